This design comes from an exercise in tuning for small area and a short achievable clock period on the open sky130 flow, not from production work. Only simulation tests tie the RTL to the original design; equivalence was not proved. The runs stand in the order in which they began. Some may have run side by side, so a run need not build on the results above it, and the first need not be the original design. The series may have gaps, and a smaller design here may also do less where the tests do not look. Power figures rest on the tool's default switching activity, not on a simulated workload.

--- run.sh ---
#!/bin/bash
# synth_recipe.tcl (not shown) runs the flow's synth.tcl, then flattens the netlist and writes it again
# the make line also repeats each setting of config.mk as NAME=value (left out here)
make -C /OpenROAD-flow-scripts/flow DESIGN_CONFIG=/design/flow/config.mk WORK_HOME=/design/flow/orfs CLKGATE_MAP_FILE= SYNTH_SCRIPT=/design/flow/synth_recipe.tcl finish
--- config.mk ---
export PLATFORM = sky130hd
export DESIGN_NAME = alpha_mean
export DESIGN_NICKNAME = alpha_mean
export VERILOG_FILES = /design/flow/design.v
export SDC_FILE = /design/flow/constraint.sdc
export NUM_CORES = 4
export LEC_CHECK = 0
export CAP_MARGIN = 20
export CORE_MARGIN = 2
export CORE_UTILIZATION = 45
export PLACE_DENSITY = 0.6
export SLEW_MARGIN = 20
--- constraint.sdc ---
create_clock -name core_clock -period 12.0 [get_ports {clk}]
set_input_delay 2.4000 -clock core_clock [delete_from_list [all_inputs] [get_ports {clk}]]
set_output_delay 2.4000 -clock core_clock [all_outputs]
set_load 0.01 [all_outputs]
--- design.v ---
module parallel_sort #
(
    parameter    DN = 25,     
    parameter    DW = 8,      
    parameter    DW_sequence = $clog2(DN)
)
(
    input                               clk             ,
    input                               rst_n           ,
    input                               sort_sig        ,  
    input       [DW*DN-1:0]             data_unsort     ,  
    output reg  [DW_sequence*DN-1:0]    sequence_sorted ,  
    output reg                          sort_finish        
);
integer i,j;
reg        [DN-1:0]             temp[DN-1:0]        ;  
reg                             temp_vld            ;
reg        [DW_sequence*DN-1:0] rank                ;  
always @(posedge clk or negedge rst_n)
begin
    if(!rst_n) begin
        for(i=0;i<DN;i=i+1)
            temp[i] <= 0;
    end
    else if(sort_sig) begin
        for(i=0;i<DN;i=i+1) begin
            for(j=0;j<DN;j=j+1) begin
                if(i>j) begin
                    if(data_unsort[i*DW+:DW]>=data_unsort[j*DW+:DW])
                        temp[i][j] <= 1;
                    else
                        temp[i][j] <= 0;
                end
                else begin
                    if(data_unsort[i*DW+:DW]>data_unsort[j*DW+:DW])
                        temp[i][j] <= 1;
                    else
                        temp[i][j] <= 0;
                end
            end
        end
    end
end
always @(posedge clk or negedge rst_n)
begin
    if(!rst_n)
        temp_vld <= 1'b0;
    else
        temp_vld <= sort_sig;
end
always @(*)
begin
    for(i=0;i<DN;i=i+1) begin
        rank[i*DW_sequence+:DW_sequence] = 0;
        for(j=0;j<DN;j=j+1)
            rank[i*DW_sequence+:DW_sequence] = rank[i*DW_sequence+:DW_sequence] + temp[i][j];
    end
end
always @(posedge clk or negedge rst_n)
begin
    if(!rst_n)
        sequence_sorted <= 0;
    else if(temp_vld)
        sequence_sorted <= rank;
end
always @(posedge clk or negedge rst_n)
begin
    if(!rst_n)
        sort_finish <= 1'b0;
    else
        sort_finish <= temp_vld;
end
endmodule
module alpha_mean
(
    input   wire            clk                 ,
    input   wire            rst_n               ,
    input   wire            win_vld             ,  
    input   wire  [199:0]   win                 ,  
    output  reg             mean_vld            ,  
    output  reg     [ 7:0]  mean_data              
);
parameter DW = 8                    ;  
parameter DN = 25                   ;  
parameter DW_sequence = $clog2(DN)  ;  
integer k;
wire    [DW_sequence*DN-1:0] sequence_sorted   ;
wire                         sort_finish       ;
reg     [DW*DN-1:0]          win_d1, win_d2    ;
reg     [DW*DN-1:0]          win_d3            ;
reg                          vld_d3            ;
reg     [11:0]               acc               ;
parallel_sort #
(
    .DN                 (DN             ),
    .DW                 (DW             )
)
parallel_sort_inst
(
    .clk                (clk            ),
    .rst_n              (rst_n          ),
    .sort_sig           (win_vld        ),
    .data_unsort        (win            ),
    .sequence_sorted    (sequence_sorted),
    .sort_finish        (sort_finish    )
);
always @(posedge clk or negedge rst_n) begin
    if(!rst_n) begin
        win_d1 <= 0;
        win_d2 <= 0;
    end
    else begin
        win_d1 <= win;
        win_d2 <= win_d1;
    end
end
always @(posedge clk or negedge rst_n) begin
    if(!rst_n) begin
        win_d3 <= 0;
        vld_d3 <= 1'b0;
    end
    else begin
        vld_d3 <= sort_finish;
        for(k=0;k<DN;k=k+1) begin
            if((sequence_sorted[k*DW_sequence+:DW_sequence] < 5'd8) ||
               (sequence_sorted[k*DW_sequence+:DW_sequence] > 5'd16))
                win_d3[k*DW+:DW] <= 8'd0;
            else
                win_d3[k*DW+:DW] <= win_d2[k*DW+:DW];
        end
    end
end
always @(*) begin
    acc = 0;
    for(k=0;k<DN;k=k+1)
        acc = acc + win_d3[k*DW+:DW];
end
always @(posedge clk or negedge rst_n) begin
    if(!rst_n) begin
        mean_data <= 8'd0;
        mean_vld  <= 1'b0;
    end
    else begin
        mean_data <= acc / 9;
        mean_vld  <= vld_d3;
    end
end
endmodule
==> results of run 1 <==
critical path, delay by kind of cell, from the launching register on:
kind	cells	cell delay [ns]
compound gates	20	4.39
flops	1	0.39
buf+inv	10	0.87
simple gates	5	1.25
fa+ha+maj	10	4.50
stage by stage:
stage | hold slack (ns) | instances
2_1_floorplan | 0.3312 | 11229
3_3_place_gp | 0.3321 | 14977
3_5_place_dp | 0.3347 | 14977
4_1_cts | 0.2992 | 15268
5_1_grt | 0.3177 | 15300
6_report | 0.2963 | 15316
timing repair:
action	4_1_cts	5_1_grt
buffers inserted	0	8
hold buffers	0	0
gates resized for setup	4	41
setup endpoints to repair	1	1
pin swaps	0	10
hold endpoints to repair	0	0
logic make-up after synthesis:
| kind of cell | Yosys count | share of synthesized area |
|---|---|---|
| flip-flops | 1337 | 0.2916 |
| XOR/XNOR | 68 | 0.005452 |
| other | 2 | 0.00006545 |
| buffers and inverters | 1687 | 0.05549 |
| AND/OR/NAND/NOR | 2333 | 0.1158 |
| multiplexers | 104 | 0.009890 |
| AO/OA/AOI/OAI | 2462 | 0.1292 |
| adder cells (fa/ha/maj) | 3235 | 0.3925 |
state kept, by name, indices dropped and copies added, names as in the netlist:
name,count
mean_data,8
parallel_sort_inst.temp,600
win_d1,200
parallel_sort_inst.sort_finish,1
parallel_sort_inst.temp_vld,1
vld_d3,1
mean_vld,1
parallel_sort_inst.sequence_sorted,125
win_d2,200
win_d3,200
path summary, 6_finish.rpt:
path / start / endpoint / slack (ns) / cells after the start
worst max-delay path: win_d3[30] / mean_data[0] / 0.46 / 45
worst min-delay path: vld_d3 / mean_vld / 0.30 / 0
worst max register to register: win_d3[30] / mean_data[0] / 0.46 / 45
worst min register to register: vld_d3 / mean_vld / 0.30 / 0
max in group asynchronous: rst_n / parallel_sort_inst.temp[24][17] / 7.95 / 3
min in group asynchronous: rst_n / win_d1[24] / 1.50 / 1
cells in the final DEF, fill, tap and decap left out, types with 11 or more instances in the layout:
cell type        count
mux2i_1             12
or4b_2              25
and2_1             207
nor2b_1            571
buf_4              311
nand4_1            592
o22a_1             141
xnor2_1             56
mux2_2              75
nor2_1             530
bufinv_16           15
nor3_1              11
clkbuf_16          162
clkinv_1            11
nand3_1             25
clkdlybuf4s50_1    165
o21ai_0            894
buf_2               44
inv_2               16
o21a_1              13
a211oi_1            15
o211a_1             18
clkbuf_8            32
a21oi_1            862
mux2i_2             12
clkbuf_1            17
o211ai_1            12
o2111ai_1          278
fa_1               608
inv_1             1522
dfrtp_1           1336
nand2b_1           297
clkinv_2            36
diode_2             39
a21o_1             125
nand2_1             33
ha_1              2621
layer usage:
layer  global-route usage  vias to the layer above
met5                    0                        -
met4               0.2917                       22
met3               0.1110                     1926
met2               0.5615                     6237
met1               0.5009                    48386
li1                     -                    41049
cell type report:
type	count	area, µm²	share of cell area
antenna	39	97.59	0.0007571
clock buffer	211	4558	0.03536
clock inverter	80	1111	0.008620
inverter	1551	5829	0.04523
multi-input combinational	8205	75280	0.5840
sequential	1337	33460	0.2596
tap	3366	4212	0.03267
timing repair buffer	527	4348	0.03373
==> impl_results.md, run 1 <==
- Die area: 259100 µm²
- Fmax: 86.69 MHz
- Syn. warnings: 3
- Wire length per cell: 33.35 µm
- Proportion of netlist area held by the largest area contributor: 0.2916
- Final setup violation count: 0
- Vias in the first global route: 97.81k
- Number of port buffers: 211
- Nets@finish: 15.22k
- Largest fanout on the critical path: 6
- Proportion of layout cells with a drive suffix above 1: 0.07052
- Setup CP Type: reg -> reg
- Die Ht: 509.0 µm
- Die width: 509.0 µm
- Clock Pin Slew Worst Setup and Hold Paths: 0.06 ns
- Initial antenna violation count: 72
- H-Tree Level Count: 4
- Post-Route M1 WL: 194700 µm
- Clk latency of the worst-skew pair: 0.88 ns
- Final min period: 11.54 ns
- Commonest cells post-synth: ha_1 (2624), inv_1 (1547), dfrtp_1 (1337)
- Count of cell types in the netlist: 92
- Count leader, synth: ha_1
- Setup TNS: 0 ns
- Final hold vios: 0
- Synth area leader: dfrtp_1
- CTS tree: built
- Post-layout util: 0.5076
- DP Worst Slack: -0.09987 ns
- Total gr overflow: 0
- Largest net degree at the start of global routing: 162
- Post-synth EDFFs: 0
- Core Region: 253900 µm²
- Worst Path Required: 12.75 ns
- Max-slew headroom: 0.1580
- Status: complete, no violations
- Most frequent CP cell: fa_1
- Top Metal Used: met5
- Max Slew Vio Count: 0
- First-pass GRT wire length: 715300 µm
- Final HPWL DP: 353800 µm
- MaxCap Viol Count: 0
- Setup slack after layout: 0.4644 ns
- Initial Utilization: 0.4519
- Area growth from synthesis to layout: 12.33%
- Crit path capture type: flop
- Worst EP arrival: 12.29 ns
- Final Skew: 0.07514 ns
- Drt first pass iters: 6
- Post-Syn Area: 114800 µm²
- Sequential area share after synthesis: 0.2916
- Finished Cell Area: 128900 µm²
- Vias per Instance: 6.374
- Standard-cell row count: 185
- Post-Syn Area per Cell: 10.22 µm²
- Worst min path class: reg -> reg
- Gate Count Post-Synth: 11.23k
- Filler cell count: 22.70k
- Primary FF master, synth: dfrtp_1
- CTS buffer count: 162
- Met2 wire len: 207300 µm
- DR iter-0 viols: 11.68k
- Post-synth ARST share: 1.000
- Worst Max-Slew Pin Slew: 1.239 ns
- DRC: 0
- GP Congestion: 0.9440
- DRT antenna net count: 0
- Crit-path max cell delay: 0.55 ns
- Crit share post-route: 0.9613
- Clk buf depth: 3
- Top cells by area, synth: dfrtp_1 (29%), ha_1 (29%), fa_1 (11%), inv_1 (5.1%), o21ai_0 (3.9%)
- Slowest CP cell: fa_1
- WL met3: 61280 µm
- WL final: 510900 µm
- Seq cells post-synth: 1337
- Clock sinks: 1337
- Critical Path Start Type: flop
- IO Pins: 212
- Via count: 97.62k
- GRT Total Usage: 0.3916
- Placed Area: 122800 µm²
- Root Buffer: clkbuf_16
Power of run 1 is not shown: default switching activity piles up to over one toggle a cycle in this logic, so the estimate is an artifact.
--- run 2: outline of the changes from run 1 ---
design.v: 148 -> 5809 lines; modules unchanged: 0
  alpha_mean: edited, 75 -> 5809 lines, shown in part
  removed: parallel_sort
==> module alpha_mean, changes in run 2, first 54 of 5873 lines <==
@@ -4,71 +4,5805 @@
     input   wire            rst_n               ,
-    input   wire            win_vld             ,  
-    input   wire  [199:0]   win                 ,  
-    output  reg             mean_vld            ,  
-    output  reg     [ 7:0]  mean_data              
+    input   wire            win_vld             ,
+    input   wire  [199:0]   win                 ,
+    output  reg             mean_vld            ,
+    output  reg     [ 7:0]  mean_data
 );
-parameter DW = 8                    ;  
-parameter DN = 25                   ;  
-parameter DW_sequence = $clog2(DN)  ;  
-integer k;
-wire    [DW_sequence*DN-1:0] sequence_sorted   ;
-wire                         sort_finish       ;
-reg     [DW*DN-1:0]          win_d1, win_d2    ;
-reg     [DW*DN-1:0]          win_d3            ;
-reg                          vld_d3            ;
-reg     [11:0]               acc               ;
-parallel_sort #
-(
-    .DN                 (DN             ),
-    .DW                 (DW             )
-)
-parallel_sort_inst
-(
-    .clk                (clk            ),
-    .rst_n              (rst_n          ),
-    .sort_sig           (win_vld        ),
-    .data_unsort        (win            ),
-    .sequence_sorted    (sequence_sorted),
-    .sort_finish        (sort_finish    )
-);
-always @(posedge clk or negedge rst_n) begin
-    if(!rst_n) begin
-        win_d1 <= 0;
-        win_d2 <= 0;
-    end
-    else begin
-        win_d1 <= win;
-        win_d2 <= win_d1;
-    end
-end
-always @(posedge clk or negedge rst_n) begin
-    if(!rst_n) begin
-        win_d3 <= 0;
-        vld_d3 <= 1'b0;
-    end
-    else begin
-        vld_d3 <= sort_finish;
-        for(k=0;k<DN;k=k+1) begin
-            if((sequence_sorted[k*DW_sequence+:DW_sequence] < 5'd8) ||
removed: run.sh
==> flow/run.sh (new file) <==
#!/bin/bash
# The standard layout (standard.sh, unchanged synthesis), with ORFS's
# repair_timing asked to reach 8.5 ns of setup slack instead of 0.
# The clock period and all constraints are the design's.
export SETUP_SLACK_MARGIN=8.5
bash standard.sh > standard.log 2>&1
==> standard.sh (new file) <==
#!/bin/bash
# synth_recipe.tcl (not shown) runs the flow's synth.tcl, then flattens the netlist and writes it again
# the make line also repeats each setting of config.mk as NAME=value (left out here)
make -C /OpenROAD-flow-scripts/flow DESIGN_CONFIG=/design/flow/config.mk WORK_HOME=/design/flow/orfs CLKGATE_MAP_FILE= SYNTH_SCRIPT=/design/flow/synth_recipe.tcl "${@:-finish}"
--- a/config.mk
+++ b/config.mk
@@ -7,6 +7,9 @@
 export LEC_CHECK = 0
+export ABC_AREA = 1
 export CAP_MARGIN = 20
 export CORE_MARGIN = 2
-export CORE_UTILIZATION = 45
-export PLACE_DENSITY = 0.6
+export CORE_UTILIZATION = 55
+export CTS_CLUSTER_DIAMETER = 150
+export CTS_CLUSTER_SIZE = 30
+export PLACE_DENSITY = 0.65
 export SLEW_MARGIN = 20
==> run 2 against run 1 <==
  * The run now fails in 5_1_grt
  * Synthesized area fell by 40%
  * Synthesized cell count down 14%
==> impl_results.md, run 2 <==
- Status: stopped before the end
- Halt Stage: 5_1_grt
- Tool Error: [ERROR GRT-0116] Global routing finished with congestion. Check the congestion regions in the DRC Viewer.
- GP Congestion: 1.149
- Die width: 358.2 µm
- Initial Utilization: 0.5561
- Root Buffer: clkbuf_16
- Commonest cells post-synth: nand2_1 (2789), inv_1 (1447), o22ai_1 (1233)
- Largest net degree at the start of global routing: 42
- Synth area leader: dfxtp_1
- Standard-cell row count: 129
- Count of cell types in the netlist: 44
- Clk buf depth: 3
- Syn. warnings: 1
- Sequential area share after synthesis: 0.2520
- Primary FF master, synth: dfxtp_1
- Gate Count Post-Synth: 9692
- Post-synth EDFFs: 0
- Die Ht: 358.2 µm
- Post-Syn Area per Cell: 7.121 µm²
- Top cells by area, synth: dfxtp_1 (25%), fa_1 (18%), nand2_1 (15%), o22ai_1 (11%), inv_1 (7.9%)
- Number of port buffers: 211
- Post-cts hold buffer count: 0
- Seq cells post-synth: 867
- Count leader, synth: nand2_1
- Post-Syn Area: 69020 µm²
- CTS buffer count: 36
- H-Tree Level Count: 2
- Proportion of netlist area held by the largest area contributor: 0.2494
- Post-synth ARST share: 0.008074
- IO Pins: 212
- Clock sinks: 867
- Final HPWL DP: 280900 µm
run 2: cell count changes after synthesis, sizes merged, moves of 571 or more:
cell   before   now
a21oi     867   234
nand2      33  2792
o22ai       9  1234
nand4     594     9
o21ai     903   155
ha       2624   121
dfxtp       0   860
nor2b     571     0
dfrtp    1337     7
run 2: worst max path at each step:
stage,slack (ns),end,depth (start not counted)
CTS,8.43,s2_3459,11
detailed placement,6.89,s2_3549,10
floorplan,8.87,s2_3414,15
global placement,6.89,s2_3549,10
run 2: cell families after synthesis:
| logic type | synth area share |
|---|---|
| buffers and inverters | 0.1415 |
| flip-flops | 0.2520 |
| AND/OR/NAND/NOR | 0.2051 |
| XOR/XNOR | 0.009644 |
| AO/OA/AOI/OAI | 0.1883 |
| adder cells (fa/ha/maj) | 0.2035 |
run 2: through the flow:
| stage | worst slack (ns) | std cells | instance area [µm²] | util |
|---|---|---|---|---|
| CTS | 8.426 | 11347 | 80100 | 0.6453 |
| detailed placement | 6.892 | 10978 | 71400 | 0.5753 |
| global placement | 6.888 | 10978 | 71400 | 0.5753 |
| floorplan | 8.865 | 9692 | 69020 | - |
run 2: what timing repair did:
action | CTS
setup endpoints to repair | 239
gates resized for setup | 1196
hold endpoints to repair | 0
cloned | 66
pin swaps | 121
buffers inserted | 258
==> run 3, diff against run 2 <==
==> flow/run.sh (replaced) <==
#!/bin/bash
# The standard layout (standard.sh, unchanged synthesis), with ORFS's
# repair_timing asked to reach 8.0 ns of setup slack instead of 0.
# The clock period and all constraints are the design's.
export SETUP_SLACK_MARGIN=8.0
bash standard.sh > standard.log 2>&1
--- a/config.mk
+++ b/config.mk
@@ -9,7 +9,7 @@
 export CAP_MARGIN = 20
-export CORE_MARGIN = 2
-export CORE_UTILIZATION = 55
-export CTS_CLUSTER_DIAMETER = 150
+export CORE_AREA = 2.3 2.72 429.64 429.76
+export CTS_CLUSTER_DIAMETER = 100
 export CTS_CLUSTER_SIZE = 30
-export PLACE_DENSITY = 0.65
+export DIE_AREA = 0 0 431.8 431.8
+export PLACE_DENSITY = 0.55
 export SLEW_MARGIN = 20
==> run 3 against run 2 <==
  * Now clean on timing, DRC and antenna
  * Synthesized cell count unchanged
  * Synthesized area unchanged
==> impl_results.md, run 3 <==
- Status: complete, no violations
- Crit-path max cell delay: 0.54 ns
- Proportion of layout cells with a drive suffix above 1: 0.09260
- Setup CP Type: reg -> reg
- Commonest cells after routing, fill and taps aside: nand2_1 (2759), inv_1 (1404), o22ai_1 (1193), dfxtp_1 (842), fa_1 (621)
- Number of port buffers: 211
- Core Region: 182500 µm²
- Maximum VDD drop: 0.5860 mV
- H-Tree Level Count: 2
- Final min period: 4.133 ns
- Initial Utilization: 0.3782
- Most frequent CP cell: nand2_1
- Sequential share of power: 0.221
- Nets@finish: 10.48k
- Total gr overflow: 0
- Worst Path Required: 12.70 ns
- Net Sw Frac: 0.5460
- Final setup violation count: 0
- Final hold vios: 0
- Drt first pass iters: 9
- DRT antenna net count: 0
- Area growth from synthesis to layout: 11.65%
- Die Ht: 431.8 µm
- Critical Path Start Type: flop
- Switch Pwr: 10.68 mW
- GP Congestion: 1.117
- Clock sinks: 867
- RSZ-0062 raised after global routing: yes
- Worst min path class: reg -> reg
- R2R Setup Slk: 7.87 ns
- Top cells by area, synth: dfxtp_1 (25%), fa_1 (18%), nand2_1 (15%), o22ai_1 (11%), inv_1 (7.9%)
- Synth area leader: dfxtp_1
- Post-synth EDFFs: 0
- Proportion of netlist area held by the largest area contributor: 0.2494
- CTS buffer count: 46
- DRC: 0
- WL final: 436100 µm
- Max reg flops: 8
- Largest net degree at the start of global routing: 42
- Clock Pin Slew Worst Setup and Hold Paths: 0.11 ns
- Commonest cells post-synth: nand2_1 (2789), inv_1 (1447), o22ai_1 (1233)
- Final HPWL DP: 304400 µm
- Post-synth ARST share: 0.008074
- Max Slew Vio Count: 0
- Largest reg by FF count: mean_data
- Slowest CP cell: fa_1
- Seq cells post-synth: 867
- Fmax: 241.9 MHz
- Initial antenna violation count: 35
- PwrDens: 253.8 nW/µm²
- Vias in the first global route: 70.05k
- Post-Syn Area per Cell: 7.121 µm²
- Setup TNS: 0 ns
- MaxCap Viol Count: 0
- Gate Count Post-Synth: 9692
- Sequential area share after synthesis: 0.2520
- Static Leak: 36.77 nW
- Max-slew headroom: 0.2208
- Root Buffer: clkbuf_16
- Vias per Instance: 6.396
- Wire length per cell: 36.46 µm
- Count leader, synth: nand2_1
- Largest fanout on the critical path: 21
- Via count: 76.49k
- Syn. warnings: 1
- Crit-path cells: buf_12 > clkinvlp_4 > buf_4 > o22ai_1 > nand3_1 > nand3_1 > nand2_1 > nand2_1 > nand2_1 > a21oi_1 > inv_1 > ha_1 > xnor2_2 > fa_1 > fa_1
- Worst Max-Slew Pin Slew: 1.169 ns
- Primary FF master, synth: dfxtp_1
- Crit path capture type: flop
- Worst EP arrival: 4.83 ns
- DR iter-0 viols: 14.71k
- First-pass GRT wire length: 584700 µm
- Clk buf depth: 3
- Most common cell after layout, fill and taps aside: nand2_1
- Top Metal Used: met5
- Post-Route M1 WL: 152700 µm
- Crit share post-route: 0.3444
- Post-Syn Area: 69020 µm²
- Count of cell types in the netlist: 44
- IO Pins: 212
- CTS tree: built
- Cell-internal power: 8.881 mW
- Die width: 431.8 µm
- Die area: 186500 µm²
- Clock power frac: 0.101
- Post-cts hold buffer count: 0
- Worst hold margin: 0.3649 ns
- Clk latency of the worst-skew pair: 0.78 ns
- WL met3: 63590 µm
- GRT Total Usage: 0.4547
- Regs by FF count: mean_data x8, vld x6
- Standard-cell row count: 157
- Met2 wire len: 171400 µm
- Gate power share: 0.678
- Final Skew: 0.06474 ns
-- run 3: power by group through the flow --
stage	clock, mW	sequential [mW]	combinational (mW)
3_5_place_dp	0	4.38	12.6
2_1_floorplan	0	4.22	6.87
5_1_grt	2.11	4.39	14.4
4_1_cts	2.00	4.32	12.8
3_3_place_gp	0	4.38	12.3
6_report	1.97	4.32	13.3
-- run 3: cells by family after synthesis --
group	after synthesis	share of synthesized area
adders and majority gates	747	0.2035
DFF	867	0.2520
and+or+nand+nor	3596	0.2051
AOI/OAI and AO/OA	2016	0.1883
xor gates and xnor gates	76	0.009644
buffers and inverters	2390	0.1415
-- run 3: worst paths after layout --
kind	cells past startpoint	startpoint	endpoint
max reg2reg	15	s1_58	s2_3513
min	0	vld[4]	vld[5]
max in group asynchronous	1	rst_n	vld[2]
max	15	s1_58	s2_3513
min reg2reg	0	vld[4]	vld[5]
min in group asynchronous	1	rst_n	vld[4]
-- run 3: per-layer routing --
metal / vias up / track usage
li1: 30975 / -
met1: 36406 / 0.5549
met2: 7056 / 0.6353
met3: 2037 / 0.1623
met4: 16 / 0.3833
met5: - / 0
-- run 3: area by class of cell --
type	count	area, µm²
inverter	1542	6115
timing repair buffer	623	5832
clock inverter	25	474.2
sequential	867	17420
antenna	17	42.54
fill	18582	105400
tap	2385	2984
multi-input combinational	6435	42910
clock buffer	48	1159
timing repair inverter	17	127.6
-- run 3: critical path, delay by kind of cell, from the launching register on --
kind	cells	cell delay [ns]
xor gates and xnor gates	1	0.29
AOI/OAI and AO/OA	2	0.54
adders and majority gates	3	1.37
DFF	1	0.38
buffers and inverters	4	0.76
and+or+nand+nor	5	0.72
-- run 3: per-stage QoR --
stage,utilization,power [mW],cell area [µm²],instances,worst slack (ns)
after floorplan,-,11.09,69020,9692,8.865
after global placement,0.3976,16.68,72560,11754,7.407
after detailed placement,0.3977,17.03,72580,11755,7.438
after CTS,0.4139,19.08,75540,11894,7.946
after global routing,0.4221,20.86,77030,11948,7.912
final,0.4223,19.56,77060,11959,7.867
-- run 3: timing repair --
action                     CTS  global route
gates resized for setup    254           295
pin swaps                    1            21
setup endpoints to repair  158           144
gates cloned                14             5
buffers inserted            52            42
==> run 4: too many edits to list; what changed since run 3 <==
design.v: 5809 -> 5959 lines; modules unchanged: 0
  alpha_mean: edited, 5809 -> 5959 lines, shown in part
==> module alpha_mean, changes in run 4, first 128 of 5219 lines <==
@@ -209,2 +209,152 @@
 reg s1_200;
+reg s2_3201;
+reg s2_3202;
+reg s2_3203;
+reg s2_3204;
+reg s2_3205;
+reg s2_3206;
+reg s2_3207;
+reg s2_3208;
+reg s2_3209;
+reg s2_3210;
+reg s2_3211;
+reg s2_3212;
+reg s2_3213;
+reg s2_3214;
+reg s2_3215;
+reg s2_3216;
+reg s2_3217;
+reg s2_3218;
+reg s2_3219;
+reg s2_3220;
+reg s2_3221;
+reg s2_3222;
+reg s2_3223;
+reg s2_3224;
+reg s2_3225;
+reg s2_3226;
+reg s2_3227;
+reg s2_3228;
+reg s2_3229;
+reg s2_3230;
+reg s2_3231;
+reg s2_3232;
+reg s2_3233;
+reg s2_3234;
+reg s2_3235;
+reg s2_3236;
+reg s2_3237;
+reg s2_3238;
+reg s2_3239;
+reg s2_3240;
+reg s2_3241;
+reg s2_3242;
+reg s2_3243;
+reg s2_3244;
+reg s2_3245;
+reg s2_3246;
+reg s2_3247;
+reg s2_3248;
+reg s2_3249;
+reg s2_3250;
+reg s2_3251;
+reg s2_3252;
+reg s2_3253;
+reg s2_3254;
+reg s2_3255;
+reg s2_3256;
+reg s2_3257;
+reg s2_3258;
+reg s2_3259;
+reg s2_3260;
+reg s2_3261;
+reg s2_3262;
+reg s2_3263;
+reg s2_3264;
+reg s2_3265;
+reg s2_3266;
+reg s2_3267;
+reg s2_3268;
+reg s2_3269;
+reg s2_3270;
+reg s2_3271;
+reg s2_3272;
+reg s2_3273;
+reg s2_3274;
+reg s2_3275;
+reg s2_3276;
+reg s2_3277;
+reg s2_3278;
+reg s2_3279;
+reg s2_3280;
+reg s2_3281;
+reg s2_3282;
+reg s2_3283;
+reg s2_3284;
+reg s2_3285;
+reg s2_3286;
+reg s2_3287;
+reg s2_3288;
+reg s2_3289;
+reg s2_3290;
+reg s2_3291;
+reg s2_3292;
+reg s2_3293;
+reg s2_3294;
+reg s2_3295;
+reg s2_3296;
+reg s2_3297;
+reg s2_3298;
+reg s2_3299;
+reg s2_3300;
+reg s2_3301;
+reg s2_3302;
+reg s2_3303;
+reg s2_3304;
+reg s2_3305;
+reg s2_3306;
+reg s2_3307;
+reg s2_3308;
+reg s2_3309;
+reg s2_3310;
+reg s2_3311;
+reg s2_3312;
+reg s2_3313;
+reg s2_3314;
+reg s2_3315;
+reg s2_3316;
+reg s2_3317;
+reg s2_3318;
+reg s2_3319;
+reg s2_3320;
+reg s2_3321;
+reg s2_3322;
+reg s2_3323;
+reg s2_3324;
+reg s2_3325;
+reg s2_3326;
--- a/config.mk
+++ b/config.mk
@@ -9,7 +9,9 @@
 export CAP_MARGIN = 20
-export CORE_AREA = 2.3 2.72 429.64 429.76
+export CELL_PAD_IN_SITES_DETAIL_PLACEMENT = 1
+export CELL_PAD_IN_SITES_GLOBAL_PLACEMENT = 2
+export CORE_AREA = 2.3 2.72 456.78 456.96
 export CTS_CLUSTER_DIAMETER = 100
 export CTS_CLUSTER_SIZE = 30
-export DIE_AREA = 0 0 431.8 431.8
-export PLACE_DENSITY = 0.55
+export DIE_AREA = 0 0 459.0 459.0
+export PLACE_DENSITY = 0.5
 export SLEW_MARGIN = 20
==> run 4 against run 3 <==
  * Maximum frequency is 0.35% lower
  * Critical path depth is 6 lower
  * Worst hold slack worse by 0.011 ns
  * Clock skew is 0.0013 ns higher
  * Final cell count is 4.2% higher
  * Sequential cell count is 75 higher
  * Final area is 1.8% higher
  * Critical path type unchanged
  * Power is 27% higher
  * Register-to-register slack hardly changed
  * Largest power group unchanged
  * Clock power is 25% higher
  * Sequential share of layout area is 1.5 points higher
==> impl_results.md, run 4 <==
- CTS tree: built
- Final min period: 4.148 ns
- Worst Max-Slew Pin Slew: 1.181 ns
- PwrDens: 315.5 nW/µm²
- Post-layout util: 0.3801
- Die Ht: 459 µm
- Initial Utilization: 0.3470
- GRT Total Usage: 0.4558
- Final Skew: 0.06603 ns
- Sequential area share after synthesis: 0.2638
- Post-Syn Area per Cell: 7.198 µm²
- Synth area leader: dfxtp_1
- Post-Syn Area: 71630 µm²
- Core Region: 206400 µm²
- Crit share post-route: 0.3457
- DR iter-0 viols: 10.74k
- Worst Path Required: 12.67 ns
- Wire length per cell: 39.68 µm
- Proportion of layout cells with a drive suffix above 1: 0.06967
- Post-synth EDFFs: 0
- Regs by FF count: mean_data x8, vld x6
- Gate Count Post-Synth: 9952
- Commonest cells after routing, fill and taps aside: nand2_1 (2810), inv_1 (1592), o22ai_1 (1113), dfxtp_1 (895), fa_1 (653)
- Count of cell types in the netlist: 48
- Largest net degree at the start of global routing: 48
- FF+latch area: 18940 µm²
- Top cells by area, synth: dfxtp_1 (26%), fa_1 (18%), nand2_1 (15%), o22ai_1 (9.7%), inv_1 (8.4%)
- H-Tree Level Count: 2
- Initial antenna violation count: 49
- Primary FF master, synth: dfxtp_1
- Status: complete, no violations
- Clk buf depth: 3
- Final hold vios: 0
- Final HPWL DP: 359300 µm
- Largest reg by FF count: mean_data
- Die area: 210700 µm²
- First-pass GRT wire length: 655700 µm
- DRC: 0
- Root Buffer: clkbuf_16
- Clock sinks: 942
- Commonest cells post-synth: nand2_1 (2811), inv_1 (1608), o22ai_1 (1116)
- Die width: 459 µm
- CTS buffer count: 56
- Max Slew Vio Count: 0
- Count leader, synth: nand2_1
- Syn. warnings: 1
- DRT antenna net count: 0
- Post-cts hold buffer count: 0
- Critical Path Start Type: flop
- MaxCap Viol Count: 0
- Setup CP Type: reg -> reg
- Nets@finish: 10.68k
- Standard-cell row count: 167
- Clock Pin Slew Worst Setup and Hold Paths: 0.12 ns
- Fmax: 241.1 MHz
- Maximum VDD drop: 1.032 mV
- Worst EP arrival: 4.81 ns
- Vias per Instance: 6.191
- WL final: 494500 µm
- Most common cell after layout, fill and taps aside: nand2_1
- Crit path capture type: flop
- Setup TNS: 0 ns
- Filler cell count: 25.29k
- Max reg flops: 8
- Via count: 77.16k
- Final setup violation count: 0
- Static Leak: 38.16 nW
- Drt first pass iters: 6
- GP Congestion: 1.021
- Multi-input gate area: 42490 µm²
- Proportion of netlist area held by the largest area contributor: 0.2613
- Area growth from synthesis to layout: 9.540%
- IO Pins: 212
- Worst min path class: reg -> reg
- Number of port buffers: 211
- RSZ-0062 raised after global routing: yes
- Clk latency of the worst-skew pair: 0.83 ns
- Max-slew headroom: 0.2041
- Vias in the first global route: 75.38k
- Largest fanout on the critical path: 30
- Post-synth ARST share: 0.007431
- Total gr overflow: 0
- Seq cells post-synth: 942
-- run 4: report_power, final --
| part | switching, mW | internal [mW] | total, mW |
|---|---|---|---|
| clock network | 1.48 | 0.987 | 2.47 |
| registers | 0.612 | 4.21 | 4.82 |
| logic | 12.0 | 5.43 | 17.5 |
| total | 14.1 | 10.6 | 24.8 |
-- run 4: logic make-up after synthesis --
family / after synthesis / synth area share
DFF: 942 / 0.2638
buffers and inverters: 2589 / 0.1452
adders and majority gates: 769 / 0.2030
muxes: 1 / 0.0001397
and+or+nand+nor: 3623 / 0.1997
AOI/OAI and AO/OA: 1959 / 0.1798
xor gates and xnor gates: 69 / 0.008437
-- run 4: timing repair --
action / CTS / global route
setup endpoints to repair: 90 / 108
resized for setup: 38 / 73
setup buffers: 3 / 14
gates cloned: 0 / 2
-- run 4: worst max-delay path, cell delays in order (launching register included) --
cell	delay, ns
dfxtp_1	0.34
buf_4	0.50
clkinvlp_4	0.65
o22ai_1	0.33
nor2_1	0.13
nor2_1	0.50
o22ai_1	0.33
fa_1	0.60
inv_1	0.06
fa_1	0.49
-- run 4: final timing paths --
| kind | slack, ns | cells after the start | start | end |
|---|---|---|---|---|
| max | 7.85 | 9 | s1_21 | s2_3225 |
| min | 0.35 | 0 | s4_4717 | s5_4788 |
| max reg2reg | 7.85 | 9 | s1_21 | s2_3225 |
| min reg2reg | 0.35 | 0 | s4_4717 | s5_4788 |
| max in group asynchronous | 9.95 | 1 | rst_n | vld[3] |
| min in group asynchronous | 1.82 | 1 | rst_n | vld[2] |
-- run 4: per-stage QoR --
step                setup WS, ns  hold slack, ns  cell area (µm²)  cells  power, mW
finish                     7.852          0.3537            78470  12463      24.76
global route               7.937          0.3584            78440  12452      26.37
CTS                        7.926          0.3469            78110  12434      24.39
detailed placement         7.782          0.3157            75830  12338      21.81
global placement           7.760          0.3200            75810  12337      21.03
floorplan                  8.681          0.3096            71630   9952      13.22
-- run 4: routing by layer --
metal,part of all wire,track usage,up-vias
met5,0.00020,0,-
met4,0.095,0.3447,14
met3,0.11,0.1136,1394
met2,0.42,0.6800,5300
met1,0.38,0.5660,39086
li1,-,-,31364
-- run 4: layout make-up --
cell class                 count  share of cell area
inverter                    1723             0.08333
antenna                       13           0.0004146
tap                         2704             0.04312
clock buffer                  58             0.01795
timing repair buffer         565             0.06227
timing repair inverter         2           0.0001913
multi-input combinational   6421              0.5415
sequential                   942              0.2414
clock inverter                35            0.009807
==> run 5, diff against run 4 <==
==> design.v: back to that of run 2 <==
==> run 5 against run 4 <==
  * Final cell count decreased by 1.3%
  * Critical path depth increased by 2
  * Global-route usage increased by 0.35 points
  * Maximum frequency increased by 0.46%
  * Largest cell class unchanged
==> impl_results.md, run 5 <==
- Count of cell types in the netlist: 44
- Post-synth ARST share: 0.008074
- Final min period: 4.129 ns
- Maximum VDD drop: 0.7448 mV
- R2r worst-path depth: 11
- Setup CP Type: reg -> reg
- Number of port buffers: 211
- R2R Setup Slk: 7.87 ns
- Drt first pass iters: 8
- Min-delay src: s4_4642
- Post-cts hold buffer count: 0
- Static Leak: 37.06 nW
- DRT antenna net count: 0
- Nets@finish: 10.50k
- Status: complete, no violations
- PwrDens: 269.8 nW/µm²
- Total gr overflow: 0
- Most common cell after layout, fill and taps aside: nand2_1
- MaxCap Viol Count: 0
- WL final: 499500 µm
- Commonest cells after routing, fill and taps aside: nand2_1 (2763), inv_1 (1409), o22ai_1 (1191), dfxtp_1 (834), fa_1 (617)
- Largest reg by FF count: mean_data
- Clock sinks: 867
- Hold path depth: 0
- IO Pins: 212
- Final HPWL DP: 357200 µm
- FF+latch area: 17440 µm²
- Vias per Instance: 6.280
- CTS tree: built
- Switch Pwr: 11.98 mW
- Initial antenna violation count: 39
- GP Congestion: 1.007
- Total power: 21.04 mW
- Sequential share of power: 0.207
- Crit path capture type: flop
- Proportion of netlist area held by the largest area contributor: 0.2494
- Largest fanout on the critical path: 25
- Count leader, synth: nand2_1
- Multi-input gate area: 43010 µm²
- Gate power share: 0.697
- Final setup violation count: 0
- Largest net degree at the start of global routing: 42
- Net Sw Frac: 0.5694
- H-Tree Level Count: 2
- Final hold vios: 0
- Core Region: 206400 µm²
- Top cells by area, synth: dfxtp_1 (25%), fa_1 (18%), nand2_1 (15%), o22ai_1 (11%), inv_1 (7.9%)
- Post-layout util: 0.3777
- Die Ht: 459 µm
- Filler cell count: 25.30k
- Fmax: 242.2 MHz
- Post-synth EDFFs: 0
- GRT Total Usage: 0.4593
- Final Skew: 0.07423 ns
- Regs by FF count: mean_data x8, vld x6
- DRC: 0
- CTS buffer count: 46
- R2R Path End: s2_3540
- Worst min path class: reg -> reg
- Reg-to-reg critical path startpoint: s1_20
- DR iter-0 viols: 11.23k
- Syn. warnings: 1
- Max-slew headroom: 0.1806
- Area growth from synthesis to layout: 12.96%
- Synth area leader: dfxtp_1
- First-pass GRT wire length: 659400 µm
- Commonest cells post-synth: nand2_1 (2789), inv_1 (1447), o22ai_1 (1233)
- Crit. Startpoint: s1_20
- Cell-internal power: 9.059 mW
- Clk latency of the worst-skew pair: 0.76 ns
- Hold Crit Endpoint: s5_4713
- Post-Syn Area per Cell: 7.121 µm²
- Proportion of layout cells with a drive suffix above 1: 0.09732
- Wire length per cell: 40.59 µm
- Die width: 459 µm
- Post-Syn Area: 69020 µm²
- Max reg flops: 8
- Clk buf depth: 3
- Gate Count Post-Synth: 9692
- Sequential area share after synthesis: 0.2520
- Max Slew Vio Count: 0
- Standard-cell row count: 167
- RSZ-0062 raised after global routing: yes
- Clock Pin Slew Worst Setup and Hold Paths: 0.11 ns
- Die area: 210700 µm²
- Seq cells post-synth: 867
- Primary FF master, synth: dfxtp_1
- Root Buffer: clkbuf_16
- Worst EP arrival: 4.82 ns
- Vias in the first global route: 74.72k
- Critical Path Start Type: flop
- Worst Max-Slew Pin Slew: 1.229 ns
- Initial Utilization: 0.3343
- Via count: 77.27k
- Crit share post-route: 0.3441
- Setup TNS: 0 ns
- Clock power frac: 0.095
- Worst Path Required: 12.69 ns
[run 5: changes by cell type after synthesis, moves of 26 or more]
| cell | before | now |
|---|---|---|
| a21oi_1 | 164 | 222 |
| a22oi_1 | 45 | 19 |
| buf_1 | 64 | 96 |
| buf_2 | 309 | 367 |
| clkbuf_1 | 436 | 312 |
| dfxtp_1 | 935 | 860 |
| fa_1 | 655 | 626 |
| inv_1 | 1608 | 1447 |
| o21ai_1 | 83 | 41 |
| o221ai_1 | 277 | 217 |
| o22ai_1 | 1116 | 1233 |
[run 5: logic make-up after synthesis]
family,Yosys count,share of synthesized area
adders and majority gates,747,0.2035
and+or+nand+nor,3596,0.2051
xor gates and xnor gates,76,0.009644
buffers and inverters,2390,0.1415
DFF,867,0.2520
AOI/OAI and AO/OA,2016,0.1883
[run 5: metal layers]
metal | vias to the layer above | share of wire | track usage
met5 | - | 0.00011 | 0
met3 | 1517 | 0.11 | 0.1067
met2 | 5616 | 0.41 | 0.6754
li1 | 31014 | - | -
met1 | 39117 | 0.38 | 0.5831
met4 | 10 | 0.095 | 0.3476
[run 5: layout make-up]
cell class | instances | share of cell area
Timing Repair inverter | 6 | 0.0005777
Clock inverter | 29 | 0.006676
Sequential cell | 867 | 0.2237
Timing Repair Buffer | 649 | 0.08026
Antenna cell | 24 | 0.0007703
Multi-Input combinational cell | 6435 | 0.5516
Tap cell | 2704 | 0.04339
Inverter | 1542 | 0.07804
Clock buffer | 49 | 0.01491
[run 5: through the flow]
stage	area [µm²]	setup WS (ns)	cells	hold WS (ns)
floorplan	69020	8.865	9692	0.3096
global placement	73460	6.948	12126	0.3150
detailed placement	73490	6.932	12127	0.3143
CTS	76710	7.952	12256	0.3419
global route	77930	7.950	12289	0.3564
finish	77970	7.871	12305	0.3420
[run 5: timing repair]
item,in CTS,in global routing
gates cloned,6,4
resized for setup,338,267
pin swaps,2,11
setup buffers,45,21
endpoints found under the setup margin,160,119
[run 5: worst max-delay path by stage]
stage / endpoint / cells past startpoint
after floorplan: s2_3414 / 15
after detailed placement: s2_3540 / 10
after CTS: s2_3540 / 11
final: s2_3540 / 11
after global routing: s2_3549 / 13
after global placement: s2_3540 / 10
[run 5: worst max-delay path, stage by stage (launching register included)]
cell and delay (ns):
dfxtp_1 0.45, clkinv_2 0.31, buf_6 0.33, o221ai_1 0.48, nand3_1 0.16, nand2_1 0.19
a21oi_1 0.10, nor2_1 0.37, fa_1 0.51, inv_1 0.10, fa_1 0.49, fa_1 0.56
[run 5: power by group through the flow]
| stage | logic [mW] | clock network, mW | registers [mW] |
|---|---|---|---|
| floorplan | 6.87 | 0 | 4.22 |
| global placement | 13.7 | 0 | 4.41 |
| finish | 14.7 | 2.01 | 4.36 |
| CTS | 14.3 | 2.04 | 4.36 |
| detailed placement | 14.2 | 0 | 4.42 |
| global route | 15.6 | 2.14 | 4.43 |
==> run 6, diff against run 5 <==
==> flow/run.sh (replaced) <==
#!/bin/bash
# The standard layout (standard.sh, unchanged synthesis), with ORFS's
# repair_timing asked to reach 8.3 ns of setup slack instead of 0.
# The clock period and all constraints are the design's.
export SETUP_SLACK_MARGIN=8.3
bash standard.sh > standard.log 2>&1
==> run 6 against run 5 <==
  * Final area rose by 6.9%
  * Routed wire length rose by 4.7%
  * Via count rose by 2.8%
  * Register-to-register slack improved by 0.30 ns
  * Synthesized area did not move
  * Power rose by 2.8%
  * Non-clock buffer count rose by 154
  * Critical path type unchanged
  * Largest cell class unchanged
==> impl_results.md, run 6 <==
- Status: complete, no violations
- Nets@finish: 10.65k
- Final Skew: 0.06666 ns
- Area growth from synthesis to layout: 20.81%
- Vias in the first global route: 75.98k
- Max-slew headroom: 0.3037
- Worst hold margin: 0.3420 ns
- Commonest cells after routing, fill and taps aside: nand2_1 (2669), inv_1 (1392), o22ai_1 (1173), dfxtp_1 (789), fa_1 (599)
- Hold path depth: 0
- Crit path buf inv count: 3
- Max Slew Vio Count: 0
- Commonest cells post-synth: nand2_1 (2789), inv_1 (1447), o22ai_1 (1233)
- CTS tree: built
- Fmax: 260.9 MHz
- Drt first pass iters: 7
- Proportion of netlist area held by the largest area contributor: 0.2494
- Crit path capture type: flop
- IO Pins: 212
- RSZ-0062 raised after global routing: yes
- Final HPWL DP: 357200 µm
- Total gr overflow: 0
- Switch Pwr: 12.21 mW
- Seq cells post-synth: 867
- CTS buffer count: 46
- Wire length per cell: 41.96 µm
- PwrDens: 259.3 nW/µm²
- Post-Syn Area per Cell: 7.121 µm²
- Final min period: 3.833 ns
- Die Ht: 459 µm
- DR iter-0 viols: 11.83k
- Most common cell after layout, fill and taps aside: nand2_1
- Initial antenna violation count: 44
- Post-Syn Area: 69020 µm²
- Maximum VDD drop: 0.7775 mV
- Initial Utilization: 0.3343
- Syn. warnings: 1
- Filler cell count: 24.93k
- DRT antenna net count: 0
- Final setup violation count: 0
- Clk buf depth: 3
- Core Region: 206400 µm²
- Vias per Instance: 6.372
- Post-synth EDFFs: 0
- Die area: 210700 µm²
- Crit-path max cell delay: 0.51 ns
- Post-cts hold buffer count: 0
- WL final: 523200 µm
- DRC: 0
- Synth area leader: dfxtp_1
- Regs by FF count: mean_data x8, vld x6
- CP delay by family, top: adder cells
- GRT Total Usage: 0.4711
- Largest fanout on the critical path: 18
- Worst Max-Slew Pin Slew: 1.042 ns
- Most frequent CP cell: nand2_1
- Critical Path Start Type: flop
- Primary FF master, synth: dfxtp_1
- Max reg flops: 8
- Via count: 79.46k
- Sequential share of power: 0.202
- R2r worst-path depth: 14
- Setup TNS: 0 ns
- Top cells by area, synth: dfxtp_1 (25%), fa_1 (18%), nand2_1 (15%), o22ai_1 (11%), inv_1 (7.9%)
- Worst EP arrival: 4.48 ns
- Clk latency of the worst-skew pair: 0.77 ns
- Worst min path class: reg -> reg
- GP Congestion: 1.007
- MaxCap Viol Count: 0
- Root Buffer: clkbuf_16
- Die width: 459 µm
- First-pass GRT wire length: 674300 µm
- Sequential area share after synthesis: 0.2520
- Placed Area: 73490 µm²
- Clock sinks: 867
- Static Leak: 38.98 nW
- Worst path depth: 14
- Slowest CP cell: fa_1
- Number of port buffers: 211
- Largest reg by FF count: mean_data
- H-Tree Level Count: 2
- Count leader, synth: nand2_1
- Clock Pin Slew Worst Setup and Hold Paths: 0.12 ns
- Cell-internal power: 9.409 mW
- Clock power frac: 0.093
- Largest net degree at the start of global routing: 42
- Count of cell types in the netlist: 44
- Post-synth ARST share: 0.008074
- Worst Path Required: 12.64 ns
- Final hold vios: 0
- Standard-cell row count: 167
- Gate power share: 0.705
- Net Sw Frac: 0.5648
- Gate Count Post-Synth: 9692
- Crit-path cells: clkbuf_8 > buf_6 > o22ai_1 > inv_1 > nand2_1 > nand2_1 > nand2_2 > nand2_1 > nand2_1 > o21ai_1 > ha_1 > xor2_2 > fa_1 > fa_1
- Setup CP Type: reg -> reg
- Crit share post-route: 0.3194
- Proportion of layout cells with a drive suffix above 1: 0.1519
- Finished Cell Area: 83380 µm²
[run 6: cell count changes in the layout (fill, tap and decap cells not counted), sizes merged, moves of 2 or more]
cell / delta
buf: +120
bufbuf: +19
clkbuf: +22
clkdlybuf4s15: +2
clkinvlp: +14
diode: +9
dlygate4sd2: -7
dlymetal6s2s: -2
inv: -11
[run 6: cells by family after synthesis]
| group | Yosys count | share of synthesized area |
|---|---|---|
| flip-flops | 867 | 0.2520 |
| AND/OR/NAND/NOR | 3596 | 0.2051 |
| AO/OA/AOI/OAI | 2016 | 0.1883 |
| buffers and inverters | 2390 | 0.1415 |
| adder cells (fa/ha/maj) | 747 | 0.2035 |
| XOR/XNOR | 76 | 0.009644 |
[run 6: area by class of cell]
cell class	count	area, µm²	area share
sequential	867	17620	0.2113
antenna	33	82.58	0.0009904
timing repair inverter	8	61.31	0.0007353
clock buffer	49	1162	0.01394
inverter	1542	6319	0.07578
tap	2704	3383	0.04057
timing repair buffer	803	9459	0.1134
multi-input combinational	6435	44770	0.5370
clock inverter	29	520.5	0.006242
[run 6: worst paths after layout]
| kind | from | slack, ns | to |
|---|---|---|---|
| max | s1_13 | 8.17 | s2_3360 |
| min reg2reg | s4_4642 | 0.34 | s5_4713 |
| max in group asynchronous | rst_n | 9.91 | mean_vld |
| max reg2reg | s1_13 | 8.17 | s2_3360 |
| min | s4_4642 | 0.34 | s5_4713 |
| min in group asynchronous | rst_n | 1.88 | vld[2] |
[run 6: power by group through the flow]
stage / registers, mW / clock network [mW] / logic [mW]
2_1_floorplan: 4.22 / 0 / 6.87
3_3_place_gp: 4.41 / 0 / 13.7
3_5_place_dp: 4.42 / 0 / 14.2
4_1_cts: 4.37 / 2.04 / 14.6
5_1_grt: 4.44 / 2.14 / 16.2
6_report: 4.37 / 2.01 / 15.2
[run 6: stage by stage]
step,setup slack (ns),std cells,power [mW],utilization
floorplan,8.865,9692,11.09,-
global placement,6.948,12126,18.14,0.3558
detailed placement,6.932,12127,18.59,0.3560
CTS,8.238,12319,21.05,0.3879
global route,8.216,12450,22.76,0.4037
finish,8.167,12470,21.62,0.4039
[run 6: repair_timing]
item                       in CTS  in global routing
cloned                         27                 26
setup endpoints to repair     208                165
pin swaps                      52                 92
resized for setup             988                505
setup buffers                  87                 92
[run 6: worst reg2reg max path, stage by stage (launching register included)]
cell and delay (ns):
dfxtp_1 0.37, clkbuf_8 0.33, buf_6 0.37, o22ai_1 0.13
inv_1 0.07, nand2_1 0.17, nand2_1 0.14, nand2_2 0.15
nand2_1 0.15, nand2_1 0.06, o21ai_1 0.19, ha_1 0.33
xor2_2 0.29, fa_1 0.51, fa_1 0.48
[run 6: per-layer routing]
| metal | vias up | share of wire | track usage | routed length [µm] |
|---|---|---|---|---|
| li1 | 31387 | - | - | - |
| met1 | 40099 | 0.38 | 0.5874 | 196400 |
| met2 | 6151 | 0.40 | 0.6846 | 211100 |
| met3 | 1797 | 0.12 | 0.1341 | 63590 |
| met4 | 22 | 0.099 | 0.3611 | 51660 |
| met5 | - | 0.00091 | 0.005052 | 476 |
==> run 7, diff against run 6 <==
==> flow/run.sh (replaced) <==
#!/bin/bash
# The standard layout (standard.sh, unchanged synthesis), with ORFS's
# repair_timing asked to reach 8.3 ns of setup slack instead of 0, and every
# input and output port buffered with sky130_fd_sc_hd__buf_1 (instead of the
# delay cell buffer_ports picks by default).
# The clock period and all constraints are the design's.
export SETUP_SLACK_MARGIN=8.3
export BUFFER_PORTS_ARGS="-buffer_cell sky130_fd_sc_hd__buf_1"
bash standard.sh > standard.log 2>&1
==> run 7 against run 6 <==
  * Critical path type unchanged
  * Final area is 1.1% higher
  * Register-to-register slack worse by 0.02 ns
  * Largest power group unchanged
  * First-iteration DRC count grew 11%
  * Still clean on timing, DRC and antenna
  * Maximum frequency decreased by 0.48%
  * Sequential share of layout area is 0.19 points lower
  * Clock-buffer cell count increased by 7
  * Final cell count up 0.69%
  * Highest routed layer unchanged
  * Worst setup slack worse by 0.019 ns
==> impl_results.md, run 7 <==
- IO Pins: 212
- Commonest cells after routing, fill and taps aside: nand2_1 (2629), inv_1 (1388), o22ai_1 (1168), dfxtp_1 (782), fa_1 (584)
- Vias in the first global route: 77.68k
- Die Ht: 459 µm
- Post-Syn Area: 69020 µm²
- Status: complete, no violations
- Min-delay src: vld[1]
- Slowest CP cell: fa_2
- Most common cell after layout, fill and taps aside: nand2_1
- Crit share post-route: 0.3210
- Max Slew Vio Count: 0
- Fmax: 259.6 MHz
- Proportion of netlist area held by the largest area contributor: 0.2494
- DRT antenna net count: 0
- Count leader, synth: nand2_1
- Worst Max-Slew Pin Slew: 1.268 ns
- Clock power frac: 0.101
- Root Buffer: clkbuf_16
- Primary FF master, synth: dfxtp_1
- Final HPWL DP: 358300 µm
- Largest fanout on the critical path: 26
- Clock Pin Slew Worst Setup and Hold Paths: 0.12 ns
- Standard-cell row count: 167
- Final min period: 3.852 ns
- Clk latency of the worst-skew pair: 0.81 ns
- Switch Pwr: 12.35 mW
- Net Sw Frac: 0.5640
- GP Congestion: 1.066
- Gate Count Post-Synth: 9692
- Max-slew headroom: 0.1549
- CTS tree: built
- Post-synth EDFFs: 0
- DRC: 0
- Area growth from synthesis to layout: 22.09%
- Seq cells post-synth: 867
- Die width: 459 µm
- Clock sinks: 867
- Sequential area share after synthesis: 0.2520
- Critical Path Start Type: flop
- Max reg flops: 8
- Reg-to-reg critical path startpoint: s1_84
- Crit path capture type: flop
- First-pass GRT wire length: 686700 µm
- Crit-path cells: buf_12 > inv_2 > buf_12 > nand2_1 > nand3_1 > nand2_1 > nand2_1 > nand2_1 > nand2_1 > nand2_1 > nand2_2 > ha_1 > xor2_2 > fa_2 > fa_1
- GRT Total Usage: 0.4802
- Worst Path Required: 12.63 ns
- Initial Utilization: 0.3343
- Final hold vios: 0
- Post-Syn Area per Cell: 7.121 µm²
- Proportion of layout cells with a drive suffix above 1: 0.1732
- Most frequent CP cell: nand2_1
- Cell-internal power: 9.547 mW
- Crit-path max cell delay: 0.64 ns
- Initial antenna violation count: 56
- Post-layout util: 0.4082
- Final Skew: 0.09563 ns
- Crit. Startpoint: s1_84
- Top cells by area, synth: dfxtp_1 (25%), fa_1 (18%), nand2_1 (15%), o22ai_1 (11%), inv_1 (7.9%)
- Largest net degree at the start of global routing: 38
- Maximum VDD drop: 0.5343 mV
- Core Region: 206400 µm²
- CTS buffer count: 52
- Synth area leader: dfxtp_1
- Final setup violation count: 0
- Setup CP Type: reg -> reg
- Post-synth ARST share: 0.008074
- Drt first pass iters: 14
- Die area: 210700 µm²
- Setup TNS: 0 ns
- H-Tree Level Count: 2
- Gate power share: 0.700
- Number of port buffers: 211
- Filler cell count: 24.94k
- Largest reg by FF count: mean_data
- Wire length per cell: 42.29 µm
- MaxCap Viol Count: 0
- Vias per Instance: 6.446
- Count of cell types in the netlist: 44
- Syn. warnings: 1
- Sequential share of power: 0.199
- CP delay by family, top: adder cells
- Via count: 80.94k
- Worst EP arrival: 4.49 ns
- PwrDens: 259.9 nW/µm²
- DR iter-0 viols: 13.18k
- Worst min path class: reg -> reg
- Total gr overflow: 0
- Commonest cells post-synth: nand2_1 (2789), inv_1 (1447), o22ai_1 (1233)
- Nets@finish: 10.73k
- Regs by FF count: mean_data x8, vld x6
- Crit path buf inv count: 3
- WL final: 531000 µm
- Static Leak: 39.27 nW
- Clk buf depth: 3
- RSZ-0062 raised after global routing: yes
-- run 7: cell types whose count changed in the layout (fill, tap and decap cells not counted), sizes merged --
cell / previous run / this run
bufbuf: 19 / 31
clkdlybuf4s50: 202 / 0
clkinvlp: 52 / 47
diode: 33 / 42
clkinv: 42 / 51
inv: 1485 / 1483
buf: 548 / 815
clkdlybuf4s15: 2 / 0
-- run 7: cell type report --
type                            instances  area, µm²  share of cell area
Antenna cell                           42      105.1            0.001247
Clock buffer                           56       1326             0.01574
Clock inverter                         32      638.1            0.007572
Inverter                             1542       6374             0.07563
Multi-Input combinational cell       6435      45570              0.5408
Sequential cell                       867      17640              0.2094
Tap cell                             2704       3383             0.04015
Timing Repair Buffer                  871       9173              0.1088
Timing Repair inverter                  7      52.55           0.0006236
-- run 7: power groups by stage --
stage	combinational (mW)	sequential (mW)	clock (mW)
2_1_floorplan	6.87	4.22	0
3_3_place_gp	13.7	4.39	0
3_5_place_dp	14.1	4.40	0
4_1_cts	14.7	4.35	2.25
5_1_grt	16.2	4.42	2.35
6_report	15.3	4.35	2.22
-- run 7: metal layers --
layer / routed length (µm) / global-route usage / up-vias
met5: 583 / 0.002067 / -
met4: 53310 / 0.3701 / 18
met3: 69210 / 0.1543 / 2088
met2: 214000 / 0.7001 / 6628
met1: 193900 / 0.5853 / 40662
li1: - / - / 31543
-- run 7: final timing paths --
| kind | to | slack (ns) | cells after the start |
|---|---|---|---|
| setup / recovery | s2_3423 | 8.15 | 15 |
| hold / removal | vld[2] | 0.37 | 0 |
| setup reg to reg | s2_3423 | 8.15 | 15 |
| hold reg to reg | vld[2] | 0.37 | 0 |
| max in group asynchronous | vld[3] | 10.26 | 1 |
| min in group asynchronous | vld[0] | 1.48 | 1 |
-- run 7: logic make-up after synthesis --
kind of cell | after synthesis | share of synthesized area
compound gates | 2016 | 0.1883
simple gates | 3596 | 0.2051
fa+ha+maj | 747 | 0.2035
buf+inv | 2390 | 0.1415
xor+xnor | 76 | 0.009644
flops | 867 | 0.2520
-- run 7: timing repair --
action / CTS / global route
setup buffers: 136 / 97
pin swaps: 86 / 157
hold buffers: 0 / 0
endpoints found under the setup margin: 217 / 154
gates resized for setup: 1161 / 506
gates cloned: 40 / 23
-- run 7: through the flow --
stage	power [mW]	cell area [µm²]	std cells	worst slack [ns]	hold slack (ns)
3_3_place_gp	18.10	72170	12130	6.797	0.3352
3_5_place_dp	18.52	72170	12130	6.752	0.3371
4_1_cts	21.34	80740	12394	8.233	0.3692
2_1_floorplan	11.09	69020	9692	8.865	0.3096
6_report	21.90	84270	12556	8.148	0.3654
5_1_grt	23.00	84200	12529	8.168	0.3734
==> run 8, diff against run 7 <==
==> flow/run.sh (replaced) <==
#!/bin/bash
# The standard layout (standard.sh, unchanged synthesis), with ORFS's
# repair_timing asked to reach 8.1 ns of setup slack instead of 0, and every
# input and output port buffered with sky130_fd_sc_hd__buf_1 (instead of the
# delay cell buffer_ports picks by default).
# The clock period and all constraints are the design's.
export SETUP_SLACK_MARGIN=8.1
export BUFFER_PORTS_ARGS="-buffer_cell sky130_fd_sc_hd__buf_1"
bash standard.sh > standard.log 2>&1
--- a/config.mk
+++ b/config.mk
@@ -11,7 +11,8 @@
 export CELL_PAD_IN_SITES_GLOBAL_PLACEMENT = 2
-export CORE_AREA = 2.3 2.72 456.78 456.96
-export CTS_CLUSTER_DIAMETER = 100
-export CTS_CLUSTER_SIZE = 30
-export DIE_AREA = 0 0 459.0 459.0
-export PLACE_DENSITY = 0.5
+export CORE_AREA = 2.3 2.72 415.84 416.16
+export CTS_CLUSTER_DIAMETER = 80
+export CTS_CLUSTER_SIZE = 20
+export DIE_AREA = 0 0 418.21 418.21
+export GPL_TIMING_DRIVEN = 1
+export PLACE_DENSITY = 0.55
 export SLEW_MARGIN = 20
==> run 8 against run 7 <==
  * First-iteration DRC count fell by 8.2%
  * Via count fell by 1.3%
  * Critical path depth fell by 5
  * Clock-buffer cell count rose by 20
  * Sequential share of layout area rose by 1.5 points
  * Clock power rose by 13%
  * Utilization rose by 4.7 points
  * Synthesized area did not move
  * Sequential power barely moved
  * Still clean on timing, DRC and antenna
  * Worst setup slack got worse by 0.23 ns
  * Maximum frequency fell by 5.6%
==> impl_results.md, run 8 <==
- PwrDens: 281.7 nW/µm²
- Count leader, synth: nand2_1
- R2r worst-path depth: 10
- Worst min path class: reg -> reg
- Crit-path cells: clkinvlp_4 > o22ai_1 > o21bai_1 > nand3_1 > nand3_1 > nand2_1 > fa_1 > inv_1 > fa_1 > fa_1
- Regs by FF count: mean_data x8, vld x6
- Core Region: 171000 µm²
- RSZ-0062 raised after global routing: yes
- Max reg flops: 8
- Final min period: 4.082 ns
- Sequential area share after synthesis: 0.2520
- Total gr overflow: 0
- IO Pins: 212
- Largest reg by FF count: mean_data
- Commonest cells post-synth: nand2_1 (2789), inv_1 (1447), o22ai_1 (1233)
- Most common cell after layout, fill and taps aside: nand2_1
- Hold Crit Endpoint: s5_4713
- Via count: 79.88k
- GP Congestion: 1.066
- Static Leak: 37.17 nW
- Proportion of layout cells with a drive suffix above 1: 0.1118
- Wire length per cell: 40.12 µm
- Hold path depth: 0
- R2R Path End: s2_3405
- CTS tree: built
- GRT Total Usage: 0.5285
- Clk buf depth: 3
- Fmax: 245.0 MHz
- DR iter-0 viols: 12.11k
- Post-layout util: 0.4556
- Die width: 418.2 µm
- Post-synth EDFFs: 0
- R2R Setup Slk: 7.92 ns
- Seq cells post-synth: 867
- Drt first pass iters: 10
- Worst Max-Slew Pin Slew: 1.269 ns
- Largest net degree at the start of global routing: 42
- Clock Pin Slew Worst Setup and Hold Paths: 0.08 ns
- CTS buffer count: 69
- Vias per Instance: 6.700
- Post-Syn Area: 69020 µm²
- Min-delay src: s4_4642
- Initial Utilization: 0.4037
- Number of port buffers: 211
- CP delay by family, top: adder cells
- Final setup violation count: 0
- Count of cell types in the netlist: 44
- Die Ht: 418.2 µm
- Final Skew: 0.07643 ns
- MaxCap Viol Count: 0
- Nets@finish: 10.56k
- Slowest CP cell: clkinvlp_4
- Crit path buf inv count: 2
- Worst EP arrival: 4.80 ns
- Syn. warnings: 1
- Root Buffer: clkbuf_16
- Synth area leader: dfxtp_1
- Final HPWL DP: 335400 µm
- Reg-to-reg critical path startpoint: s1_53
- Max Slew Vio Count: 0
- Setup CP Type: reg -> reg
- Post-Syn Area per Cell: 7.121 µm²
- Clock sinks: 867
- Maximum VDD drop: 0.6178 mV
- Crit share post-route: 0.3401
- Worst Path Required: 12.72 ns
- Max-slew headroom: 0.1540
- Area growth from synthesis to layout: 12.86%
- Post-synth ARST share: 0.008074
- Clk latency of the worst-skew pair: 0.84 ns
- Gate Count Post-Synth: 9692
- Final hold vios: 0
- DRC: 0
- Vias in the first global route: 77.56k
- WL final: 478300 µm
- Proportion of netlist area held by the largest area contributor: 0.2494
- Critical Path Start Type: flop
- Total power: 21.95 mW
- Initial antenna violation count: 50
- Setup TNS: 0 ns
- Die area: 174900 µm²
- Most frequent CP cell: fa_1
- Commonest cells after routing, fill and taps aside: nand2_1 (2746), inv_1 (1401), o22ai_1 (1186), dfxtp_1 (832), fa_1 (614)
- Top cells by area, synth: dfxtp_1 (25%), fa_1 (18%), nand2_1 (15%), o22ai_1 (11%), inv_1 (7.9%)
- Crit path capture type: flop
- First-pass GRT wire length: 634900 µm
- Worst hold margin: 0.3396 ns
- Post-cts hold buffer count: 0
- Primary FF master, synth: dfxtp_1
- H-Tree Level Count: 3
- DRT antenna net count: 0
- Standard-cell row count: 152
- Status: complete, no violations
- Largest fanout on the critical path: 20
- Crit-path max cell delay: 0.64 ns
run 8: changes by cell type in the layout (fill, tap and decap cells not counted), moves of 32 or more:
| cell | before | now |
|---|---|---|
| a21oi_1 | 105 | 161 |
| o221ai_2 | 47 | 11 |
| buf_4 | 367 | 334 |
| nand3_1 | 421 | 453 |
| nand2_2 | 147 | 43 |
| dfxtp_4 | 62 | 22 |
| o21ai_0 | 62 | 95 |
| o21bai_1 | 36 | 68 |
| dfxtp_1 | 782 | 832 |
| buf_12 | 136 | 42 |
| nand2_1 | 2629 | 2746 |
| o221ai_1 | 162 | 202 |
run 8: final cells by class:
| class | count | area (µm²) |
|---|---|---|
| fillers | 21151 | 93080 |
| multi-input cells | 6435 | 43420 |
| flip-flops and latches | 867 | 17480 |
| inverters | 1542 | 6197 |
| repair buffers | 680 | 5466 |
| well taps | 2233 | 2794 |
| clock buffers | 76 | 1805 |
| clock inverters | 35 | 528.0 |
| diodes | 43 | 107.6 |
| repair inverters | 12 | 90.09 |
run 8: how the worst max path moves through the flow:
stage | from | slack [ns] | to | cells past startpoint
after floorplan | s1_34 | 8.87 | s2_3414 | 15
after global placement | s1_106 | 7.04 | s2_3468 | 12
after detailed placement | s1_106 | 7.02 | s2_3504 | 13
after CTS | s1_83 | 8.10 | s2_3360 | 11
after global routing | s1_123 | 7.97 | s2_3486 | 12
final | s1_53 | 7.92 | s2_3405 | 10
run 8: metrics by stage:
step	instances	setup WS, ns	instance area [µm²]
2_1_floorplan	9692	8.865	69020
3_3_place_gp	11624	7.041	71250
3_5_place_dp	11624	7.017	71250
4_1_cts	11819	8.100	75730
5_1_grt	11882	7.975	77790
6_report	11923	7.918	77890
run 8: worst reg2reg max path: cells and delay by family, from the launching register on:
| kind | cells | cell delay [ns] |
|---|---|---|
| AOI/OAI and AO/OA | 2 | 0.61 |
| DFF | 1 | 0.55 |
| adders and majority gates | 3 | 1.65 |
| buffers and inverters | 2 | 0.73 |
| and+or+nand+nor | 3 | 0.44 |
run 8: cell families after synthesis:
family / synth area share
AOI/OAI and AO/OA: 0.1883
DFF: 0.2520
buffers and inverters: 0.1415
xor gates and xnor gates: 0.009644
adders and majority gates: 0.2035
and+or+nand+nor: 0.2051
run 8: where the power goes:
part / switching [mW] / leakage [nW] / internal (mW) / total (mW)
logic: 10.5 / 28.7 / 4.53 / 15.1
clock network: 1.30 / 1.13 / 1.19 / 2.50
registers: 0.534 / 7.32 / 3.85 / 4.38
total: 12.4 / 37.2 / 9.57 / 21.9
run 8: per-layer routing:
metal	global-route usage	wire, µm	part of all wire
met1	0.6245	167300	0.35
met2	0.7399	189200	0.40
met3	0.1959	66380	0.14
met4	0.4842	55220	0.12
met5	0.002223	200	0.00042
run 8: what timing repair did:
action | CTS | global route
pin swaps | 8 | 28
gates resized for setup | 416 | 368
gates cloned | 12 | 10
setup buffers | 72 | 49
endpoints found under the setup margin | 163 | 138
## Run 9: large edit since run 8, in outline
design.v: 5809 -> 5809 lines; modules unchanged: 0
  alpha_mean: edited, 5809 -> 5809 lines, shown in part
==> module alpha_mean, changes in run 9, first 35 of 3611 lines <==
@@ -874,10 +874,10 @@
 wire g208 = (s1_8 & ~s1_16) | ((s1_8 | ~s1_16) & g207);
-wire g209 = s1_1 & ~s1_17;
-wire g210 = (s1_2 & ~s1_18) | ((s1_2 | ~s1_18) & g209);
-wire g211 = (s1_3 & ~s1_19) | ((s1_3 | ~s1_19) & g210);
-wire g212 = (s1_4 & ~s1_20) | ((s1_4 | ~s1_20) & g211);
-wire g213 = (s1_5 & ~s1_21) | ((s1_5 | ~s1_21) & g212);
-wire g214 = (s1_6 & ~s1_22) | ((s1_6 | ~s1_22) & g213);
-wire g215 = (s1_7 & ~s1_23) | ((s1_7 | ~s1_23) & g214);
-wire g216 = (s1_8 & ~s1_24) | ((s1_8 | ~s1_24) & g215);
+wire g209 = s1_17 | ~s1_1;
+wire g210 = (s1_18 & ~s1_2) | ((s1_18 | ~s1_2) & g209);
+wire g211 = (s1_19 & ~s1_3) | ((s1_19 | ~s1_3) & g210);
+wire g212 = (s1_20 & ~s1_4) | ((s1_20 | ~s1_4) & g211);
+wire g213 = (s1_21 & ~s1_5) | ((s1_21 | ~s1_5) & g212);
+wire g214 = (s1_22 & ~s1_6) | ((s1_22 | ~s1_6) & g213);
+wire g215 = (s1_23 & ~s1_7) | ((s1_23 | ~s1_7) & g214);
+wire g216 = (s1_24 & ~s1_8) | ((s1_24 | ~s1_8) & g215);
 wire g217 = s1_1 & ~s1_25;
@@ -890,10 +890,10 @@
 wire g224 = (s1_8 & ~s1_32) | ((s1_8 | ~s1_32) & g223);
-wire g225 = s1_1 & ~s1_33;
-wire g226 = (s1_2 & ~s1_34) | ((s1_2 | ~s1_34) & g225);
-wire g227 = (s1_3 & ~s1_35) | ((s1_3 | ~s1_35) & g226);
-wire g228 = (s1_4 & ~s1_36) | ((s1_4 | ~s1_36) & g227);
-wire g229 = (s1_5 & ~s1_37) | ((s1_5 | ~s1_37) & g228);
-wire g230 = (s1_6 & ~s1_38) | ((s1_6 | ~s1_38) & g229);
-wire g231 = (s1_7 & ~s1_39) | ((s1_7 | ~s1_39) & g230);
-wire g232 = (s1_8 & ~s1_40) | ((s1_8 | ~s1_40) & g231);
+wire g225 = s1_33 | ~s1_1;
+wire g226 = (s1_34 & ~s1_2) | ((s1_34 | ~s1_2) & g225);
+wire g227 = (s1_35 & ~s1_3) | ((s1_35 | ~s1_3) & g226);
+wire g228 = (s1_36 & ~s1_4) | ((s1_36 | ~s1_4) & g227);
+wire g229 = (s1_37 & ~s1_5) | ((s1_37 | ~s1_5) & g228);
+wire g230 = (s1_38 & ~s1_6) | ((s1_38 | ~s1_6) & g229);
==> run 9 against run 8 <==
  * Still clean
  * Synthesized area grew 0.60%
  * First-iteration DRC count is 12% higher
  * Non-clock buffer count grew 86
  * Die area unchanged
  * Synthesized cell count grew 0.87%
  * Sequential power about the same
  * Via count grew 2.2%
  * Worst setup slack gained 0.050 ns
  * Final cell count is 1.1% higher
  * Highest routed layer unchanged
==> impl_results.md, run 9 <==
- Status: complete, no violations
- Max reg flops: 8
- MaxCap Viol Count: 0
- Clock Pin Slew Worst Setup and Hold Paths: 0.09 ns
- Setup TNS: 0 ns
- Seq cells post-synth: 867
- Final HPWL DP: 337800 µm
- Largest reg by FF count: mean_data
- Vias in the first global route: 78.35k
- Core Region: 171000 µm²
- Initial Utilization: 0.4061
- Final setup violation count: 0
- Critical Path Start Type: flop
- Regs by FF count: mean_data x8, vld x6
- Crit-path max cell delay: 0.60 ns
- RSZ-0062 raised after global routing: yes
- CTS tree: built
- Die area: 174900 µm²
- PwrDens: 263.3 nW/µm²
- Count of cell types in the netlist: 47
- Post-synth EDFFs: 0
- Crit share post-route: 0.3360
- Worst hold margin: 0.3349 ns
- Worst EP arrival: 4.62 ns
- Commonest cells after routing, fill and taps aside: nand2_1 (2586), inv_1 (1399), o22ai_1 (1090), dfxtp_1 (824), fa_1 (601)
- Die width: 418.2 µm
- Syn. warnings: 1
- Max-slew headroom: 0.2679
- Final Skew: 0.07182 ns
- Wire length per cell: 40.58 µm
- Slowest CP cell: fa_1
- Total gr overflow: 0
- Proportion of netlist area held by the largest area contributor: 0.2479
- Final min period: 4.031 ns
- R2R Setup Slk: 7.97 ns
- Vias per Instance: 6.771
- Final hold vios: 0
- Primary FF master, synth: dfxtp_1
- Static Leak: 37.32 nW
- CTS buffer count: 67
- Worst path depth: 11
- Filler cell count: 21.17k
- Most common cell after layout, fill and taps aside: nand2_1
- Crit. Startpoint: s1_91
- Crit-path cells: buf_12 > inv_4 > o221ai_1 > a21oi_2 > o21bai_1 > o221ai_2 > nand2_1 > o21ai_0 > fa_1 > fa_1 > fa_1
- Drt first pass iters: 7
- Initial antenna violation count: 44
- Commonest cells post-synth: nand2_1 (2644), inv_1 (1455), o22ai_1 (1117)
- R2r worst-path depth: 11
- Post-Syn Area: 69440 µm²
- Post-synth ARST share: 0.008074
- CP delay by family, top: adder cells
- H-Tree Level Count: 3
- Sequential area share after synthesis: 0.2505
- Largest net degree at the start of global routing: 39
- Finished Cell Area: 79080 µm²
- Fmax: 248.0 MHz
- Clk buf depth: 3
- Die Ht: 418.2 µm
- DRT antenna net count: 0
- Clock sinks: 867
- Most frequent CP cell: fa_1
- Largest fanout on the critical path: 32
- WL final: 489400 µm
- Top cells by area, synth: dfxtp_1 (25%), fa_1 (18%), nand2_1 (14%), o22ai_1 (10%), inv_1 (7.9%)
- Proportion of layout cells with a drive suffix above 1: 0.1204
- Setup crit end: s2_3369
- Max Slew Vio Count: 0
- Number of port buffers: 211
- Worst Max-Slew Pin Slew: 1.098 ns
- Maximum VDD drop: 0.6601 mV
- R2R Path End: s2_3369
- GRT Total Usage: 0.5350
- Setup CP Type: reg -> reg
- Area growth from synthesis to layout: 13.88%
- Nets@finish: 10.71k
- DR iter-0 viols: 13.60k
- Crit path capture type: flop
- Root Buffer: clkbuf_16
- Worst Path Required: 12.59 ns
- Post-Syn Area per Cell: 7.103 µm²
- Synth area leader: dfxtp_1
- Worst min path class: reg -> reg
- GP Congestion: 1.069
- Via count: 81.66k
- Clk latency of the worst-skew pair: 0.76 ns
- Placed Area: 71740 µm²
- Post-cts hold buffer count: 0
- IO Pins: 212
- DRC: 0
- First-pass GRT wire length: 642100 µm
- Gate Count Post-Synth: 9776
- Count leader, synth: nand2_1
- Standard-cell row count: 152
- Reg-to-reg critical path startpoint: s1_91
- Crit path buf inv count: 2
-- run 9: cell types whose count changed in the layout (fill, tap and decap cells not counted), sizes merged, moves of 10 or more --
cell,change
a22oi,+19
o21bai,-22
inv,-11
xnor2,+10
diode,-17
fa,-15
o211ai,+60
o22ai,-116
nand2,-142
buf,+74
nor2,+82
o21ai,+169
-- run 9: final cells by class --
type	count	area (µm²)	area share
sequential	867	17490	0.2212
multi-input combinational	6502	43670	0.5522
clock buffer	74	1743	0.02204
timing repair inverter	15	113.9	0.001440
antenna	26	65.06	0.0008228
inverter	1549	6236	0.07886
clock inverter	28	389.1	0.004921
tap	2233	2794	0.03533
timing repair buffer	766	6573	0.08312
-- run 9: kinds of logic (layout without fill, tap and decap cells) --
group / Yosys count / after routing / synth area share
simple gates: 3550 / 3550 / 0.2021
buf+inv: 2407 / 2432 / 0.1419
compound gates: 2129 / 2129 / 0.1957
flops: 867 / 867 / 0.2505
fa+ha+maj: 739 / 739 / 0.1992
xor+xnor: 84 / 84 / 0.01060
other cells: 0 / 26 / 0
-- run 9: worst min path at each step --
| stage | start | to | slack (ns) | cells past startpoint |
|---|---|---|---|---|
| 5_1_grt | s4_4642 | s5_4713 | 0.35 | 0 |
| 6_report | s4_4643 | s5_4714 | 0.33 | 0 |
| 2_1_floorplan | s4_4642 | s5_4713 | 0.31 | 0 |
| 3_3_place_gp | s4_4643 | s5_4714 | 0.31 | 0 |
| 4_1_cts | s4_4643 | s5_4714 | 0.34 | 0 |
| 3_5_place_dp | s4_4643 | s5_4714 | 0.31 | 0 |
-- run 9: layer usage --
metal,track usage,vias to the layer above,part of all wire
met2,0.7477,7133,0.39
met4,0.4771,34,0.11
met3,0.2142,2418,0.15
met1,0.6281,40395,0.35
met5,0.001389,-,0.0016
li1,-,31680,-
-- run 9: stage by stage --
step           instances  power, mW  utilization  worst slack [ns]
2_1_floorplan       9776      11.10            -             8.818
4_1_cts            11929      20.11       0.4462             8.088
6_report           12060      20.82       0.4625             7.969
5_1_grt            12037      21.85       0.4622             8.018
3_3_place_gp       11718      16.87       0.4196             6.897
3_5_place_dp       11718      17.58       0.4196             6.998
-- run 9: repair_timing --
item / CTS / global route
setup buffers: 94 / 82
pin swaps: 24 / 86
gates cloned: 15 / 21
endpoints found under the setup margin: 167 / 147
resized for setup: 437 / 452
hold endpoints to repair: 0 / 0
-- run 9: report_power, final --
group          internal [mW]  switching (mW)
clock network           1.12            1.25
logic                   4.33            9.73
registers               3.85           0.536
==> run 10, diff against run 9 <==
==> design.v: back to that of run 2 <==
--- a/config.mk
+++ b/config.mk
@@ -11,8 +11,8 @@
 export CELL_PAD_IN_SITES_GLOBAL_PLACEMENT = 2
-export CORE_AREA = 2.3 2.72 415.84 416.16
-export CTS_CLUSTER_DIAMETER = 80
-export CTS_CLUSTER_SIZE = 20
-export DIE_AREA = 0 0 418.21 418.21
+export CORE_AREA = 2.3 2.72 456.78 456.96
+export CTS_CLUSTER_DIAMETER = 100
+export CTS_CLUSTER_SIZE = 30
+export DIE_AREA = 0 0 459.0 459.0
 export GPL_TIMING_DRIVEN = 1
-export PLACE_DENSITY = 0.55
+export PLACE_DENSITY = 0.5
 export SLEW_MARGIN = 20
==> run 10 against run 9 <==
  * Combinational power up 5%
  * Sequential power is 1% lower
  * Utilization down 7.9 points
  * Largest power group unchanged
==> impl_results.md, run 10 <==
- Status: complete, no violations
- Standard-cell row count: 167
- Placed cell count: 12.13k
- Maximum VDD drop: 0.5374 mV
- Seq cells post-synth: 867
- CTS buffer count: 52
- Area growth from synthesis to layout: 14.69%
- Worst EP arrival: 4.71 ns
- Count of cell types in the netlist: 44
- Post-synth ARST share: 0.008074
- Number of port buffers: 211
- Worst Max-Slew Pin Slew: 1.124 ns
- Final HPWL DP: 358300 µm
- Crit path capture type: flop
- CTS tree: built
- Final min period: 4.045 ns
- Crit. Startpoint: s1_196
- First-pass GRT wire length: 664100 µm
- PwrDens: 270.0 nW/µm²
- Final Skew: 0.08518 ns
- Vias per Instance: 6.320
- H-Tree Level Count: 2
- Post-cts hold buffer count: 0
- Reg-to-reg critical path startpoint: s1_196
- MaxCap Viol Count: 0
- Total gr overflow: 0
- Top cells by area, synth: dfxtp_1 (25%), fa_1 (18%), nand2_1 (15%), o22ai_1 (11%), inv_1 (7.9%)
- Root Buffer: clkbuf_16
- Post-synth EDFFs: 0
- Wire length per cell: 40.98 µm
- Max reg flops: 8
- Fmax: 247.2 MHz
- Multi-input gate area: 43880 µm²
- Clock Pin Slew Worst Setup and Hold Paths: 0.11 ns
- DRT antenna net count: 0
- Largest reg by FF count: mean_data
- Max Slew Vio Count: 0
- Initial Utilization: 0.3343
- Proportion of layout cells with a drive suffix above 1: 0.1241
- Gate Count Post-Synth: 9692
- Worst min path class: reg -> reg
- Setup TNS: 0 ns
- Static Leak: 37.30 nW
- IO Pins: 212
- Post-Syn Area: 69020 µm²
- FF+latch area: 17500 µm²
- Nets@finish: 10.56k
- Commonest cells post-synth: nand2_1 (2789), inv_1 (1447), o22ai_1 (1233)
- Clock sinks: 867
- Post-Syn Area per Cell: 7.121 µm²
- Max-slew headroom: 0.2479
- Vias in the first global route: 75.98k
- DRC: 0
- Count leader, synth: nand2_1
- Filler cell count: 25.25k
- Largest fanout on the critical path: 33
- Commonest cells after routing, fill and taps aside: nand2_1 (2729), inv_1 (1395), o22ai_1 (1177), dfxtp_1 (819), fa_1 (603)
- WL final: 506900 µm
- Sequential area share after synthesis: 0.2520
- Die Ht: 459 µm
- Final hold vios: 0
- Primary FF master, synth: dfxtp_1
- Proportion of netlist area held by the largest area contributor: 0.2494
- Fin cells: 12.37k
- Largest net degree at the start of global routing: 42
- Via count: 78.18k
- Clk latency of the worst-skew pair: 0.80 ns
- Critical Path Start Type: flop
- Synth area leader: dfxtp_1
- Final setup violation count: 0
- Initial antenna violation count: 47
- Core Region: 206400 µm²
- Most common cell after layout, fill and taps aside: nand2_1
- Clk buf depth: 3
- Die area: 210700 µm²
- GRT Total Usage: 0.4627
- DR iter-0 viols: 11.68k
- Crit share post-route: 0.3371
- Drt first pass iters: 7
- RSZ-0062 raised after global routing: yes
- Worst Path Required: 12.67 ns
- Regs by FF count: mean_data x8, vld x6
- Setup CP Type: reg -> reg
- GP Congestion: 1.066
- Post-layout util: 0.3834
- Die width: 459 µm
- Min-delay src: vld[2]
- Syn. warnings: 1
run 10: cell types whose count changed after synthesis, moves of 15 or more:
cell and delta:
nand2_1 +145, o21bai_1 +23, nor2_1 -81, o211ai_1 -61, clkbuf_1 -29, fa_1 +15
inv_2 +16, o22ai_1 +116, buf_1 +29, a22oi_1 -19, o21ai_0 -164
run 10: report_power, final:
group | internal [mW] | switching [mW] | leakage, nW
logic | 4.55 | 10.3 | 29.1
registers | 3.85 | 0.495 | 7.32
clock network | 0.899 | 1.32 | 0.916
total | 9.30 | 12.1 | 37.3
run 10: critical path, stage by stage (launching register included):
cell and delay (ns):
dfxtp_1 0.34, buf_4 0.49, clkinv_4 0.35, nor2_1 0.18, a21oi_1 0.05, o21bai_1 0.38
nand3_1 0.24, a21oi_2 0.33, fa_1 0.51, fa_1 0.53, fa_1 0.49
run 10: through the flow:
step	area, µm²	hold WS, ns	setup WS [ns]	power (mW)
after floorplan	69020	0.3096	8.865	11.09
after global placement	72170	0.3352	6.797	18.10
after detailed placement	72170	0.3371	6.752	18.52
after CTS	77030	0.3692	8.083	21.01
after global routing	79130	0.3734	8.031	22.55
final	79160	0.3665	7.955	21.38
run 10: layer usage:
| layer | part of all wire | vias up | track usage | routed length, µm |
|---|---|---|---|---|
| met3 | 0.12 | 1693 | 0.1218 | 59470 |
| met1 | 0.37 | 39478 | 0.5748 | 189400 |
| met2 | 0.41 | 5862 | 0.6840 | 209700 |
| met4 | 0.095 | 8 | 0.3519 | 48320 |
| met5 | 0.00010 | - | 0.0006889 | 52 |
| li1 | - | 31142 | - | - |
run 10: area by class of cell:
cell class              instances  share of cell area
repair inverters                7           0.0006639
inverters                    1542             0.07814
clock inverters                32            0.008061
diodes                         20           0.0006322
flip-flops and latches        867              0.2211
repair buffers                707             0.07764
multi-input cells            6435              0.5543
clock buffers                  56             0.01675
well taps                    2704             0.04274
run 10: logic make-up (layout without fill, tap and decap cells):
family | count (synthesis) | count (layout) | share of synthesized area
other | 0 | 20 | 0
xor gates and xnor gates | 76 | 76 | 0.009644
adders and majority gates | 747 | 747 | 0.2035
buffers and inverters | 2390 | 2344 | 0.1415
AOI/OAI and AO/OA | 2016 | 2016 | 0.1883
DFF | 867 | 867 | 0.2520
and+or+nand+nor | 3596 | 3596 | 0.2051
run 10: worst paths after layout:
check	end	slack [ns]	depth (start not counted)
hold reg to reg	vld[3]	0.37	0
setup / recovery	s2_3567	7.96	10
hold / removal	vld[3]	0.37	0
setup reg to reg	s2_3567	7.96	10
min in group asynchronous	vld[0]	1.48	1
max in group asynchronous	vld[3]	10.26	1
run 10: timing repair:
action,4_1_cts,5_1_grt
pin swaps,13,46
gates resized for setup,609,377
endpoints found under the setup margin,164,129
buffers inserted,67,44
gates cloned,10,11
endpoints found under the hold margin,0,0
==> run 11, diff against run 10 <==
--- a/config.mk
+++ b/config.mk
@@ -18 +18,2 @@
 export SLEW_MARGIN = 20
+export TNS_END_PERCENT = 5
==> run 11 against run 10 <==
  * Clock-buffer cell count unchanged
  * First-iteration DRC count down 6.0%
  * Highest routed layer unchanged
  * Sequential cell count unchanged
  * Largest power group unchanged
==> impl_results.md, run 11 <==
- Syn. warnings: 1
- Post-synth ARST share: 0.008074
- Crit path capture type: flop
- Number of port buffers: 211
- Wire length per cell: 40.68 µm
- Crit share post-route: 0.3470
- R2R Setup Slk: 7.84 ns
- Total power: 21.27 mW
- Sequential area share after synthesis: 0.2520
- Count leader, synth: nand2_1
- Crit-path max cell delay: 0.58 ns
- Clk buf depth: 3
- DRC: 0
- Max Slew Vio Count: 0
- Setup CP Type: reg -> reg
- Commonest cells after routing, fill and taps aside: nand2_1 (2757), inv_1 (1400), o22ai_1 (1189), dfxtp_1 (832), fa_1 (608)
- Worst Max-Slew Pin Slew: 1.177 ns
- Commonest cells post-synth: nand2_1 (2789), inv_1 (1447), o22ai_1 (1233)
- Core Region: 206400 µm²
- Synth area leader: dfxtp_1
- Reg-to-reg critical path startpoint: s1_69
- Area growth from synthesis to layout: 12.55%
- Post-Syn Area: 69020 µm²
- Gate Count Post-Synth: 9692
- DR iter-0 viols: 10.97k
- Worst min path class: reg -> reg
- Most common cell after layout, fill and taps aside: nand2_1
- Met1 Use GR: 0.5743
- Hold Crit Endpoint: vld[3]
- Hold path depth: 0
- Crit-path cells: buf_4 > inv_2 > o22ai_1 > o21bai_1 > nand3_1 > a21oi_1 > fa_1 > fa_1 > fa_1
- CTS buffer count: 52
- Clock Pin Slew Worst Setup and Hold Paths: 0.11 ns
- Post-cts hold buffer count: 0
- CP delay by family, top: adder cells
- R2R Path End: s2_3531
- Maximum VDD drop: 0.5451 mV
- Drt first pass iters: 6
- Final min period: 4.164 ns
- Via count: 77.70k
- Largest net degree at the start of global routing: 42
- MaxCap Viol Count: 0
- Largest fanout on the critical path: 20
- Final Skew: 0.08433 ns
- Final hold vios: 0
- Worst path depth: 9
- Initial Utilization: 0.3343
- Worst hold margin: 0.3662 ns
- Max reg flops: 8
- Vias per Instance: 6.303
- WL final: 501600 µm
- Post-Syn Area per Cell: 7.121 µm²
- GRT busiest layer: met2
- Post-layout util: 0.3763
- Regs by FF count: mean_data x8, vld x6
- Largest reg by FF count: mean_data
- H-Tree Level Count: 2
- Initial antenna violation count: 44
- GRT Total Usage: 0.4629
- GP Congestion: 1.066
- Final HPWL DP: 358300 µm
- Die area: 210700 µm²
- Setup TNS: 0 ns
- Worst EP arrival: 4.78 ns
- Finished Cell Area: 77680 µm²
- Min-delay src: vld[2]
- First-pass GRT wire length: 664400 µm
- Primary FF master, synth: dfxtp_1
- Worst Path Required: 12.62 ns
- Standard-cell row count: 167
- Top cells by area, synth: dfxtp_1 (25%), fa_1 (18%), nand2_1 (15%), o22ai_1 (11%), inv_1 (7.9%)
- R2r worst-path depth: 9
- Fmax: 240.1 MHz
- Status: complete, no violations
- Nets@finish: 10.52k
- Clock sinks: 867
- Proportion of netlist area held by the largest area contributor: 0.2494
- CTS tree: built
- Die width: 459 µm
- IO Pins: 212
- Seq cells post-synth: 867
- Placed Area: 72170 µm²
- Vias in the first global route: 75.90k
- Critical Path Start Type: flop
- Proportion of layout cells with a drive suffix above 1: 0.1079
- Final setup violation count: 0
- Count of cell types in the netlist: 44
- GR Layer Usage met3: 0.1216
- Die Ht: 459 µm
- Clk latency of the worst-skew pair: 0.80 ns
- Crit path buf inv count: 2
- Most frequent CP cell: fa_1
- GR Util met2: 0.6866
- DRT antenna net count: 0
- Slowest CP cell: inv_2
- Total gr overflow: 0
- RSZ-0062 raised after global routing: yes
- Static Leak: 36.80 nW
- Post-synth EDFFs: 0
- Crit. Startpoint: s1_69
- Max-slew headroom: 0.2086
- Root Buffer: clkbuf_16
- PwrDens: 273.8 nW/µm²
[run 11: worst reg2reg max path, delay by kind of cell, from the launching register on]
kind            cells  cell delay (ns)
fa+ha+maj           3             1.53
buf+inv             2             0.82
simple gates        1             0.41
flops               1             0.32
compound gates      3             0.91
[run 11: layer usage]
layer / vias to the layer above / routed length [µm]
met2: 5671 / 208500
met3: 1582 / 56580
met5: - / 75
met1: 39372 / 188900
li1: 31062 / -
met4: 12 / 47490
[run 11: what timing repair did]
action,in CTS,in global routing
cloned,9,4
buffers inserted,62,15
endpoints found under the setup margin,164,150
pin swaps,9,23
gates resized for setup,568,159
[run 11: stage by stage]
step                      instances  setup WS (ns)
final                         12328          7.836
after global routing          12316          7.941
after CTS                     12289          8.073
after detailed placement      12130          6.752
after global placement        12130          6.797
after floorplan                9692          8.865
[run 11: where the power goes]
group          total (mW)  switching (mW)  internal [mW]
sequential           4.34           0.493           3.85
combinational        14.7            10.2           4.46
clock                2.22            1.32          0.900
[run 11: worst max path at each step]
stage / end / slack (ns)
after floorplan: s2_3414 / 8.87
after global placement: s2_3540 / 6.80
after detailed placement: s2_3540 / 6.75
after CTS: s2_3459 / 8.07
after global routing: s2_3450 / 7.94
final: s2_3531 / 7.84
[run 11: cells by family after synthesis]
family	after synthesis	share of synthesized area
AO/OA/AOI/OAI	2016	0.1883
XOR/XNOR	76	0.009644
adder cells (fa/ha/maj)	747	0.2035
buffers and inverters	2390	0.1415
flip-flops	867	0.2520
AND/OR/NAND/NOR	3596	0.2051
[run 11: layout make-up]
type | instances | area [µm²]
diodes | 20 | 50.05
repair buffers | 665 | 5309
fillers | 25379 | 128800
repair inverters | 7 | 50.05
inverters | 1542 | 6136
well taps | 2704 | 3383
clock inverters | 32 | 638.1
clock buffers | 56 | 1326
flip-flops and latches | 867 | 17460
multi-input cells | 6435 | 43330
==> run 12, diff against run 11 <==
==> flow/run.sh (replaced) <==
#!/bin/bash
# The standard layout (standard.sh, unchanged synthesis), with ORFS's
# repair_timing asked to reach 8.3 ns of setup slack instead of 0, and every
# input and output port buffered with sky130_fd_sc_hd__buf_1 (instead of the
# delay cell buffer_ports picks by default).
# The clock period and all constraints are the design's.
export SETUP_SLACK_MARGIN=8.3
export BUFFER_PORTS_ARGS="-buffer_cell sky130_fd_sc_hd__buf_1"
bash standard.sh > standard.log 2>&1
==> run 12 against run 11 <==
  * Die area is the same
  * Final area grew 4.7%
  * Register-to-register slack gained 0.25 ns
  * Sequential cell count is the same
  * Maximum frequency grew 6.5%
  * Critical path depth grew 3
  * Worst hold slack lost 0.00089 ns
  * Clock-buffer cell count is the same
  * First-iteration DRC count grew 11%
  * Synthesized cell count is the same
  * Synthesized area is the same
  * Still clean
==> impl_results.md, run 12 <==
- Status: complete, no violations
- Number of port buffers: 211
- FF+latch area: 17570 µm²
- Largest fanout on the critical path: 13
- Count of cell types in the netlist: 44
- Worst Path Required: 12.68 ns
- Fmax: 255.7 MHz
- Proportion of netlist area held by the largest area contributor: 0.2494
- PwrDens: 264.7 nW/µm²
- Crit path capture type: flop
- Filler cell count: 25.09k
- DRT antenna net count: 0
- IO Pins: 212
- Maximum VDD drop: 0.5469 mV
- Post-synth EDFFs: 0
- R2r worst-path depth: 12
- CTS tree: built
- Max reg flops: 8
- Vias in the first global route: 76.70k
- RSZ-0062 raised after global routing: yes
- Post-Syn Area: 69020 µm²
- R2R Setup Slk: 8.09 ns
- Hold path depth: 0
- Max-slew headroom: 0.2600
- Worst EP arrival: 4.59 ns
- Worst path depth: 12
- GRT Total Usage: 0.4673
- GP Congestion: 1.066
- Critical Path Start Type: flop
- First-pass GRT wire length: 670300 µm
- Initial antenna violation count: 46
- Top cells by area, synth: dfxtp_1 (25%), fa_1 (18%), nand2_1 (15%), o22ai_1 (11%), inv_1 (7.9%)
- Clock Pin Slew Worst Setup and Hold Paths: 0.11 ns
- Die area: 210700 µm²
- Vias per Instance: 6.367
- Drt first pass iters: 9
- Final min period: 3.910 ns
- Root Buffer: clkbuf_16
- Total power: 21.54 mW
- CP delay by family, top: adder cells
- Clk buf depth: 3
- Commonest cells post-synth: nand2_1 (2789), inv_1 (1447), o22ai_1 (1233)
- Crit-path cells: buf_12 > clkinvlp_4 > buf_6 > o221ai_1 > nand3_1 > nand2_1 > nand2_1 > a21oi_1 > fa_2 > inv_1 > fa_1 > fa_1
- Area growth from synthesis to layout: 17.88%
- Total gr overflow: 0
- CTS buffer count: 52
- Seq cells post-synth: 867
- Die Ht: 459 µm
- Slowest CP cell: o221ai_1
- Clk latency of the worst-skew pair: 0.82 ns
- Commonest cells after routing, fill and taps aside: nand2_1 (2688), inv_1 (1391), o22ai_1 (1174), dfxtp_1 (798), fa_1 (591)
- Fin cells: 12.45k
- Multi-input gate area: 44420 µm²
- Crit share post-route: 0.3258
- Via count: 79.30k
- Die width: 459 µm
- Proportion of layout cells with a drive suffix above 1: 0.1457
- Largest reg by FF count: mean_data
- Gate Count Post-Synth: 9692
- Sequential area share after synthesis: 0.2520
- Final Skew: 0.09811 ns
- Post-Syn Area per Cell: 7.121 µm²
- Final hold vios: 0
- Placed cell count: 12.13k
- Clock sinks: 867
- DRC: 0
- Syn. warnings: 1
- WL final: 517200 µm
- Core Region: 206400 µm²
- Regs by FF count: mean_data x8, vld x6
- Initial Utilization: 0.3343
- Setup CP Type: reg -> reg
- Nets@finish: 10.64k
- Crit-path max cell delay: 0.61 ns
- DR iter-0 viols: 12.14k
- Setup slack after layout: 8.090 ns
- DP Worst Slack: 6.752 ns
- Most common cell after layout, fill and taps aside: nand2_1
- Standard-cell row count: 167
- Worst Max-Slew Pin Slew: 1.110 ns
- Synth area leader: dfxtp_1
- Setup TNS: 0 ns
- Count leader, synth: nand2_1
- Worst min path class: reg -> reg
- Final HPWL DP: 358300 µm
- Post-synth ARST share: 0.008074
- MaxCap Viol Count: 0
- Primary FF master, synth: dfxtp_1
- Final setup violation count: 0
- H-Tree Level Count: 2
- Static Leak: 38.18 nW
- Crit path buf inv count: 4
- Wire length per cell: 41.53 µm
- Max Slew Vio Count: 0
- Largest net degree at the start of global routing: 42
## run 12: cell counts after synthesis
No cell type changed its count.
## run 12: worst paths after layout
check                             from  endpoint
max in group asynchronous        rst_n    vld[3]
worst min-delay path            vld[1]    vld[2]
worst max-delay path             s1_91   s2_3522
worst max register to register   s1_91   s2_3522
worst min register to register  vld[1]    vld[2]
min in group asynchronous        rst_n    vld[0]
## run 12: layout make-up
cell class,instances,area share
diodes,25,0.0007689
multi-input cells,6435,0.5459
repair buffers,786,0.09329
clock buffers,56,0.01630
repair inverters,7,0.0006459
clock inverters,32,0.007843
well taps,2704,0.04158
flip-flops and latches,867,0.2160
inverters,1542,0.07766
## run 12: where the power goes
part	total, mW	internal, mW	switching (mW)	leakage, nW
registers	4.35	3.85	0.505	7.33
clock network	2.23	0.899	1.33	0.916
logic	15.0	4.63	10.3	29.9
total	21.5	9.37	12.2	38.2
## run 12: layer usage
metal,global-route usage,vias to the layer above,routed length (µm),share of wire
li1,-,31325,-,-
met5,0.001837,-,45,0.000087
met4,0.3555,6,49880,0.096
met1,0.5765,40075,192000,0.37
met2,0.6886,6015,212300,0.41
met3,0.1323,1877,63020,0.12
## run 12: cells by family (layout without fill, tap and decap cells)
| logic type | after synthesis | count (layout) | share of synthesized area |
|---|---|---|---|
| AOI/OAI and AO/OA | 2016 | 2016 | 0.1883 |
| xor gates and xnor gates | 76 | 76 | 0.009644 |
| adders and majority gates | 747 | 747 | 0.2035 |
| buffers and inverters | 2390 | 2423 | 0.1415 |
| DFF | 867 | 867 | 0.2520 |
| other | 0 | 25 | 0 |
| and+or+nand+nor | 3596 | 3596 | 0.2051 |
## run 12: stage by stage
step                      hold WS, ns    util  area [µm²]
after floorplan                0.3096       -       69020
after global placement         0.3352  0.3496       72170
after detailed placement       0.3371  0.3496       72170
after CTS                      0.3692  0.3795       78340
after global routing           0.3734  0.3939       81320
final                          0.3653  0.3941       81360
## run 12: what timing repair did
| action | 4_1_cts | 5_1_grt |
|---|---|---|
| pin swaps | 33 | 85 |
| cloned | 19 | 24 |
| buffers inserted | 87 | 81 |
| endpoints found under the setup margin | 217 | 173 |
| resized for setup | 825 | 456 |
| hold endpoints to repair | 0 | 0 |
| hold buffers | 0 | 0 |
==> run 13, diff against run 12 <==
==> flow/run.sh (replaced) <==
#!/bin/bash
# The standard layout (standard.sh, unchanged synthesis), with ORFS's
# repair_timing asked to reach 8.4 ns of setup slack instead of 0.
# The clock period and all constraints are the design's.
export SETUP_SLACK_MARGIN=8.4
bash standard.sh > standard.log 2>&1
--- a/config.mk
+++ b/config.mk
@@ -15,3 +15,2 @@
 export DIE_AREA = 0 0 459.0 459.0
-export GPL_TIMING_DRIVEN = 1
 export PLACE_DENSITY = 0.5
==> run 13 against run 12 <==
  * Critical path type unchanged
  * Synthesized area did not move
  * Maximum frequency rose by 1.0%
  * Critical path depth fell by 1
  * Via count rose by 1.6%
  * Worst setup slack improved by 0.039 ns
  * Power rose by 0.40%
  * Routed wire length rose by 1.9%
  * Worst hold slack got worse by 0.023 ns
  * Clock skew fell by 0.033 ns
  * Non-clock buffer count rose by 35
  * Sequential cell count did not move
  * Clock-buffer cell count fell by 7
==> impl_results.md, run 13 <==
- Final hold vios: 0
- Initial Utilization: 0.3343
- Post-cts hold buffer count: 0
- Placed Area: 73490 µm²
- H-Tree Level Count: 2
- GRT Total Usage: 0.4741
- Area growth from synthesis to layout: 21.38%
- Root Buffer: clkbuf_16
- Clock power frac: 0.093
- Finished Cell Area: 83780 µm²
- Commonest cells after routing, fill and taps aside: nand2_1 (2659), inv_1 (1391), o22ai_1 (1175), dfxtp_1 (787), fa_1 (594)
- Final Skew: 0.06494 ns
- Post-synth EDFFs: 0
- FF+latch area: 17630 µm²
- Die area: 210700 µm²
- Clock Pin Slew Worst Setup and Hold Paths: 0.11 ns
- Synth area leader: dfxtp_1
- Commonest cells post-synth: nand2_1 (2789), inv_1 (1447), o22ai_1 (1233)
- Static Leak: 39.16 nW
- CTS tree: built
- Crit path capture type: flop
- Proportion of netlist area held by the largest area contributor: 0.2494
- Wire length per cell: 42.18 µm
- R2R Setup Slk: 8.13 ns
- Nets@finish: 10.67k
- Count of cell types in the netlist: 44
- Gate Count Post-Synth: 9692
- Fmax: 258.3 MHz
- Fin cells: 12.49k
- Setup crit end: s2_3540
- Post-Syn Area per Cell: 7.121 µm²
- Reg-to-reg critical path startpoint: s1_20
- Final setup violation count: 0
- DR iter-0 viols: 12.36k
- Total power: 21.62 mW
- Switch Pwr: 12.25 mW
- Clk latency of the worst-skew pair: 0.77 ns
- Max Slew Vio Count: 0
- Post-synth ARST share: 0.008074
- CTS buffer count: 46
- Worst hold margin: 0.3421 ns
- Worst EP arrival: 4.56 ns
- Post-Syn Area: 69020 µm²
- Filler cell count: 24.90k
- Setup CP Type: reg -> reg
- Syn. warnings: 1
- Number of port buffers: 211
- Max-slew headroom: 0.2526
- Crit. Startpoint: s1_20
- DRC: 0
- Clock sinks: 867
- Critical Path Start Type: flop
- Die width: 459 µm
- R2r worst-path depth: 11
- Final HPWL DP: 357200 µm
- Worst Path Required: 12.69 ns
- Worst Max-Slew Pin Slew: 1.121 ns
- Gate power share: 0.705
- Drt first pass iters: 9
- Largest net degree at the start of global routing: 42
- Standard-cell row count: 167
- Via count: 80.54k
- Initial antenna violation count: 48
- RSZ-0062 raised after global routing: yes
- Proportion of layout cells with a drive suffix above 1: 0.1542
- Core Region: 206400 µm²
- Sequential share of power: 0.202
- Worst min path class: reg -> reg
- First-pass GRT wire length: 678400 µm
- GP Congestion: 1.007
- Primary FF master, synth: dfxtp_1
- Net Sw Frac: 0.5666
- Max reg flops: 8
- Sequential area share after synthesis: 0.2520
- Top cells by area, synth: dfxtp_1 (25%), fa_1 (18%), nand2_1 (15%), o22ai_1 (11%), inv_1 (7.9%)
- Multi-input gate area: 44840 µm²
- Setup TNS: 0 ns
- Maximum VDD drop: 0.7503 mV
- Clk buf depth: 3
- Crit share post-route: 0.3226
- R2R Path End: s2_3540
- DP Worst Slack: 6.932 ns
- Largest fanout on the critical path: 25
- Seq cells post-synth: 867
- Vias per Instance: 6.449
- Regs by FF count: mean_data x8, vld x6
- Status: complete, no violations
- Cell-internal power: 9.371 mW
- Total gr overflow: 0
- Count leader, synth: nand2_1
- IO Pins: 212
- DRT antenna net count: 0
- WL final: 526800 µm
- Vias in the first global route: 76.26k
- Post-layout util: 0.4058
- Most common cell after layout, fill and taps aside: nand2_1
- Final min period: 3.871 ns
- Setup slack after layout: 8.129 ns
- Placed cell count: 12.13k
- Largest reg by FF count: mean_data
- MaxCap Viol Count: 0
- PwrDens: 258.1 nW/µm²
- Die Ht: 459 µm
==> run 13: worst min-delay path by stage <==
stage / end / from / depth (start not counted) / slack, ns
finish: s5_4713 / s4_4642 / 0 / 0.34
global route: s5_4713 / s4_4642 / 0 / 0.36
CTS: s5_4713 / s4_4642 / 0 / 0.34
detailed placement: s5_4713 / s4_4642 / 0 / 0.31
global placement: s5_4713 / s4_4642 / 0 / 0.32
floorplan: s5_4713 / s4_4642 / 0 / 0.31
==> run 13: repair_timing <==
item | CTS | global route
pin swaps | 65 | 86
resized for setup | 1036 | 447
buffers inserted | 112 | 81
cloned | 32 | 25
endpoints found under the setup margin | 245 | 216
==> run 13: critical path, cell delays in order (launching register included) <==
cell and delay, ns:
dfxtp_1 0.51, clkinv_4 0.24, buf_8 0.28, o221ai_2 0.44, nand3_1 0.17, nand2_1 0.18
a21oi_1 0.11, nor2_2 0.26, fa_1 0.48, inv_1 0.10, fa_2 0.47, fa_1 0.54
==> run 13: layout make-up <==
type | count | area share
Sequential cell | 867 | 0.2105
Clock inverter | 29 | 0.006213
Multi-Input combinational cell | 6435 | 0.5353
Inverter | 1542 | 0.07541
Timing Repair Buffer | 821 | 0.1166
Timing Repair inverter | 8 | 0.0007318
Clock buffer | 49 | 0.01387
Tap cell | 2704 | 0.04038
Antenna cell | 34 | 0.001016
==> run 13: kinds of logic after synthesis <==
group           after synthesis  share of synthesized area
flops                       867                     0.2520
simple gates               3596                     0.2051
buf+inv                    2390                     0.1415
xor+xnor                     76                   0.009644
fa+ha+maj                   747                     0.2035
compound gates             2016                     0.1883
==> run 13: layer usage <==
layer,vias to the layer above,routed length (µm),GRT usage
met5,-,351,0
met4,12,53060,0.3618
met3,1942,65290,0.1374
met2,6518,211300,0.6881
met1,40653,196800,0.5911
li1,31418,-,-
==> run 13: power by group through the flow <==
stage / combinational (mW) / sequential (mW) / clock [mW]
after detailed placement: 14.2 / 4.42 / 0
final: 15.2 / 4.37 / 2.02
after global placement: 13.7 / 4.41 / 0
after global routing: 16.2 / 4.44 / 2.14
after floorplan: 6.87 / 4.22 / 0
after CTS: 14.6 / 4.37 / 2.04
==> run 14, diff against run 13 <==
==> flow/run.sh (replaced) <==
#!/bin/bash
# The standard layout (standard.sh, unchanged synthesis), with ORFS's
# repair_timing asked to reach 8.45 ns of setup slack instead of 0, and every
# input and output port buffered with sky130_fd_sc_hd__buf_1 (instead of the
# delay cell buffer_ports picks by default).
# The clock period and all constraints are the design's.
export SETUP_SLACK_MARGIN=8.45
export BUFFER_PORTS_ARGS="-buffer_cell sky130_fd_sc_hd__buf_1"
bash standard.sh > standard.log 2>&1
--- a/config.mk
+++ b/config.mk
@@ -15,2 +15,3 @@
 export DIE_AREA = 0 0 459.0 459.0
+export GPL_TIMING_DRIVEN = 1
 export PLACE_DENSITY = 0.5
==> run 14 against run 13 <==
  * Synthesized cell count unchanged
  * Global-route usage barely moved
  * Clock-buffer cell count increased by 7
  * Still clean
  * Final cell count up 0.22%
  * Highest routed layer unchanged
  * Combinational power about the same
  * Worst setup slack got worse by 0.022 ns
==> impl_results.md, run 14 <==
- Final min period: 3.893 ns
- R2r worst-path depth: 16
- Slowest CP cell: a21boi_1
- CTS buffer count: 52
- Finished Cell Area: 82850 µm²
- DRT antenna net count: 0
- Max-slew headroom: 0.09165
- GRT Total Usage: 0.4743
- Final Skew: 0.09008 ns
- Placed Area: 72170 µm²
- Commonest cells post-synth: nand2_1 (2789), inv_1 (1447), o22ai_1 (1233)
- Met1 Use GR: 0.5846
- Largest reg by FF count: mean_data
- Final HPWL DP: 358300 µm
- Crit share post-route: 0.3244
- Core Region: 206400 µm²
- Crit-path cells: buf_12 > inv_2 > buf_8 > nand2_1 > o21ai_0 > nand2_1 > nand2_2 > nand3_1 > nand3_1 > nand2_1 > nand2_1 > nand2_1 > nand2_1 > nand2_1 > a21boi_1 > fa_1
- Die area: 210700 µm²
- Post-cts hold buffer count: 0
- Setup TNS: 0 ns
- Total gr overflow: 0
- Count leader, synth: nand2_1
- Worst min path class: reg -> reg
- Gate Count Post-Synth: 9692
- Static Leak: 38.77 nW
- Count of cell types in the netlist: 44
- Standard-cell row count: 167
- WL final: 525700 µm
- Nets@finish: 10.69k
- Number of port buffers: 211
- DR iter-0 viols: 12.07k
- Worst Max-Slew Pin Slew: 1.363 ns
- Area growth from synthesis to layout: 20.03%
- Post-synth EDFFs: 0
- PwrDens: 262.2 nW/µm²
- Die Ht: 459 µm
- Critical Path Start Type: flop
- Regs by FF count: mean_data x8, vld x6
- Commonest cells after routing, fill and taps aside: nand2_1 (2650), inv_1 (1391), o22ai_1 (1177), dfxtp_1 (786), fa_1 (586)
- Most frequent CP cell: nand2_1
- Max reg flops: 8
- CTS tree: built
- Fmax: 256.9 MHz
- R2R Setup Slk: 8.11 ns
- Maximum VDD drop: 0.5398 mV
- IO Pins: 212
- H-Tree Level Count: 2
- CP delay by family, top: simple AND/OR/NAND/NOR gates
- Seq cells post-synth: 867
- Initial antenna violation count: 46
- Crit path capture type: flop
- Proportion of netlist area held by the largest area contributor: 0.2494
- Post-synth ARST share: 0.008074
- Final setup violation count: 0
- Max Slew Vio Count: 0
- Largest fanout on the critical path: 22
- Final hold vios: 0
- RSZ-0062 raised after global routing: yes
- Synth area leader: dfxtp_1
- Clk buf depth: 3
- Proportion of layout cells with a drive suffix above 1: 0.1607
- Die width: 459 µm
- Clock sinks: 867
- Top cells by area, synth: dfxtp_1 (25%), fa_1 (18%), nand2_1 (15%), o22ai_1 (11%), inv_1 (7.9%)
- Drt first pass iters: 8
- Vias per Instance: 6.385
- GR Util met2: 0.6907
- MaxCap Viol Count: 0
- Initial Utilization: 0.3343
- R2R Path End: s2_3355
- Min-delay src: vld[2]
- Worst Path Required: 12.63 ns
- Hold Crit Endpoint: vld[3]
- Wire length per cell: 42.00 µm
- GRT busiest layer: met2
- Clk latency of the worst-skew pair: 0.81 ns
- Clock Pin Slew Worst Setup and Hold Paths: 0.11 ns
- Post-Syn Area per Cell: 7.121 µm²
- Crit-path max cell delay: 0.75 ns
- Crit path buf inv count: 3
- Status: complete, no violations
- First-pass GRT wire length: 679100 µm
- Post-Syn Area: 69020 µm²
- Syn. warnings: 1
- Via count: 79.92k
- DRC: 0
- Reg-to-reg critical path startpoint: s1_178
- GR Layer Usage met3: 0.1407
- Sequential area share after synthesis: 0.2520
- Largest net degree at the start of global routing: 40
- Setup CP Type: reg -> reg
- Most common cell after layout, fill and taps aside: nand2_1
- Root Buffer: clkbuf_16
- Worst EP arrival: 4.53 ns
- GP Congestion: 1.066
- Hold path depth: 0
- Primary FF master, synth: dfxtp_1
- Vias in the first global route: 77.24k
run 14: worst max-delay path by stage:
stage	startpoint	to	cells past startpoint
2_1_floorplan	s1_34	s2_3414	15
3_3_place_gp	s1_171	s2_3540	10
3_5_place_dp	s1_171	s2_3540	10
4_1_cts	s1_74	s2_3432	13
5_1_grt	s1_91	s2_3477	14
6_report	s1_178	s2_3355	16
run 14: through the flow:
stage	total power [mW]	worst slack [ns]	hold slack, ns	std cells	utilization
floorplan	11.09	8.865	0.3096	9692	-
global route	22.87	8.139	0.3734	12492	0.4010
detailed placement	18.52	6.752	0.3371	12130	0.3496
finish	21.72	8.107	0.3660	12516	0.4013
CTS	21.18	8.143	0.3692	12357	0.3840
global placement	18.10	6.797	0.3352	12130	0.3496
run 14: what timing repair did:
item / CTS / global route
pin swaps: 39 / 119
setup endpoints to repair: 251 / 217
gates resized for setup: 925 / 553
endpoints found under the hold margin: 0 / 0
gates cloned: 31 / 23
buffers inserted: 108 / 102
run 14: metal layers:
layer  routed length [µm]  part of all wire
met1               194000              0.37
met2               212000              0.40
met3                65980              0.13
met4                53110              0.10
met5                  556            0.0011
run 14: cells by family (layout without fill, tap and decap cells):
| kind of cell | count (synthesis) | count (layout) | share of synthesized area |
|---|---|---|---|
| compound gates | 2016 | 2016 | 0.1883 |
| xor+xnor | 76 | 76 | 0.009644 |
| fa+ha+maj | 747 | 747 | 0.2035 |
| buf+inv | 2390 | 2476 | 0.1415 |
| flops | 867 | 867 | 0.2520 |
| other cells | 0 | 34 | 0 |
| simple gates | 3596 | 3596 | 0.2051 |
run 14: worst reg2reg max path, stage by stage, from the launching register on:
cell and delay [ns]:
dfxtp_4 0.40, buf_12 0.18, inv_2 0.09, buf_8 0.23, nand2_1 0.13, o21ai_0 0.08, nand2_1 0.08, nand2_2 0.16
nand3_1 0.17, nand3_1 0.21, nand2_1 0.17, nand2_1 0.19, nand2_1 0.12, nand2_1 0.09, nand2_1 0.10, a21boi_1 0.75
fa_1 0.57
run 14: where the power goes:
part	internal, mW	switching (mW)
Combinational	4.72	10.4
Clock	0.899	1.32
Sequential	3.84	0.504
Total	9.47	12.3
run 14: cell type report:
class | count | area, µm²
antenna | 34 | 85.08
inverter | 1542 | 6325
fill | 24990 | 123600
timing repair buffer | 839 | 8493
multi-input combinational | 6435 | 44910
clock buffer | 56 | 1326
timing repair inverter | 7 | 52.55
tap | 2704 | 3383
clock inverter | 32 | 638.1
sequential | 867 | 17630

-- afterwards: timing with drivers on the ports --
How much do the figures lean on ideal ports? The routed layouts below were timed once more, with nothing changed but the port constraints. Step 1 assumes that a clkbuf_16 drives the clock port and a buf_2 every other input. Step 2 adds t to the input delays and takes it off the output delays; t is the mean of the earliest and latest rising clock arrival at the registers after step 1. Input paths then give back, and output paths get back, about the clock's delay inside the block. Slacks: ideal / step 1 / step 2; pairs: ideal / step 1.
| run | t, ns | setup slack, ns | hold WS [ns] | slew at the worst register clock pin (ns) |
|---|---|---|---|---|
| run 1 | 0.942 | 0.464 / 0.464 / 0.464 | 0.296 / 0.296 / 0.296 | 0.07 / 0.07 |
| run 3 | 0.829 | 7.867 / 7.867 / 7.867 | 0.365 / 0.365 / 0.365 | 0.12 / 0.12 |
| run 4 | 0.901 | 7.852 / 7.852 / 7.852 | 0.354 / 0.354 / 0.354 | 0.12 / 0.12 |
| run 5 | 0.823 | 7.871 / 7.871 / 7.871 | 0.342 / 0.342 / 0.342 | 0.12 / 0.12 |
| run 6 | 0.831 | 8.167 / 8.167 / 8.167 | 0.342 / 0.342 / 0.342 | 0.12 / 0.12 |
| run 7 | 0.860 | 8.148 / 8.148 / 8.148 | 0.365 / 0.365 / 0.365 | 0.12 / 0.12 |
| run 8 | 0.901 | 7.918 / 7.918 / 7.918 | 0.340 / 0.340 / 0.340 | 0.09 / 0.09 |
| run 9 | 0.821 | 7.969 / 7.969 / 7.969 | 0.335 / 0.335 / 0.335 | 0.09 / 0.09 |
| run 10 | 0.862 | 7.955 / 7.955 / 7.955 | 0.366 / 0.366 / 0.366 | 0.12 / 0.12 |
| run 11 | 0.854 | 7.836 / 7.836 / 7.836 | 0.366 / 0.366 / 0.366 | 0.12 / 0.12 |
| run 12 | 0.869 | 8.090 / 8.090 / 8.090 | 0.365 / 0.365 / 0.365 | 0.12 / 0.12 |
| run 13 | 0.832 | 8.129 / 8.129 / 8.129 | 0.342 / 0.342 / 0.342 | 0.12 / 0.12 |
| run 14 | 0.868 | 8.107 / 8.107 / 8.107 | 0.366 / 0.366 / 0.366 | 0.12 / 0.12 |
After both steps every run listed still meets setup and hold.
